Background: an optimization exercise with open tools, aiming at small area. Do not read the settings as production practice. Function was checked by simulation only, so behaviour that the tests miss may differ from the original. Runs are listed by start time; runs that overlapped did not see each other's results, and the first one shown may already differ from the original design. The series may have gaps, and a smaller design here may also do less where the tests do not look. Power and IR drop assume default switching activity.

==> design/flow/design.v <==
module RAM(din,clk,rst_n,rx_valid,dout,tx_valid);
parameter MEM_DEPTH = 256;
parameter ADDR_SIZE = 8;
reg[ADDR_SIZE-1:0] mem[MEM_DEPTH-1:0];
input clk,rst_n,rx_valid;
input[9:0] din;
output reg[ADDR_SIZE-1:0] dout;
output reg tx_valid;
reg[ADDR_SIZE-1:0] addr_wr;
reg[ADDR_SIZE-1:0] addr_rd;
always @(posedge clk or negedge rst_n) begin
	if (!rst_n) begin 
            dout<=0;
            addr_rd<=0;
            addr_wr<=0;
            tx_valid<=0;
	            end
	else begin
         tx_valid<=(din[9:8]==2'b11 && rx_valid)?1:0;
        if(rx_valid) begin
		case(din[9:8])
		2'b00 : addr_wr<=din[7:0];
		2'b10 : addr_rd<=din[7:0];
        2'b11 : dout<=mem[addr_rd];
        default : ;
          endcase
        end
	end
end
always @(posedge clk) begin
	if (rst_n && rx_valid && din[9:8]==2'b01) mem[addr_wr]<=din[7:0];
end
endmodule
module SPI_SLAVE(MOSI,tx_valid,tx_data,rst_n,SS_n,clk,MISO,rx_valid,rx_data);
parameter IDLE = 3'b000;
parameter CHK_CMD = 3'b001;
parameter WRITE = 3'b010;
parameter READ_DATA = 3'b011;
parameter READ_ADD = 3'b100;
input clk,rst_n,tx_valid,MOSI,SS_n;
input[7:0] tx_data;
output reg MISO;
output rx_valid;
output reg[9:0] rx_data;
reg[3:0] counter_1,counter_2;
reg stop,read_data;
reg[2:0] cs,ns;
always @(posedge clk or negedge rst_n) begin
	if (~rst_n) begin
	       cs<=IDLE;
	       read_data<=0;
	end
	else begin
	       cs<=ns;
	       if(cs==READ_ADD && counter_1<=10) read_data<=1;
	       else if(cs==READ_DATA && counter_1<=10) read_data<=0;
	end
end
always @(*) begin
	case(cs)
	IDLE : begin
		ns=SS_n?IDLE:CHK_CMD;
	end 
	CHK_CMD : begin
	    if(SS_n) ns=IDLE;
		else if(~MOSI) ns=WRITE;
		else if(~read_data) begin
			ns=READ_ADD;
		end
		else begin
			ns=READ_DATA;
		end 
	end
	WRITE: ns=SS_n?IDLE:WRITE;
    READ_ADD: ns=SS_n?IDLE:READ_ADD;
    READ_DATA: ns=SS_n?IDLE:READ_DATA;
    default : ns=IDLE;
    endcase  
end
always @(posedge clk) begin
	case(cs)
	IDLE: begin 
	    counter_1<=1;
	    counter_2<=1;
	end
	WRITE: begin
	if(counter_1<=10) begin
		rx_data[10-counter_1]<=MOSI;
	    counter_1<=counter_1+1;
	    end
	end
	READ_ADD: begin
		if(counter_1<=10) begin
		rx_data[10-counter_1]<=MOSI;
	    counter_1<=counter_1+1;
	    end
	end
    READ_DATA: begin
    	if(counter_1<=10) begin
    	rx_data[10-counter_1]<=MOSI;
	    counter_1<=counter_1+1;
	    end
	    if(tx_valid && counter_2<=8) begin
	    	MISO<=tx_data[8-counter_2];
	    	counter_2<=counter_2+1;
	    end
    end
    default: begin
    	counter_1<=1;
	    counter_2<=1;
    end
    endcase
end
assign rx_valid = ((cs==WRITE || cs==READ_DATA || cs==READ_ADD) && counter_1>10)?1:0;
endmodule 
module SPI_Wrapper(MISO,MOSI,SS_n,clk,rst_n);
parameter MEM_DEPTH = 256;
parameter ADDR_SIZE = 8;
input MOSI,SS_n,clk,rst_n;
output MISO;
wire[9:0] rx_data;
wire[7:0] tx_data;
wire tx_valid,rx_valid;
RAM #(MEM_DEPTH,ADDR_SIZE) ram(rx_data,clk,rst_n,rx_valid,tx_data,tx_valid);
SPI_SLAVE spi(MOSI,tx_valid,tx_data,rst_n,SS_n,clk,MISO,rx_valid,rx_data);
endmodule
==> design/flow/run.sh <==
#!/bin/bash
# synth_recipe.tcl (not shown) runs the flow's synth.tcl, then flattens the netlist and writes it again
# the make line also repeats each setting of config.mk as NAME=value (left out here)
make -C /OpenROAD-flow-scripts/flow DESIGN_CONFIG=/design/flow/config.mk WORK_HOME=/design/flow/orfs CLKGATE_MAP_FILE= SYNTH_SCRIPT=/design/flow/synth_recipe.tcl finish
==> design/flow/config.mk <==
export PLATFORM = sky130hd
export DESIGN_NAME = SPI_Wrapper
export DESIGN_NICKNAME = SPI_Wrapper
export VERILOG_FILES = /design/flow/design.v
export SDC_FILE = /design/flow/constraint.sdc
export NUM_CORES = 4
export LEC_CHECK = 0
export CAP_MARGIN = 20
export CORE_MARGIN = 2
export CORE_UTILIZATION = 40
export SLEW_MARGIN = 20
==> design/flow/constraint.sdc <==
create_clock -name core_clock -period 5.0 [get_ports {clk}]
set_input_delay 1.0000 -clock core_clock [delete_from_list [all_inputs] [get_ports {clk}]]
set_output_delay 1.0000 -clock core_clock [all_outputs]
set_load 0.01 [all_outputs]
==> impl_metrics.toml, run 1 <==
[cells_and_area]
layout.cells.non_filler = 6983
multi_input_area_mm2 = 0.0183
final_common_cell = "edfxtp_1"
ff_latch_area_mm2 = 0.0628
fillers = 17000
final_cell_mix = "2063 x edfxtp_1, 417 x mux4_2, 316 x nor2_1, 208 x clkbuf_16, 189 x mux2i_1"
syn_to_final_growth_pct = 11.8
layout-drive-gt1-share = 0.213
num-nets-final = 4134

[floorplan]
rows = 166
ios = 5
die_y_um = 459
core_mm2 = 0.205
die_area_mm2 = 0.210
die_w_um = 459
start_util = 0.403

[clock_tree]
cts-root-buf = "clkbuf_16"
cts.reportedPaths.clkPinSlew_ns = 0.06
tritoncts = "yes"
h-tree-depth = 4
clock_path_buffers = 3
clock_latency_ns = 0.86
cts_buffers = 206
post_cts_buffers = 0
cts_resized = 0
holdBufCountCts = 0
clock_sinks = 2096

[sta]
rsz0062_at_grt = "false"
fin_tns_setup_ns = 0
worst_pin_slew_ns = 1.20
fmax_mhz = 230
hold_viol = 0
setup_violations = 0
postLayoutSetupSlackWorst_ns = 0.650
maxSlewHeadroom = 0.187
finalCriticalPeriod_ns = 4.35
fin_skew_ns = 0.0461
period_share = 0.870
maxSlewViolCount = 0

[logic_synthesis]
syn_area_per_cell_um2 = 20.7
synth_ff_type = "edfxtp_1"
ys_ff_latch = 2096
synth_edf_count = 2063
syn_nets = 4015
postSynth.asyncResetShare = 0.0138
synth-seq-area-share = 0.759
syn_area_mm2 = 0.0827
ys_types = 79
syn_inst = 3999
synth_warnings = 2

[place]
dp.cells = 6597
gp_congestion = 0.865
hpwl_um = 132000
io_buffer_count = 4
pre_cts_ws_ns = 0.378

[power]
p_per_area_mw_per_mm2 = 395
leakage_nw = 26.5
peakVddDrop_mv = 0.346

[worst_hold_path]
min_path_cells = 2
hold_class = "reg2reg"

[global_routing]
grt_max_degree = 202
grt_usage = 0.206
overflow = 0
antenna_found_initial = 7
grt_pass1_wl_um = 309000
grt_pass1_vias = 41100

[worst_setup_path]
slowest_stage = "nor2_1"
required_ns = 5.47
cp.arrival_ns = 4.81
critical_path.cell_chain = "nor2b_1, o2111a_1, nand3b_1, nor3_1, nand2_1, nor2_1"
r2r_cells = 6
crit_fanout = 16
cp-end-kind = "register"
critPathKind = "reg2reg"
cp-start-kind = "register"
cp_slowest_stage_delay_ns = 0.84

[drt]
drt_first_pass_iters = 8
wl_per_cell_um = 31.1
routed_wl_um = 218000
vias = 41100
vias_per_cell = 5.88
drc = 0
antenna_left = 0
drt-initial-drc-count = 5053

[outcome]
outcome = "no timing/DRC/antenna violations"

[job]
cap_violations = 0
synth_stat cells (all sizes together) (7+ instances only):
master,n,area share
a22oi,21,0.0019
dfrtp,29,0.0088
buf,142,0.016
nor2,317,0.014
nand3,38,0.0023
mux2,42,0.0057
o22ai,66,0.0051
edfxtp,2063,0.75
nor4,15,0.0011
nor2b,18,0.0014
clkbuf,87,0.0040
a2111oi,23,0.0026
nand2,108,0.0049
a21oi,46,0.0028
mux4,461,0.13
o21ai,49,0.0030
nand3b,7,0.00064
o211ai,11,0.0012
ha,12,0.0018
a211oi,26,0.0024
nand4,13,0.00098
nor3,46,0.0028
and2,17,0.0013
o311ai,7,0.00083
inv,15,0.00068
o221ai,28,0.0030
mux2i,189,0.023
report_power, final:
part	internal (W)	switching (W)	total (W)
Sequential	0.0199	0.0000642	0.0200
Clock	0.00864	0.00664	0.0153
Combinational	0.000203	0.00107	0.00128
Total	0.0288	0.00778	0.0365
metal layers:
layer,GRT usage,vias up,share of wire
li1,-,16900,-
met1,0.288,22000,0.41
met2,0.316,1906,0.47
met3,0.0523,313,0.094
met4,0.0663,0,0.031
met5,0,-,0
state kept, by name, summed over array words and instances (netlist names):
name and flops:
ram.mem 2048, spi.rx_data 10, ram.addr_rd 8, ram.addr_wr 8
ram.dout 8, spi.counter_1 4, spi.counter_2 4, spi.cs 3
ram.tx_valid 1, spi.MISO 1, spi.read_data 1
final cells by class:
| type | count | area share |
|---|---|---|
| diodes | 1 | 0.0000271 |
| repair buffers | 141 | 0.0147 |
| inverters | 15 | 0.000663 |
| flip-flops and latches | 2096 | 0.679 |
| multi-input cells | 1658 | 0.198 |
| clock inverters | 122 | 0.0133 |
| well taps | 2688 | 0.0364 |
| clock buffers | 262 | 0.0587 |
stage by stage:
| step | utilization | cell area (um2) | power [W] | hold slack (ns) |
|---|---|---|---|---|
| after floorplan | - | 82700 | 0.0211 | 0.451 |
| after global placement | 0.419 | 85800 | 0.0216 | 0.495 |
| after detailed placement | 0.419 | 85800 | 0.0217 | 0.500 |
| after CTS | 0.451 | 92500 | 0.0368 | 0.513 |
| after global routing | 0.451 | 92500 | 0.0375 | 0.552 |
| final | 0.451 | 92500 | 0.0365 | 0.513 |
path summary, 6_finish.rpt:
| path | slack, ns | end | startpoint |
|---|---|---|---|
| worst max-delay path | 0.65 | ram.mem[25][3]$_DFFE_PP_ | spi.cs[1]$_DFF_PN0_ |
| worst min-delay path | 0.51 | ram.dout[7]$_DFFE_PN0P_ | ram.dout[7]$_DFFE_PN0P_ |
| worst max register to register | 0.65 | ram.mem[25][3]$_DFFE_PP_ | spi.cs[1]$_DFF_PN0_ |
| worst min register to register | 0.51 | ram.dout[7]$_DFFE_PN0P_ | ram.dout[7]$_DFFE_PN0P_ |
| max in group asynchronous | 3.95 | ram.addr_rd[2]$_DFFE_PN0P_ | rst_n |
| min in group asynchronous | 0.62 | ram.addr_rd[7]$_DFFE_PN0P_ | rst_n |
logic make-up (layout without fill, tap and decap cells):
| group | count (synthesis) | count (layout) | synth area share |
|---|---|---|---|
| xor gates and xnor gates | 7 | 7 | 0.000741 |
| DFF | 2096 | 2096 | 0.759 |
| and+or+nand+nor | 621 | 621 | 0.0340 |
| adders and majority gates | 12 | 12 | 0.00182 |
| buffers and inverters | 245 | 540 | 0.0207 |
| muxes | 692 | 692 | 0.156 |
| other | 0 | 1 | 0 |
| AOI/OAI and AO/OA | 326 | 326 | 0.0279 |
critical path, delay by kind of cell (launching register included):
family | cells | cell delay [ns]
and+or+nand+nor | 5 | 3.11
AOI/OAI and AO/OA | 1 | 0.31
DFF | 1 | 0.51
==> run 2: changes to the inputs <==
==> design/flow/design.v (replaced) <==
module RAM(clk,rst_n,ld_wa,ld_ra,ld_wr,rx_byte,rx_last,tx_data);
parameter MEM_DEPTH = 256;
parameter ADDR_SIZE = 8;
localparam NW = 18;           
localparam NR = 19;           
input clk,rst_n,ld_wa,ld_ra,ld_wr;
input[7:0] rx_byte,rx_last;
output reg[7:0] tx_data;
reg[ADDR_SIZE-1:0] addr_wr;
reg[ADDR_SIZE-1:0] addr_rd;
reg[ADDR_SIZE-1:0] wp_addr;   
reg[7:0] wp_data;             
reg[7:0] c;
reg[8*MEM_DEPTH-1:0] ring;
function integer wtap;        
	input integer k;
	wtap = (k * MEM_DEPTH) / NW;
endfunction
function integer iswtap;      
	input integer s;
	integer k;
	begin
		iswtap = 0;
		for (k = 0; k < NW; k = k + 1)
			if (wtap(k) == s) iswtap = 1;
	end
endfunction
function integer rtap;        
	input integer k;
	rtap = (k * MEM_DEPTH) / NR;
endfunction
always @(posedge clk or negedge rst_n) begin
	if (!rst_n) begin
		addr_wr <= 0;
		addr_rd <= 0;
	end else begin
		if (ld_wa) addr_wr <= rx_last;
		if (ld_ra) addr_rd <= rx_last;
	end
end
always @(posedge clk) begin
	c <= c + 8'd1;
	if (ld_wr) begin
		wp_addr <= addr_wr;
		wp_data <= rx_byte;
	end
end
wire[7:0] u = wp_addr + c + 8'd1;
wire[7:0] v = addr_rd + c;
genvar s, k;
generate
	for (s = 0; s < MEM_DEPTH; s = s + 1) begin : st
		wire[7:0] prev = ring[8*((s+MEM_DEPTH-1)%MEM_DEPTH) +: 8];
		if (iswtap(s)) begin : wt
			always @(posedge clk)
				ring[8*s +: 8] <= (u == s) ? wp_data : prev;
		end else begin : pl
			always @(posedge clk)
				ring[8*s +: 8] <= prev;
		end
	end
endgenerate
wire[8*NR-1:0] rterm;
generate
	for (k = 0; k < NR; k = k + 1) begin : rt
		assign rterm[8*k +: 8] = (v == rtap(k)) ? ring[8*rtap(k) +: 8] : 8'd0;
	end
endgenerate
reg[7:0] rword;
reg rhit;
integer i;
always @(*) begin
	rword = 8'd0;
	rhit = 1'b0;
	for (i = 0; i < NR; i = i + 1) begin
		rword = rword | rterm[8*i +: 8];
		rhit = rhit | (v == rtap(i));
	end
end
always @(posedge clk) begin
	if (wp_addr == addr_rd) tx_data <= wp_data;
	else if (rhit) tx_data <= rword;
end
endmodule
module SPI_SLAVE(MOSI,SS_n,clk,rst_n,tx_data,MISO,ld_wa,ld_ra,ld_wr,rx_byte,rx_last);
input clk,rst_n,MOSI,SS_n;
input[7:0] tx_data;           
output reg MISO;
output ld_wa;                 
output ld_ra;                 
output ld_wr;                 
output[7:0] rx_byte;          
output[7:0] rx_last;          
localparam IDLE = 2'd0;
localparam CHK  = 2'd1;
localparam DATA = 2'd2;
reg[1:0] cs;
reg[4:0] cnt;                 
reg[9:0] rx;
reg read_data;                
reg rdd;                      
always @(posedge clk or negedge rst_n) begin
	if (~rst_n) begin
		cs <= IDLE;
		read_data <= 1'b0;
	end else begin
		case (cs)
		IDLE: cs <= SS_n ? IDLE : CHK;
		CHK: begin
			cs <= SS_n ? IDLE : DATA;
			if (~SS_n && MOSI) read_data <= ~read_data;
		end
		DATA: cs <= SS_n ? IDLE : DATA;
		default: cs <= IDLE;
		endcase
	end
end
always @(posedge clk) begin
	rx <= {rx[8:0], MOSI};
	if (cs == CHK) begin
		cnt <= 5'd1;
		rdd <= MOSI & read_data;
	end else begin
		if (cnt != 5'd20) cnt <= cnt + 5'd1;
		if (cnt == 5'd1 || cnt == 5'd2) rdd <= rdd & MOSI;
	end
	if (cs == DATA && rdd && cnt >= 5'd12 && cnt <= 5'd19)
		MISO <= tx_data[5'd19 - cnt];
end
wire at11 = (cs == DATA) && (cnt == 5'd10) && ~SS_n;
assign ld_wa = at11 && rx[8:7] == 2'b00;
assign ld_ra = at11 && rx[8:7] == 2'b10;
assign ld_wr = (cs == DATA) && (cnt == 5'd11) && rx[9:8] == 2'b01;
assign rx_byte = rx[7:0];
assign rx_last = {rx[6:0], MOSI};
endmodule
module SPI_Wrapper(MISO,MOSI,SS_n,clk,rst_n);
parameter MEM_DEPTH = 256;
parameter ADDR_SIZE = 8;
input MOSI,SS_n,clk,rst_n;
output MISO;
wire[7:0] tx_data,rx_byte,rx_last;
wire ld_wa,ld_ra,ld_wr;
RAM #(MEM_DEPTH,ADDR_SIZE) ram(clk,rst_n,ld_wa,ld_ra,ld_wr,rx_byte,rx_last,tx_data);
SPI_SLAVE spi(MOSI,SS_n,clk,rst_n,tx_data,MISO,ld_wa,ld_ra,ld_wr,rx_byte,rx_last);
endmodule
==> run 2 against run 1 <==
- via count decreased by 53%
- first-iteration DRC count decreased by 77%
- global-route usage decreased by 6.5 points
- die area decreased by 42%
- largest cell class unchanged
- critical endpoint is now ram.tx_data[4]$_DFFE_PP_
- critical path depth increased by 5
- critical path type unchanged
==> impl_metrics.toml, run 2 <==
[floorplan]
die_area_mm2 = 0.123
die_w_um = 350
rows = 126
die_y_um = 350
core_mm2 = 0.118
ios = 5
start_util = 0.405

[cells_and_area]
final_common_cell = "dfxtp_1"
num-nets-final = 2944
layout-drive-gt1-share = 0.160
top_register = "ram.ring"
final_cell_mix = "2071 x dfxtp_1, 184 x clkbuf_16, 145 x mux2_2, 46 x clkbuf_8, 40 x clkbuf_1"
syn_to_final_growth_pct = 17.2
utilization = 0.474
largest_register_ffs = 2048
biggestRegsByFlops = "ram.ring x2048, spi.rx x10"

[place]
gp_congestion = 0.825
hpwl_um = 54300
pre_cts_ws_ns = 0.861
io_buffer_count = 4

[global_routing]
grt_pass1_wl_um = 123000
grt_pass1_vias = 19000
grt_usage = 0.141
antenna_found_initial = 21
grt_max_degree = 20
overflow = 0

[clock_tree]
tritoncts = "yes"
cts_buffers = 180
holdBufCountCts = 0
cts.reportedPaths.clkPinSlew_ns = 0.07
cts_resized = 0
post_cts_buffers = 0
clock_sinks = 2116
h-tree-depth = 4
clock_path_buffers = 3
cts-root-buf = "clkbuf_16"
clock_latency_ns = 0.79

[logic_synthesis]
synthDominantCellAreaShare = 0.866
postSynth.asyncResetShare = 0.00898
ys_ff_latch = 2116
synth.most_common_cell = "dfxtp_1"
synth_ff_type = "dfxtp_1"
syn_nets = 2780
synth_compound_area_frac = 0.0260
synth_area_leader_cell = "dfxtp_1"
synth_warnings = 2
syn_inst = 2751
synthSimpleGateAreaFrac = 0.0241
syn_area_per_cell_um2 = 17.4
synthAdderAreaFrac = 0.00684
syn_area_mm2 = 0.0479
synth_xor_area_frac = 0.00677
synth_top_family_by_area = "multiplexers"
synth_mux_area_frac = 0.0390
synth-seq-area-share = 0.892
synth_commonest_cells = "2071 x dfxtp_1, 145 x mux2_2, 36 x nor2_1, 26 x edfxtp_1, 24 x nand2_1"
synth_edf_count = 26
synth_area_leaders = "dfxtp_1 87%, mux2_2 3.4%, edfxtp_1 1.6%"
ys_types = 83

[power]
p_per_area_mw_per_mm2 = 558
leakage_nw = 22.4
p_total_w = 0.0314
p_comb_frac = 0.006
p_clk_frac = 0.451
swShare = 0.194
power.switching_w = 0.00609
power.internal_w = 0.0253
peakVddDrop_mv = 0.367
seqPwrFrac = 0.543

[job]
cap_violations = 0

[worst_setup_path]
rrSetupSlack_ns = 0.81
critPathKind = "reg2reg"
regToRegStartpoint = "ram.c[0]$_DFF_P_"
r2r_cells = 11
crit_fanout = 11
reg2reg_to = "ram.tx_data[4]$_DFFE_PP_"
cp-end-kind = "register"
cp-start-kind = "register"
required_ns = 5.35
cp.arrival_ns = 4.54

[drt]
wl_per_cell_um = 18.2
drt_first_pass_iters = 7
drt-initial-drc-count = 1162
antenna_left = 0
drc = 0
vias_per_cell = 4.17
vias = 19500
routed_wl_um = 84800

[sta]
worst_pin_slew_ns = 1.03
rsz0062_at_grt = "false"
maxSlewViolCount = 0
fmax_mhz = 239
hold_viol = 0
period_share = 0.837
postLayoutSetupSlackWorst_ns = 0.813
fin_skew_ns = 0.0281
finalCriticalPeriod_ns = 4.19
maxSlewHeadroom = 0.314
fin_tns_setup_ns = 0
setup_violations = 0

[worst_hold_path]
holdPathEnd = "ram.ring[951]$_DFF_P_"
min_from = "ram.ring[943]$_DFF_P_"
min_path_cells = 0
hold_class = "reg2reg"

[outcome]
outcome = "no timing/DRC/antenna violations"
## run 2: changes by cell type in the layout (fill, tap and decap cells not counted), moves of 64 or more
cell / previous run / this run
o22ai_1: 64 / 0
dfxtp_1: 4 / 2071
mux4_2: 417 / 2
mux2_2: 42 / 145
buf_4: 113 / 21
nor2_1: 316 / 36
mux2i_1: 189 / 1
edfxtp_1: 2063 / 26
nand2_1: 106 / 24
## run 2: cells by family (layout without fill, tap and decap cells)
family,count (synthesis),count (layout)
flops,2116,2116
other cells,0,4
simple gates,196,196
xor+xnor,37,37
fa+ha+maj,25,25
mux,164,164
compound gates,153,153
buf+inv,60,369
## run 2: through the flow
stage,instances,area (um2),hold slack [ns]
finish,4664,56200,0.303
global route,4660,56100,0.310
CTS,4660,56100,0.306
detailed placement,4333,49900,0.312
global placement,4333,49900,0.309
floorplan,2751,47900,0.310
## run 2: power by group through the flow
stage / registers (W) / logic [W] / clock network (W)
after floorplan: 0.0174 / 0.000145 / 0
after global placement: 0.0174 / 0.000191 / 0
after detailed placement: 0.0174 / 0.000192 / 0
after CTS: 0.0170 / 0.000194 / 0.0145
after global routing: 0.0170 / 0.000219 / 0.0152
final: 0.0170 / 0.000192 / 0.0141
## run 2: worst max-delay path, stage by stage (launching register included)
cell and delay, ns:
dfxtp_1 0.38, ha_1 0.22, inv_1 0.08, fa_1 0.54, nand2b_1 0.19, a21oi_1 0.31, xor2_2 0.46, nor4b_1 0.18
and2_1 0.28, or3_1 0.36, nor4_1 0.25, nand4b_1 0.49
## run 2: per-layer routing
metal	vias to the layer above	track usage	wire [um]
li1	9421	-	-
met1	9459	0.200	42100
met2	414	0.204	35400
met3	161	0.0356	4650
met4	0	0.0603	2650
met5	-	0	0
## run 2: worst max path at each step
stage	startpoint	endpoint	cells after the start
2_1_floorplan	ram.c[0]$_DFF_P_	ram.tx_data[0]$_DFFE_PP_	13
3_3_place_gp	ram.addr_rd[0]$_DFFE_PN0P_	ram.tx_data[1]$_DFFE_PP_	11
3_5_place_dp	ram.c[0]$_DFF_P_	ram.tx_data[1]$_DFFE_PP_	11
4_1_cts	ram.c[0]$_DFF_P_	ram.tx_data[4]$_DFFE_PP_	11
5_1_grt	ram.c[0]$_DFF_P_	ram.tx_data[4]$_DFFE_PP_	11
6_report	ram.c[0]$_DFF_P_	ram.tx_data[4]$_DFFE_PP_	11
## run 2: layout make-up
type                    instances  area (um2)
fillers                      9967       62200
clock inverters                57         841
well taps                    1600        2000
multi-input cells             575        4930
inverters                      17        63.8
diodes                          4        10.0
flip-flops and latches       2116       42700
clock buffers                 270        5390
repair buffers                 25         198
==> run 3: changes to the inputs <==
--- a/design/flow/config.mk
+++ b/design/flow/config.mk
@@ -7,5 +7,8 @@
 export LEC_CHECK = 0
 export CAP_MARGIN = 20
 export CORE_MARGIN = 2
-export CORE_UTILIZATION = 40
+export CORE_UTILIZATION = 65
+export CTS_BUF_LIST = sky130_fd_sc_hd__clkbuf_8
+export CTS_CLUSTER_DIAMETER = 60
+export CTS_CLUSTER_SIZE = 20
 export SLEW_MARGIN = 20
==> run 3 against run 2 <==
- clock skew up 0.033 ns
- synthesized area unchanged
- cell area down 9.2%
- critical path type unchanged
- hold slack worse by 0.016 ns
- clock-buffer cell count down 151
- cell count down 18%
- largest cell class unchanged
- global-route usage up 8.9 points
- first-iteration DRC count down 4.9%
- sequential share of layout area up 7.7 points
==> impl_metrics.toml, run 3 <==
[logic_synthesis]
synth_ff_type = "dfxtp_1"
synth_warnings = 2
synth_area_leader_cell = "dfxtp_1"
ys_ff_latch = 2116
syn_nets = 2780
syn_area_mm2 = 0.0479
synth_edf_count = 26
syn_area_per_cell_um2 = 17.4
syn_inst = 2751
synth_area_leaders = "dfxtp_1 87%, mux2_2 3.4%, edfxtp_1 1.6%"
synth-seq-area-share = 0.892
ys_types = 83
postSynth.asyncResetShare = 0.00898
synth.most_common_cell = "dfxtp_1"
synth_commonest_cells = "2071 x dfxtp_1, 145 x mux2_2, 36 x nor2_1, 26 x edfxtp_1, 24 x nand2_1"
synthDominantCellAreaShare = 0.866

[worst_setup_path]
cp_slowest_stage_delay_ns = 0.86
regToRegStartpoint = "ram.addr_rd[0]$_DFFE_PN0P_"
critical_path.cell_chain = "ha_1, inv_1, fa_1, nand2b_1, a21oi_1, xor2_1, buf_4, nor3_1, and3_1, a22o_1, nor3_1, a41oi_2"
reg2reg_to = "ram.tx_data[3]$_DFFE_PP_"
cp-end-kind = "register"
required_ns = 5.62
crit_fanout = 14
cp.arrival_ns = 4.75
cp-start-kind = "register"
r2r_cells = 12
rrSetupSlack_ns = 0.87
critPathMostFrequentCell = "nor3_1"
slowest_stage = "nor3_1"
critPathKind = "reg2reg"

[place]
dp.cells = 3689
pre_cts_ws_ns = 0.904
io_buffer_count = 4
hpwl_um = 58600
placed_cell_area_mm2 = 0.0491
gp_congestion = 0.875

[sta]
worst_pin_slew_ns = 1.14
maxSlewViolCount = 0
fin_tns_setup_ns = 0
rsz0062_at_grt = "false"
fin_skew_ns = 0.0611
finalCriticalPeriod_ns = 4.13
period_share = 0.827
maxSlewHeadroom = 0.236
postLayoutSetupSlackWorst_ns = 0.866
fmax_mhz = 242
setup_violations = 0
hold_viol = 0

[drt]
vias_per_cell = 4.89
wl_per_cell_um = 22.4
drc = 0
antenna_left = 0
drt_first_pass_iters = 5
vias = 18800
routed_wl_um = 85800
drt-initial-drc-count = 1105

[clock_tree]
cts.reportedPaths.clkPinSlew_ns = 0.12
h-tree-depth = 3
clock_path_buffers = 3
cts_buffers = 118
tritoncts = "yes"
cts_resized = 0
holdBufCountCts = 0
post_cts_buffers = 0
clock_sinks = 2116
cts-root-buf = "clkbuf_8"
clock_latency_ns = 0.78

[floorplan]
core_mm2 = 0.0730
ios = 5
start_util = 0.656
die_area_mm2 = 0.0759
rows = 99
die_w_um = 275
die_y_um = 275

[power]
peakVddDrop_mv = 0.429
swShare = 0.199
p_per_area_mw_per_mm2 = 473
leakage_nw = 20.4
p_comb_frac = 0.008
seqPwrFrac = 0.707
power.internal_w = 0.0193
p_clk_frac = 0.285
power.switching_w = 0.00478

[global_routing]
busiest_layer = "met2"
grt_pass1_wl_um = 123000
met3_usage = 0.0365
globalRouteMet2Util = 0.365
antenna_found_initial = 18
overflow = 0
grt_util_met1 = 0.328
grt_pass1_vias = 19100
grt_max_degree = 22
grt_usage = 0.230

[cells_and_area]
utilization = 0.699
final_common_cell = "dfxtp_1"
num-nets-final = 2879
biggestRegsByFlops = "ram.ring x2048, spi.rx x10"
fin_area_mm2 = 0.0510
fillers = 4428
final_cell_mix = "2071 x dfxtp_1, 145 x mux2_2, 119 x clkbuf_8, 36 x nor2_1, 28 x inv_1"
syn_to_final_growth_pct = 6.41
layout-drive-gt1-share = 0.114
top_register = "ram.ring"
multi_input_area_mm2 = 0.00493
layout.cells.non_filler = 3833
ff_latch_area_mm2 = 0.0427
largest_register_ffs = 2048

[job]
cap_violations = 0

[outcome]
outcome = "no timing/DRC/antenna violations"

[worst_hold_path]
min_from = "ram.ring[1414]$_DFF_P_"
min_path_cells = 0
hold_class = "reg2reg"
holdPathEnd = "ram.ring[1422]$_DFF_P_"
-- run 3: kinds of logic after synthesis --
kind of cell | Yosys count | share of synthesized area
mux | 164 | 0.0390
fa+ha+maj | 25 | 0.00684
simple gates | 196 | 0.0241
xor+xnor | 37 | 0.00677
flops | 2116 | 0.892
buf+inv | 60 | 0.00541
compound gates | 153 | 0.0260
-- run 3: how the worst max path moves through the flow --
stage,start,end,slack (ns),cells after the start
2_1_floorplan,ram.c[0]$_DFF_P_,ram.tx_data[0]$_DFFE_PP_,1.59,13
5_1_grt,ram.addr_rd[0]$_DFFE_PN0P_,ram.tx_data[3]$_DFFE_PP_,0.60,12
3_3_place_gp,ram.c[0]$_DFF_P_,ram.tx_data[3]$_DFFE_PP_,0.97,12
6_report,ram.addr_rd[0]$_DFFE_PN0P_,ram.tx_data[3]$_DFFE_PP_,0.87,12
3_5_place_dp,ram.c[0]$_DFF_P_,ram.tx_data[3]$_DFFE_PP_,0.90,12
4_1_cts,ram.addr_rd[0]$_DFFE_PN0P_,ram.tx_data[3]$_DFFE_PP_,0.84,12
-- run 3: area by class of cell --
| class | instances | area share |
|---|---|---|
| multi-input cells | 575 | 0.0967 |
| clock buffers | 119 | 0.0321 |
| flip-flops and latches | 2116 | 0.838 |
| repair buffers | 22 | 0.00344 |
| well taps | 959 | 0.0235 |
| inverters | 17 | 0.00125 |
| diodes | 3 | 0.000147 |
| clock inverters | 22 | 0.00469 |
-- run 3: power groups by stage --
stage	clock, W	sequential, W	combinational [W]
floorplan	0	0.0174	0.000145
global placement	0	0.0174	0.000186
detailed placement	0	0.0174	0.000196
CTS	0.00703	0.0170	0.000197
global route	0.00763	0.0170	0.000217
finish	0.00687	0.0170	0.000198
-- run 3: critical path, delay by kind of cell (launching register included) --
kind,cells,cell delay (ns)
compound gates,3,0.65
xor+xnor,1,0.14
fa+ha+maj,2,0.75
buf+inv,2,0.29
flops,1,0.40
simple gates,4,1.73
-- run 3: metal layers --
metal / up-vias / share of wire
met5: - / 0
met4: 0 / 0.028
met3: 130 / 0.038
met2: 330 / 0.46
met1: 9154 / 0.48
li1: 9140 / -
-- run 3: stage by stage --
step                hold slack [ns]  total power (W)
floorplan                     0.310           0.0175
global placement              0.309           0.0176
detailed placement            0.312           0.0176
CTS                           0.284           0.0242
global route                  0.277           0.0249
finish                        0.287           0.0241
==> run 4: changes to the inputs <==
--- a/design/flow/config.mk
+++ b/design/flow/config.mk
@@ -7,7 +7,7 @@
 export LEC_CHECK = 0
 export CAP_MARGIN = 20
 export CORE_MARGIN = 2
-export CORE_UTILIZATION = 65
+export CORE_UTILIZATION = 40
 export CTS_BUF_LIST = sky130_fd_sc_hd__clkbuf_8
 export CTS_CLUSTER_DIAMETER = 60
 export CTS_CLUSTER_SIZE = 20
==> run 4 against run 3 <==
- global-route usage down 9.6 points
- hold slack gained 0.014 ns
- largest cell class unchanged
- critical endpoint is now ram.tx_data[4]$_DFFE_PP_
- cell count up 17%
- non-clock buffer count grew 3
- register-to-register slack got worse by 0.06 ns
- clock power is 2% higher
- still clean on timing, DRC and antenna
- clock skew shrank 0.018 ns
- routed wire length fell by 5.0%
- cell area up 1.8%
- die area increased by 61%
==> impl_metrics.toml, run 4 <==
[cells_and_area]
multi_input_area_mm2 = 0.00493
top_register = "ram.ring"
biggestRegsByFlops = "ram.ring x2048, spi.rx x10"
ff_latch_area_mm2 = 0.0427
final_common_cell = "dfxtp_1"
final_cell_mix = "2071 x dfxtp_1, 145 x mux2_2, 122 x clkbuf_8, 36 x nor2_1, 27 x inv_1"
num-nets-final = 2883
utilization = 0.438
layout.cells.non_filler = 4487
fin_area_mm2 = 0.0519
layout-drive-gt1-share = 0.118
largest_register_ffs = 2048
syn_to_final_growth_pct = 8.28
fillers = 10400

[place]
dp.cells = 4333
placed_cell_area_mm2 = 0.0499
hpwl_um = 54300
io_buffer_count = 4
gp_congestion = 0.825
pre_cts_ws_ns = 0.861

[drt]
vias_per_cell = 4.18
vias = 18800
wl_per_cell_um = 18.2
routed_wl_um = 81500
antenna_left = 0
drt_first_pass_iters = 5
drc = 0
drt-initial-drc-count = 1173

[worst_setup_path]
cp-end-kind = "register"
rrSetupSlack_ns = 0.81
critPathKind = "reg2reg"
required_ns = 5.39
cp.arrival_ns = 4.59
critPathLaunch = "ram.addr_rd[0]$_DFFE_PN0P_"
crit_fanout = 11
cp-start-kind = "register"
regToRegStartpoint = "ram.addr_rd[0]$_DFFE_PN0P_"

[logic_synthesis]
syn_area_per_cell_um2 = 17.4
synth_commonest_cells = "2071 x dfxtp_1, 145 x mux2_2, 36 x nor2_1, 26 x edfxtp_1, 24 x nand2_1"
synth.most_common_cell = "dfxtp_1"
ys_types = 83
synth_area_leaders = "dfxtp_1 87%, mux2_2 3.4%, edfxtp_1 1.6%"
syn_inst = 2751
ys_ff_latch = 2116
synth_ff_type = "dfxtp_1"
synth_area_leader_cell = "dfxtp_1"
syn_area_mm2 = 0.0479
synthDominantCellAreaShare = 0.866
syn_nets = 2780
synth-seq-area-share = 0.892
synth_edf_count = 26
synth_warnings = 2
postSynth.asyncResetShare = 0.00898

[sta]
setup_violations = 0
maxSlewHeadroom = 0.297
fin_tns_setup_ns = 0
rsz0062_at_grt = "false"
hold_viol = 0
maxSlewViolCount = 0
period_share = 0.839
postLayoutSetupSlackWorst_ns = 0.807
worst_pin_slew_ns = 1.05
finalCriticalPeriod_ns = 4.19
fin_skew_ns = 0.0433
fmax_mhz = 238

[global_routing]
grt_pass1_vias = 18000
grt_usage = 0.134
overflow = 0
grt_max_degree = 22
grt_pass1_wl_um = 118000
antenna_found_initial = 24

[power]
power.internal_w = 0.0194
p_comb_frac = 0.008
p_clk_frac = 0.290
peakVddDrop_mv = 0.306
seqPwrFrac = 0.702
p_per_area_mw_per_mm2 = 467
swShare = 0.200
power.switching_w = 0.00484
leakage_nw = 20.4

[clock_tree]
clock_path_buffers = 3
cts_buffers = 119
holdBufCountCts = 0
clock_sinks = 2116
h-tree-depth = 3
tritoncts = "yes"
cts-root-buf = "clkbuf_8"
cts.reportedPaths.clkPinSlew_ns = 0.12
clock_latency_ns = 0.84
post_cts_buffers = 0
cts_resized = 0

[floorplan]
rows = 126
core_mm2 = 0.118
die_area_mm2 = 0.123
die_w_um = 350
start_util = 0.405
die_y_um = 350
ios = 5

[worst_hold_path]
hold_class = "reg2reg"
min_from = "ram.ring[1302]$_DFF_P_"

[job]
cap_violations = 0

[outcome]
outcome = "no timing/DRC/antenna violations"
## run 4: cell counts after synthesis
No cell type changed its count.
## run 4: final timing paths
kind / endpoint / depth (start not counted)
setup / recovery: ram.tx_data[4]$_DFFE_PP_ / 11
hold / removal: ram.ring[1310]$_DFF_P_ / 0
setup reg to reg: ram.tx_data[4]$_DFFE_PP_ / 11
hold reg to reg: ram.ring[1310]$_DFF_P_ / 0
max in group asynchronous: ram.addr_rd[1]$_DFFE_PN0P_ / 1
min in group asynchronous: spi.cs[1]$_DFF_PN0_ / 1
## run 4: layer usage
layer | track usage | up-vias | wire length (um)
met5 | 0 | - | 0
met4 | 0.0441 | 0 | 2420
met3 | 0.0292 | 143 | 4120
met2 | 0.196 | 349 | 33700
met1 | 0.197 | 9127 | 41200
li1 | - | 9141 | -
## run 4: area by class of cell
cell class                      instances  share of cell area
Multi-Input combinational cell        575              0.0951
Clock inverter                         26             0.00487
Tap cell                             1600              0.0386
Antenna cell                            6            0.000290
Timing Repair Buffer                   25             0.00381
Inverter                               17             0.00123
Clock buffer                          122              0.0324
Sequential cell                      2116               0.824
## run 4: cells by family (layout without fill, tap and decap cells)
family / Yosys count / after routing / share of synthesized area
xor gates and xnor gates: 37 / 37 / 0.00677
and+or+nand+nor: 196 / 196 / 0.0241
DFF: 2116 / 2116 / 0.892
other: 0 / 6 / 0
buffers and inverters: 60 / 190 / 0.00541
adders and majority gates: 25 / 25 / 0.00684
AOI/OAI and AO/OA: 153 / 153 / 0.0260
muxes: 164 / 164 / 0.0390
## run 4: worst max-delay path, cell delays in order (launching register included)
cell,delay (ns)
dfrtp_1,0.40
ha_1,0.21
inv_1,0.08
fa_1,0.54
nand2b_1,0.19
a21oi_1,0.31
xor2_2,0.46
nor4b_1,0.18
and2_1,0.28
or3_1,0.36
nor4_1,0.26
nand4b_1,0.49
## run 4: stage by stage
step	total power, W	hold slack (ns)
6_report	0.0242	0.301
2_1_floorplan	0.0175	0.310
4_1_cts	0.0245	0.305
3_5_place_dp	0.0176	0.312
3_3_place_gp	0.0176	0.309
5_1_grt	0.0252	0.316
## run 4: power groups by stage
stage	clock, W	sequential [W]	combinational (W)
after CTS	0.00733	0.0170	0.000194
after global placement	0	0.0174	0.000191
after detailed placement	0	0.0174	0.000192
after global routing	0.00793	0.0170	0.000219
after floorplan	0	0.0174	0.000145
final	0.00704	0.0170	0.000192
==> run 5: changes to the inputs <==
==> design/flow/config.mk (replaced) <==
export PLATFORM = sky130hd
export DESIGN_NAME = SPI_Wrapper
export DESIGN_NICKNAME = SPI_Wrapper
export VERILOG_FILES = /design/flow/design.v
export SDC_FILE = /design/flow/constraint.sdc
export NUM_CORES = 4
export LEC_CHECK = 0
export ABC_AREA = 1
export CAP_MARGIN = 20
export CORE_MARGIN = 2
export CORE_UTILIZATION = 65
export CTS_BUF_LIST = sky130_fd_sc_hd__clkbuf_8
export CTS_CLUSTER_DIAMETER = 60
export CTS_CLUSTER_SIZE = 18
export SLEW_MARGIN = 20
==> run 5 against run 4 <==
- register-to-register slack improved by 0.65 ns
- still clean
- critical path type unchanged
- clock skew rose by 0.0066 ns
- highest routed layer unchanged
- utilization rose by 26 points
- setup slack improved by 0.65 ns
==> impl_metrics.toml, run 5 <==
[cells_and_area]
layout.cells.non_filler = 4255
top_register = "ram.ring"
num-nets-final = 3296
syn_to_final_growth_pct = 6.88
final_cell_mix = "2071 x dfxtp_1, 322 x nand2_1, 148 x nand3_1, 144 x clkbuf_8, 140 x o21ai_0"
fillers = 4685
layout-drive-gt1-share = 0.0713
largest_register_ffs = 2048
final_common_cell = "dfxtp_1"
multi_input_area_mm2 = 0.00468
biggestRegsByFlops = "ram.ring x2048, spi.rx x10"
ff_latch_area_mm2 = 0.0427

[worst_setup_path]
crit_fanout = 14
critical_path.cell_chain = "ha_1, inv_1, fa_1, xor2_2, nand2_1, nor2_2, nand3_1, nand4_1, nor2_1, nand4_1"
rrSetupSlack_ns = 1.46
slowest_stage = "nor2_2"
cp_slowest_stage_delay_ns = 0.49
regToRegStartpoint = "ram.addr_rd[0]$_DFFE_PN0P_"
cp-start-kind = "register"
required_ns = 5.46
path_buf_inv = 1
cp-end-kind = "register"
cp.arrival_ns = 4.00
reg2reg_to = "ram.tx_data[6]$_DFFE_PP_"
r2r_cells = 10
critPathKind = "reg2reg"
critPathMostFrequentCell = "nand4_1"
critPathLaunch = "ram.addr_rd[0]$_DFFE_PN0P_"
cp_top_family = "simple AND/OR/NAND/NOR gates"

[clock_tree]
clock_path_buffers = 3
clock_sinks = 2116
cts-root-buf = "clkbuf_8"
cts_resized = 0
h-tree-depth = 4
post_cts_buffers = 0
tritoncts = "yes"
clock_latency_ns = 0.82
holdBufCountCts = 0
cts.reportedPaths.clkPinSlew_ns = 0.11
cts_buffers = 138

[logic_synthesis]
syn_area_per_cell_um2 = 15.2
synthDominantCellAreaShare = 0.865
ys_ff_latch = 2116
synth_area_leader_cell = "dfxtp_1"
synth-seq-area-share = 0.892
synth.most_common_cell = "dfxtp_1"
synth_warnings = 2
syn_area_mm2 = 0.0479
syn_nets = 3188
synth_ff_type = "dfxtp_1"
postSynth.asyncResetShare = 0.00898
syn_inst = 3159
synth_commonest_cells = "2071 x dfxtp_1, 322 x nand2_1, 148 x nand3_1, 140 x o21ai_0, 109 x nor2_1"
synth_edf_count = 26
ys_types = 42
synth_area_leaders = "dfxtp_1 87%, nand2_1 2.5%, edfxtp_1 1.6%"

[floorplan]
start_util = 0.657
die_area_mm2 = 0.0759
die_w_um = 275
ios = 5
rows = 99
core_mm2 = 0.0730
die_y_um = 275

[drt]
routed_wl_um = 85100
antenna_left = 0
wl_per_cell_um = 20.0
vias = 20800
drt_first_pass_iters = 5
vias_per_cell = 4.88
drc = 0
drt-initial-drc-count = 1402

[sta]
fin_skew_ns = 0.0499
maxSlewHeadroom = 0.364
worst_pin_slew_ns = 0.952
hold_viol = 0
setup_violations = 0
rsz0062_at_grt = "false"
fmax_mhz = 282
period_share = 0.708
finalCriticalPeriod_ns = 3.54
fin_tns_setup_ns = 0
maxSlewViolCount = 0

[power]
leakage_nw = 20.7
p_per_area_mw_per_mm2 = 483
peakVddDrop_mv = 0.438

[place]
hpwl_um = 57600
gp_congestion = 0.857
io_buffer_count = 4
dp.cells = 4086

[global_routing]
grt_usage = 0.230
grt_pass1_wl_um = 126000
grt_max_degree = 36
grt_pass1_vias = 20800
antenna_found_initial = 10
overflow = 0

[worst_hold_path]
hold_class = "in2async"

[job]
cap_violations = 0

[outcome]
outcome = "no timing/DRC/antenna violations"
==> run 5: changes by cell type after synthesis, moves of 15 or more <==
cell,previous run,this run
a22o_1,15,0
a22oi_1,23,0
and3_1,17,1
buf_2,9,27
inv_1,17,72
mux2_1,16,0
mux2_2,145,15
nand2_1,24,322
nand3_1,21,148
nand4_1,9,53
nor2_1,36,109
nor2_2,0,19
o21ai_0,9,140
o21ai_1,4,21
==> run 5: final cells by class <==
type,instances,area share
antenna,2,0.0000977
tap,959,0.0234
clock buffer,144,0.0387
sequential,2116,0.834
clock inverter,23,0.00452
multi-input combinational,923,0.0914
inverter,74,0.00542
timing repair buffer,14,0.00215
==> run 5: worst register-to-register path: cells and delay by family (launching register included) <==
kind / cells / cell delay, ns
buffers and inverters: 1 / 0.07
adder cells (fa/ha/maj): 2 / 0.70
XOR/XNOR: 1 / 0.46
AND/OR/NAND/NOR: 6 / 1.54
flip-flops: 1 / 0.42
==> run 5: cell families (layout without fill, tap and decap cells) <==
kind of cell               count (synthesis)  after routing  share of synthesized area
AOI/OAI and AO/OA                        183            183                     0.0197
xor gates and xnor gates                  22             22                    0.00418
adders and majority gates                 25             25                    0.00684
buffers and inverters                    120            255                     0.0109
DFF                                     2116           2116                      0.892
muxes                                     15             15                    0.00353
other                                      0              2                          0
and+or+nand+nor                          678            678                     0.0632
==> run 5: how the worst max path moves through the flow <==
stage                                          end  slack [ns]  depth (start not counted)
after CTS                 ram.tx_data[4]$_DFFE_PP_        1.47                         10
after floorplan           ram.tx_data[0]$_DFFE_PP_        2.31                         15
after detailed placement  ram.tx_data[4]$_DFFE_PP_        1.47                         10
after global placement    ram.tx_data[2]$_DFFE_PP_        1.53                         10
final                     ram.tx_data[6]$_DFFE_PP_        1.46                         10
after global routing      ram.tx_data[0]$_DFFE_PP_        1.22                         11
==> run 5: report_power, final <==
| group | total [W] | switching [W] | internal, W |
|---|---|---|---|
| clock | 0.00746 | 0.00474 | 0.00273 |
| sequential | 0.0170 | 0.0000490 | 0.0169 |
| combinational | 0.000287 | 0.000199 | 0.0000885 |
==> run 5: per-layer routing <==
layer / global-route usage / up-vias / wire, um
met2: 0.367 / 369 / 39200
met3: 0.0373 / 118 / 2990
met5: 0 / - / 0
met4: 0.0663 / 0 / 1820
met1: 0.327 / 10100 / 41100
li1: - / 10200 / -
==> run 5: per-stage QoR <==
step                 util  area (um2)  hold WS (ns)  total power (W)  setup slack, ns
floorplan               -       47900         0.310           0.0176             2.31
global placement    0.671       49000         0.309           0.0176             1.53
detailed placement  0.671       49000         0.312           0.0177             1.47
CTS                 0.702       51200         0.308           0.0249             1.47
global route        0.702       51200         0.127           0.0256             1.22
finish              0.702       51200         0.133           0.0247             1.46
==> run 6: changes to the inputs <==
--- a/design/flow/design.v
+++ b/design/flow/design.v
@@ -2,7 +2,7 @@
 parameter MEM_DEPTH = 256;
 parameter ADDR_SIZE = 8;
 localparam NW = 18;           
-localparam NR = 19;           
+localparam NR = 18;           
 input clk,rst_n,ld_wa,ld_ra,ld_wr;
 input[7:0] rx_byte,rx_last;
 output reg[7:0] tx_data;
@@ -84,8 +84,8 @@
 endmodule
 module SPI_SLAVE(MOSI,SS_n,clk,rst_n,tx_data,MISO,ld_wa,ld_ra,ld_wr,rx_byte,rx_last);
 input clk,rst_n,MOSI,SS_n;
-input[7:0] tx_data;           
-output reg MISO;
+input[7:0] tx_data;
+output MISO;
 output ld_wa;                 
 output ld_ra;                 
 output ld_wr;                 
@@ -95,7 +95,7 @@
 localparam CHK  = 2'd1;
 localparam DATA = 2'd2;
 reg[1:0] cs;
-reg[4:0] cnt;                 
+reg[4:0] cnt;
 reg[9:0] rx;
 reg read_data;                
 reg rdd;                      
@@ -118,19 +118,18 @@
 always @(posedge clk) begin
 	rx <= {rx[8:0], MOSI};
 	if (cs == CHK) begin
-		cnt <= 5'd1;
+		cnt <= 5'd4;
 		rdd <= MOSI & read_data;
 	end else begin
-		if (cnt != 5'd20) cnt <= cnt + 5'd1;
-		if (cnt == 5'd1 || cnt == 5'd2) rdd <= rdd & MOSI;
+		if (cnt != 5'd31) cnt <= cnt + 5'd1;
+		if (cnt == 5'd4 || cnt == 5'd5) rdd <= rdd & MOSI;
 	end
-	if (cs == DATA && rdd && cnt >= 5'd12 && cnt <= 5'd19)
-		MISO <= tx_data[5'd19 - cnt];
 end
-wire at11 = (cs == DATA) && (cnt == 5'd10) && ~SS_n;
+assign MISO = rdd && cnt[4:3] == 2'b10 && tx_data[3'd7 - cnt[2:0]];
+wire at11 = (cs == DATA) && (cnt == 5'd13) && ~SS_n;
 assign ld_wa = at11 && rx[8:7] == 2'b00;
 assign ld_ra = at11 && rx[8:7] == 2'b10;
-assign ld_wr = (cs == DATA) && (cnt == 5'd11) && rx[9:8] == 2'b01;
+assign ld_wr = (cs == DATA) && (cnt == 5'd14) && rx[9:8] == 2'b01;
 assign rx_byte = rx[7:0];
 assign rx_last = {rx[6:0], MOSI};
 endmodule
--- a/design/flow/config.mk
+++ b/design/flow/config.mk
@@ -11,5 +11,5 @@
 export CORE_UTILIZATION = 65
 export CTS_BUF_LIST = sky130_fd_sc_hd__clkbuf_8
 export CTS_CLUSTER_DIAMETER = 60
-export CTS_CLUSTER_SIZE = 18
+export CTS_CLUSTER_SIZE = 20
 export SLEW_MARGIN = 20
==> run 6 against run 5 <==
- register-to-register slack better by 0.06 ns
- synthesized area is 0.31% lower
- hold slack gained 0.18 ns
- first-iteration DRC count up 11%
- utilization down 0.51 points
- via count is 2.7% lower
- clock-buffer cell count is 24 lower
- routed wire length decreased by 8.1%
- largest power group unchanged
- highest routed layer is now met5
==> impl_metrics.toml, run 6 <==
[outcome]
outcome = "no timing/DRC/antenna violations"

[clock_tree]
cts.reportedPaths.clkPinSlew_ns = 0.12
clock_latency_ns = 0.79
post_cts_buffers = 0
holdBufCountCts = 0
cts_resized = 0
clock_path_buffers = 3
h-tree-depth = 3
cts_buffers = 119
cts-root-buf = "clkbuf_8"
clock_sinks = 2115
tritoncts = "yes"

[sta]
period_share = 0.799
worst_pin_slew_ns = 0.969
setup_violations = 0
finalCriticalPeriod_ns = 3.99
fin_tns_setup_ns = 0
maxSlewViolCount = 0
fmax_mhz = 250
maxSlewHeadroom = 0.352
rsz0062_at_grt = "false"
fin_skew_ns = 0.0332
whs_ns = 0.318
hold_viol = 0

[worst_setup_path]
slowest_stage = "clkdlybuf4s50_1"
critPathKind = "reg2out"
r2r_cells = 14
cp-end-kind = "output pin"
cp_slowest_stage_delay_ns = 0.58
cp-start-kind = "register"
path_buf_inv = 2
required_ns = 4.00
cp.arrival_ns = 2.99
crit_fanout = 8
critical_path_depth = 6
critical_path.cell_chain = "inv_1, o21ai_0, o22ai_1, o2111ai_1, nor2_1, clkdlybuf4s50_1"
cp_top_family = "buffers and inverters"

[drt]
drc = 0
wl_per_cell_um = 18.6
drt_first_pass_iters = 8
antenna_left = 0
vias = 20200
vias_per_cell = 4.81
drt-initial-drc-count = 1553
routed_wl_um = 78200

[global_routing]
antenna_found_initial = 17
grt_pass1_wl_um = 116000
overflow = 0
grt_usage = 0.210
grt_max_degree = 37
grt_pass1_vias = 19600

[job]
cap_violations = 0

[cells_and_area]
fin_area_mm2 = 0.0507
final_cell_mix = "2071 x dfxtp_1, 284 x nand2_1, 164 x nand3_1, 121 x o21ai_1, 120 x clkbuf_8"
largest_register_ffs = 2048
layout-drive-gt1-share = 0.0661
biggestRegsByFlops = "ram.ring x2048, spi.rx x10"
num-nets-final = 3245
final_common_cell = "dfxtp_1"
top_register = "ram.ring"
syn_to_final_growth_pct = 6.25
fillers = 4957

[place]
hpwl_um = 53600
placed_cell_area_mm2 = 0.0488
gp_congestion = 0.968
io_buffer_count = 4

[logic_synthesis]
synth_commonest_cells = "2071 x dfxtp_1, 284 x nand2_1, 164 x nand3_1, 121 x o21ai_1, 94 x nor2_1"
synth_area_leader_cell = "dfxtp_1"
syn_area_per_cell_um2 = 15.2
synth_warnings = 2
ys_ff_latch = 2115
synth.most_common_cell = "dfxtp_1"
postSynth.asyncResetShare = 0.00898
syn_inst = 3132
syn_nets = 3162
ys_types = 43
synth_area_leaders = "dfxtp_1 87%, nand2_1 2.2%, nand3_1 1.7%"
synth_edf_count = 25
synthDominantCellAreaShare = 0.868
synth-seq-area-share = 0.894
synth_ff_type = "dfxtp_1"
syn_area_mm2 = 0.0478

[power]
peakVddDrop_mv = 0.375
leakage_nw = 20.4
p_per_area_mw_per_mm2 = 481

[worst_hold_path]
hold_class = "reg2reg"
min_path_cells = 0

[floorplan]
die_y_um = 275
die_w_um = 275
core_mm2 = 0.0728
ios = 5
start_util = 0.656
rows = 99
die_area_mm2 = 0.0757
## run 6: stage by stage
step,std cells,setup slack [ns],total power [W],util
2_1_floorplan,3132,2.30,0.0176,-
3_3_place_gp,4053,1.75,0.0177,0.670
3_5_place_dp,4053,1.59,0.0178,0.670
4_1_cts,4196,1.03,0.0246,0.697
5_1_grt,4199,0.897,0.0253,0.697
6_report,4201,1.01,0.0244,0.697
## run 6: worst paths after layout
kind | end | startpoint | slack, ns
hold / removal | ram.ring[1133]$_DFF_P_ | ram.ring[1125]$_DFF_P_ | 0.32
hold reg to reg | ram.ring[1133]$_DFF_P_ | ram.ring[1125]$_DFF_P_ | 0.32
setup reg to reg | ram.tx_data[0]$_DFFE_PP_ | ram.addr_rd[0]$_DFFE_PN0P_ | 1.52
setup / recovery | MISO | spi.cnt[0]$_SDFFE_PP0P_ | 1.01
min in group asynchronous | spi.read_data$_DFFE_PN0P_ | rst_n | 0.74
max in group asynchronous | ram.addr_rd[7]$_DFFE_PN0P_ | rst_n | 3.65
## run 6: layer usage
| metal | up-vias | part of all wire | track usage |
|---|---|---|---|
| li1 | 10000 | - | - |
| met1 | 9512 | 0.50 | 0.310 |
| met2 | 493 | 0.42 | 0.307 |
| met3 | 194 | 0.045 | 0.0382 |
| met4 | 2 | 0.042 | 0.0862 |
| met5 | - | 0.00014 | 0 |
## run 6: power by group
part | total (W) | internal, W | leakage (nW) | switching [W]
clock | 0.00701 | 0.00243 | 1.01 | 0.00458
combinational | 0.000364 | 0.000104 | 2.14 | 0.000260
sequential | 0.0170 | 0.0170 | 17.2 | 0.0000739
total | 0.0244 | 0.0195 | 20.4 | 0.00491
## run 6: area by class of cell
class / instances / area, um2 / area share
clock buffers: 120 / 1650 / 0.0325
repair buffers: 15 / 123 / 0.00242
well taps: 959 / 1200 / 0.0236
multi-input cells: 882 / 4480 / 0.0883
inverters: 82 / 308 / 0.00607
diodes: 5 / 12.5 / 0.000247
flip-flops and latches: 2115 / 42700 / 0.841
clock inverters: 23 / 280 / 0.00552
## run 6: cells by family (layout without fill, tap and decap cells)
| kind of cell | Yosys count | after routing | synth area share |
|---|---|---|---|
| DFF | 2115 | 2115 | 0.894 |
| adders and majority gates | 26 | 26 | 0.00713 |
| other | 0 | 5 | 0 |
| buffers and inverters | 135 | 240 | 0.0125 |
| xor gates and xnor gates | 17 | 17 | 0.00343 |
| and+or+nand+nor | 642 | 642 | 0.0614 |
| AOI/OAI and AO/OA | 197 | 197 | 0.0218 |
## run 6: worst register-to-register path: cells and delay by family (launching register included)
| family | cells | cell delay [ns] |
|---|---|---|
| simple gates | 11 | 1.77 |
| flops | 1 | 0.42 |
| buf+inv | 1 | 0.39 |
| fa+ha+maj | 2 | 0.77 |
==> run 7: changes to the inputs <==
==> design/flow/flow/run.sh (new file) <==
#!/bin/bash
# The standard layout (standard.sh: standard synthesis, floorplan,
# placement, CTS, routing, finish), with clock tree synthesis run without
# dummy loads. Each step's own log is under orfs/logs/; make's output goes
# to standard.log here.
set -euo pipefail
export CTS_ARGS="-sink_clustering_enable -repair_clock_nets -dont_use_dummy_load -buf_list sky130_fd_sc_hd__clkbuf_8 -sink_clustering_size 20 -sink_clustering_max_diameter 60"
bash standard.sh finish > standard.log 2>&1
==> design/flow/standard.sh (new file) <==
#!/bin/bash
# synth_recipe.tcl (not shown) runs the flow's synth.tcl, then flattens the netlist and writes it again
# the make line also repeats each setting of config.mk as NAME=value (left out here)
make -C /OpenROAD-flow-scripts/flow DESIGN_CONFIG=/design/flow/config.mk WORK_HOME=/design/flow/orfs CLKGATE_MAP_FILE= SYNTH_SCRIPT=/design/flow/synth_recipe.tcl "${@:-finish}"
removed: design/flow/run.sh
==> run 7 against run 6 <==
- non-clock buffer count did not move
- sequential cell count is the same
- routed wire length decreased by 0.24%
- synthesized area unchanged
- critical path depth unchanged
- largest power group unchanged
- maximum frequency increased by 2.0%
- utilization shrank 0.41 points
- still clean
- total power fell by 1.9%
- sequential power about the same
- register-to-register slack got worse by 0.03 ns
- via count hardly changed
==> impl_metrics.toml, run 7 <==
[clock_tree]
h-tree-depth = 3
clock_path_buffers = 3
cts_resized = 0
cts-root-buf = "clkbuf_8"
holdBufCountCts = 0
clock_latency_ns = 0.78
clock_sinks = 2115
post_cts_buffers = 0
tritoncts = "yes"
cts_buffers = 119
cts.reportedPaths.clkPinSlew_ns = 0.12

[worst_setup_path]
cp-end-kind = "output pin"
regToRegStartpoint = "ram.addr_rd[0]$_DFFE_PN0P_"
critical_path.cell_chain = "inv_1, o21ai_0, o22ai_1, o2111ai_1, nor2_1, clkdlybuf4s50_1"
cp.arrival_ns = 2.91
required_ns = 4.00
path_buf_inv = 2
cp_slowest_stage_delay_ns = 0.58
cp-start-kind = "register"
slowest_stage = "clkdlybuf4s50_1"
critPathKind = "reg2out"
critPathLaunch = "spi.cnt[0]$_SDFFE_PP0P_"
cp_top_family = "buffers and inverters"
crit_fanout = 8

[cells_and_area]
layout-drive-gt1-share = 0.0613
syn_to_final_growth_pct = 5.62
fillers = 4995
num-nets-final = 3245
top_register = "ram.ring"
final_cell_mix = "2071 x dfxtp_1, 284 x nand2_1, 164 x nand3_1, 121 x o21ai_1, 119 x clkbuf_8"
fin_area_mm2 = 0.0504
final_common_cell = "dfxtp_1"
biggestRegsByFlops = "ram.ring x2048, spi.rx x10"
largest_register_ffs = 2048

[place]
placed_cell_area_mm2 = 0.0488
hpwl_um = 53600
gp_congestion = 0.968
io_buffer_count = 4

[floorplan]
start_util = 0.656
die_y_um = 275
core_mm2 = 0.0728
ios = 5
die_area_mm2 = 0.0757
die_w_um = 275
rows = 99

[global_routing]
grt_max_degree = 37
grt_pass1_vias = 19600
grt_pass1_wl_um = 116000
grt_usage = 0.210
antenna_found_initial = 15
overflow = 0

[logic_synthesis]
syn_inst = 3132
synth_edf_count = 25
ys_types = 43
postSynth.asyncResetShare = 0.00898
syn_nets = 3162
synth_ff_type = "dfxtp_1"
synth-seq-area-share = 0.894
synthDominantCellAreaShare = 0.868
synth.most_common_cell = "dfxtp_1"
syn_area_per_cell_um2 = 15.2
ys_ff_latch = 2115
synth_area_leader_cell = "dfxtp_1"
syn_area_mm2 = 0.0478
synth_commonest_cells = "2071 x dfxtp_1, 284 x nand2_1, 164 x nand3_1, 121 x o21ai_1, 94 x nor2_1"
synth_warnings = 2
synth_area_leaders = "dfxtp_1 87%, nand2_1 2.2%, nand3_1 1.7%"

[worst_hold_path]
hold_class = "reg2reg"
min_from = "ram.ring[1272]$_DFF_P_"

[sta]
fin_tns_setup_ns = 0
rsz0062_at_grt = "false"
worst_pin_slew_ns = 0.953
period_share = 0.783
finalCriticalPeriod_ns = 3.91
fmax_mhz = 255
maxSlewViolCount = 0
maxSlewHeadroom = 0.363
fin_skew_ns = 0.100
setup_violations = 0
hold_viol = 0

[drt]
antenna_left = 0
drc = 0
wl_per_cell_um = 18.7
routed_wl_um = 78000
drt-initial-drc-count = 1642
drt_first_pass_iters = 6
vias = 20200
vias_per_cell = 4.85

[power]
leakage_nw = 20.2
p_total_w = 0.0239
p_per_area_mw_per_mm2 = 475
peakVddDrop_mv = 0.374

[outcome]
outcome = "no timing/DRC/antenna violations"

[job]
cap_violations = 0
run 7: kinds of logic after synthesis:
group / share of synthesized area
flip-flops: 0.894
AND/OR/NAND/NOR: 0.0614
AO/OA/AOI/OAI: 0.0218
buffers and inverters: 0.0125
adder cells (fa/ha/maj): 0.00713
XOR/XNOR: 0.00343
run 7: area by class of cell:
type | count | area [um2] | area share
tap | 959 | 1200 | 0.0238
inverter | 82 | 308 | 0.00610
antenna | 3 | 7.51 | 0.000149
multi-input combinational | 882 | 4480 | 0.0889
clock buffer | 119 | 1640 | 0.0325
timing repair buffer | 15 | 123 | 0.00243
sequential | 2115 | 42700 | 0.846
run 7: final timing paths:
path                                         endpoint  slack [ns]  cells past startpoint
hold / removal                 ram.ring[1280]$_DFF_P_        0.27                      0
max in group asynchronous  ram.addr_wr[7]$_DFFE_PN0P_        3.59                      1
min in group asynchronous  ram.addr_wr[1]$_DFFE_PN0P_        0.78                      1
setup reg to reg             ram.tx_data[0]$_DFFE_PP_        1.49                     14
hold reg to reg                ram.ring[1280]$_DFF_P_        0.27                      0
setup / recovery                                 MISO        1.09                      6
run 7: per-stage QoR:
stage	util	setup WS, ns	std cells	hold slack [ns]
after floorplan	-	2.30	3132	0.310
after global placement	0.670	1.75	4053	0.309
after detailed placement	0.670	1.59	4053	0.312
after CTS	0.692	1.10	4172	0.282
after global routing	0.693	0.959	4174	0.280
final	0.693	1.09	4175	0.274
run 7: where the power goes:
| group | leakage (nW) | switching (W) | total, W | internal [W] |
|---|---|---|---|---|
| logic | 2.14 | 0.000256 | 0.000359 | 0.000103 |
| clock network | 0.856 | 0.00441 | 0.00654 | 0.00214 |
| registers | 17.2 | 0.0000737 | 0.0170 | 0.0170 |
run 7: per-layer routing:
layer / wire length (um) / vias up / track usage / part of all wire
li1: - / 9987 / - / -
met1: 38800 / 9555 / 0.310 / 0.50
met2: 32400 / 489 / 0.306 / 0.42
met3: 3610 / 198 / 0.0394 / 0.046
met4: 3180 / 2 / 0.0861 / 0.041
met5: 7 / - / 0 / 0.000090
==> run 8: changes to the inputs <==
--- a/design/flow/design.v
+++ b/design/flow/design.v
@@ -1,8 +1,6 @@
 module RAM(clk,rst_n,ld_wa,ld_ra,ld_wr,rx_byte,rx_last,tx_data);
 parameter MEM_DEPTH = 256;
 parameter ADDR_SIZE = 8;
-localparam NW = 18;           
-localparam NR = 18;           
 input clk,rst_n,ld_wa,ld_ra,ld_wr;
 input[7:0] rx_byte,rx_last;
 output reg[7:0] tx_data;
@@ -10,25 +8,9 @@
 reg[ADDR_SIZE-1:0] addr_rd;
 reg[ADDR_SIZE-1:0] wp_addr;   
 reg[7:0] wp_data;             
-reg[7:0] c;
-reg[8*MEM_DEPTH-1:0] ring;
-function integer wtap;        
-	input integer k;
-	wtap = (k * MEM_DEPTH) / NW;
-endfunction
-function integer iswtap;      
-	input integer s;
-	integer k;
-	begin
-		iswtap = 0;
-		for (k = 0; k < NW; k = k + 1)
-			if (wtap(k) == s) iswtap = 1;
-	end
-endfunction
-function integer rtap;        
-	input integer k;
-	rtap = (k * MEM_DEPTH) / NR;
-endfunction
+reg[7:0] w0;                  
+reg[3:0] c;
+reg[7:0] ring[0:15][0:15];    
 always @(posedge clk or negedge rst_n) begin
 	if (!rst_n) begin
 		addr_wr <= 0;
@@ -38,48 +20,39 @@
 		if (ld_ra) addr_rd <= rx_last;
 	end
 end
+wire wa0 = (addr_wr == 0);
 always @(posedge clk) begin
-	c <= c + 8'd1;
-	if (ld_wr) begin
+	c <= c + 4'd1;
+	if (ld_wr && wa0) w0 <= rx_byte;
+	if (ld_wr && !wa0) begin
 		wp_addr <= addr_wr;
 		wp_data <= rx_byte;
 	end
 end
-wire[7:0] u = wp_addr + c + 8'd1;
-wire[7:0] v = addr_rd + c;
-genvar s, k;
+wire wphase = ((wp_addr[7:4] ^ c) == 4'hf);
+genvar r, s;
 generate
-	for (s = 0; s < MEM_DEPTH; s = s + 1) begin : st
-		wire[7:0] prev = ring[8*((s+MEM_DEPTH-1)%MEM_DEPTH) +: 8];
-		if (iswtap(s)) begin : wt
+	for (r = 0; r < 16; r = r + 1) begin : rg
+		always @(posedge clk)
+			ring[r][0] <= (wphase && wp_addr[3:0] == r) ? wp_data : ring[r][15];
+		for (s = 1; s < 16; s = s + 1) begin : sl
 			always @(posedge clk)
-				ring[8*s +: 8] <= (u == s) ? wp_data : prev;
-		end else begin : pl
-			always @(posedge clk)
-				ring[8*s +: 8] <= prev;
+				ring[r][s] <= ring[r][s-1];
 		end
 	end
 endgenerate
-wire[8*NR-1:0] rterm;
-generate
-	for (k = 0; k < NR; k = k + 1) begin : rt
-		assign rterm[8*k +: 8] = (v == rtap(k)) ? ring[8*rtap(k) +: 8] : 8'd0;
+wire[3:0] rh = addr_rd[7:4] ^ c;
+wire rphase = (rh == 4'hf);
+wire rphase7 = (rh[2:0] == 3'h7);
+wire[7:0] w15 = ring[addr_rd[3:0]][15];
+wire[7:0] w7 = ring[addr_rd[3:0]][7];
+always @(posedge clk) begin
+	if (addr_rd == 0) tx_data <= w0;
+	else if (addr_rd == wp_addr) tx_data <= wp_data;
+	else begin
+		if (rphase) tx_data[6:0] <= w15[6:0];
+		if (rphase7) tx_data[7] <= rh[3] ? w15[7] : w7[7];
 	end
-endgenerate
-reg[7:0] rword;
-reg rhit;
-integer i;
-always @(*) begin
-	rword = 8'd0;
-	rhit = 1'b0;
-	for (i = 0; i < NR; i = i + 1) begin
-		rword = rword | rterm[8*i +: 8];
-		rhit = rhit | (v == rtap(i));
-	end
-end
-always @(posedge clk) begin
-	if (wp_addr == addr_rd) tx_data <= wp_data;
-	else if (rhit) tx_data <= rword;
 end
 endmodule
 module SPI_SLAVE(MOSI,SS_n,clk,rst_n,tx_data,MISO,ld_wa,ld_ra,ld_wr,rx_byte,rx_last);
==> design/flow/run.sh (new file) <==
#!/bin/bash
# synth_recipe.tcl (not shown) runs the flow's synth.tcl, then flattens the netlist and writes it again
# the make line also repeats each setting of config.mk as NAME=value (left out here)
make -C /OpenROAD-flow-scripts/flow DESIGN_CONFIG=/design/flow/config.mk WORK_HOME=/design/flow/orfs CLKGATE_MAP_FILE= SYNTH_SCRIPT=/design/flow/synth_recipe.tcl finish
removed: design/flow/flow/run.sh
removed: design/flow/standard.sh
==> run 8 against run 7 <==
- register-to-register slack better by 1.1 ns
- maximum frequency grew 14%
- cell area shrank 2.2%
- total power is 0.95% higher
- combinational power is 6.1% lower
- sequential cell count grew 4
- critical path type unchanged
==> impl_metrics.toml, run 8 <==
[worst_setup_path]
path_buf_inv = 2
slowest_stage = "clkdlybuf4s50_1"
cp-end-kind = "output pin"
critPathKind = "reg2out"
cp_slowest_stage_delay_ns = 0.57
required_ns = 4.00
r2r_cells = 7
reg2reg_to = "ram.tx_data[4]$_DFFE_PP_"
cp-start-kind = "register"
cp.arrival_ns = 2.43
rrSetupSlack_ns = 2.55
cp_top_family = "buffers and inverters"
regToRegStartpoint = "ram.addr_rd[1]$_DFFE_PN0P_"
crit_fanout = 8
critical_path.cell_chain = "inv_1, nor2_1, o22ai_1, nand2_1, a21oi_1, clkdlybuf4s50_1"

[drt]
wl_per_cell_um = 17.2
drt-initial-drc-count = 1018
routed_wl_um = 68000
antenna_left = 0
vias_per_cell = 4.66
drt_first_pass_iters = 5
vias = 18500
drc = 0

[sta]
fin_skew_ns = 0.0274
setup_violations = 0
hold_viol = 0
worst_pin_slew_ns = 0.979
period_share = 0.686
maxSlewHeadroom = 0.346
fin_tns_setup_ns = 0
fmax_mhz = 292
finalCriticalPeriod_ns = 3.43
rsz0062_at_grt = "false"
maxSlewViolCount = 0

[logic_synthesis]
synth_compound_area_frac = 0.0193
synth_commonest_cells = "2067 x dfxtp_1, 359 x nand2_1, 149 x o21ai_0, 57 x nor2_1, 55 x inv_1"
synthAdderAreaFrac = 0.00270
synth_area_leaders = "dfxtp_1 89%, nand2_1 2.9%, edfxtp_1 2.1%"
postSynth.asyncResetShare = 0.00897
synth_xor_area_frac = 0.00283
synth-seq-area-share = 0.924
syn_area_mm2 = 0.0464
syn_nets = 2917
synthSimpleGateAreaFrac = 0.0441
synth_area_leader_cell = "dfxtp_1"
synth_edf_count = 33
ys_ff_latch = 2119
ys_types = 31
synth_mux_area_frac = 0
synth.most_common_cell = "dfxtp_1"
synth_warnings = 3
syn_inst = 2903
synthDominantCellAreaShare = 0.892
synth_top_family_by_area = "simple AND/OR/NAND/NOR gates"
syn_area_per_cell_um2 = 16.0
synth_ff_type = "dfxtp_1"

[cells_and_area]
final_common_cell = "dfxtp_1"
top_register = "ram.ring"
final_cell_mix = "2067 x dfxtp_1, 359 x nand2_1, 149 x o21ai_0, 119 x clkbuf_8, 61 x inv_1"
ff_latch_area_mm2 = 0.0428
multi_input_area_mm2 = 0.00320
fillers = 4696
syn_to_final_growth_pct = 6.35
biggestRegsByFlops = "ram.ring x2048, spi.rx x10"
fin_area_mm2 = 0.0493
num-nets-final = 3019
largest_register_ffs = 2048
layout-drive-gt1-share = 0.0493

[place]
placed_cell_area_mm2 = 0.0475
gp_congestion = 0.946
io_buffer_count = 4
hpwl_um = 44300

[clock_tree]
h-tree-depth = 3
cts_resized = 0
cts_buffers = 117
cts-root-buf = "clkbuf_8"
clock_latency_ns = 0.77
cts.reportedPaths.clkPinSlew_ns = 0.11
tritoncts = "yes"
clock_sinks = 2119
clock_path_buffers = 3
post_cts_buffers = 0
holdBufCountCts = 0

[outcome]
outcome = "no timing/DRC/antenna violations"

[worst_hold_path]
min_from = "ram.ring[141][5]$_DFF_P_"
hold_class = "reg2reg"
min_path_cells = 0
holdPathEnd = "ram.ring[142][5]$_DFF_P_"

[floorplan]
rows = 97
die_area_mm2 = 0.0735
ios = 5
core_mm2 = 0.0704
die_y_um = 271
die_w_um = 271
start_util = 0.659

[global_routing]
grt_max_degree = 22
grt_pass1_wl_um = 104000
grt_usage = 0.188
grt_pass1_vias = 18200
overflow = 0
antenna_found_initial = 1

[power]
peakVddDrop_mv = 0.419
p_comb_frac = 0.014
p_clk_frac = 0.280
leakage_nw = 19.7
swShare = 0.199
power.internal_w = 0.0194
power.switching_w = 0.00481
p_per_area_mw_per_mm2 = 490
seqPwrFrac = 0.706

[job]
cap_violations = 0
[run 8: logic make-up after synthesis]
kind of cell,count (synthesis)
buf+inv,86
fa+ha+maj,10
xor+xnor,15
simple gates,497
flops,2119
compound gates,176
[run 8: worst max path at each step]
| stage | startpoint | end | slack (ns) | depth (start not counted) |
|---|---|---|---|---|
| 2_1_floorplan | spi.cs[0]$_DFF_PN0_ | ram.wp_addr[0]$_DFFE_PP_ | 2.88 | 5 |
| 3_3_place_gp | spi.cnt[0]$_SDFFE_PP0P_ | MISO | 2.40 | 6 |
| 3_5_place_dp | spi.cnt[0]$_SDFFE_PP0P_ | MISO | 2.42 | 6 |
| 4_1_cts | spi.cnt[0]$_SDFFE_PP0P_ | MISO | 1.52 | 6 |
| 5_1_grt | spi.cnt[0]$_SDFFE_PP0P_ | MISO | 1.43 | 6 |
| 6_report | spi.cnt[0]$_SDFFE_PP0P_ | MISO | 1.57 | 6 |
[run 8: through the flow]
stage / instances / util / total power, W / hold slack, ns / worst slack (ns)
floorplan: 2903 / - / 0.0177 / 0.310 / 2.88
global placement: 3826 / 0.675 / 0.0178 / 0.309 / 2.40
detailed placement: 3826 / 0.675 / 0.0178 / 0.312 / 2.42
CTS: 3961 / 0.701 / 0.0244 / 0.323 / 1.52
global route: 3962 / 0.701 / 0.0251 / 0.315 / 1.43
finish: 3964 / 0.701 / 0.0242 / 0.322 / 1.57
[run 8: routing by layer]
layer  wire length, um  track usage  vias to the layer above
met5                 0            0                        -
met4              2450       0.0740                        0
met3              2770       0.0349                      140
met2             29300        0.285                      328
met1             33500        0.272                     8780
li1                  -            -                     9216
[run 8: final cells by class]
| cell class | count | area share |
|---|---|---|
| inverters | 57 | 0.00434 |
| diodes | 3 | 0.000152 |
| multi-input cells | 698 | 0.0648 |
| clock buffers | 119 | 0.0332 |
| well taps | 940 | 0.0238 |
| clock inverters | 16 | 0.00304 |
| flip-flops and latches | 2119 | 0.869 |
| repair buffers | 12 | 0.00203 |
[run 8: power groups by stage]
| stage | combinational (W) | sequential (W) | clock (W) |
|---|---|---|---|
| 2_1_floorplan | 0.000244 | 0.0174 | 0 |
| 3_3_place_gp | 0.000320 | 0.0175 | 0 |
| 3_5_place_dp | 0.000331 | 0.0175 | 0 |
| 4_1_cts | 0.000333 | 0.0171 | 0.00700 |
| 5_1_grt | 0.000387 | 0.0171 | 0.00760 |
| 6_report | 0.000337 | 0.0171 | 0.00676 |
==> run 9: changes to the inputs <==
==> design/flow/flow/run.sh (new file) <==
#!/bin/bash
# The standard layout (standard.sh: standard synthesis, floorplan,
# placement, CTS, routing, finish), with clock tree synthesis run without
# dummy loads. Each step's own log is under orfs/logs/; make's output goes
# to standard.log here.
set -euo pipefail
export CTS_ARGS="-sink_clustering_enable -repair_clock_nets -dont_use_dummy_load -buf_list sky130_fd_sc_hd__clkbuf_8 -sink_clustering_size 20 -sink_clustering_max_diameter 60"
bash standard.sh finish > standard.log 2>&1
==> design/flow/standard.sh (new file) <==
#!/bin/bash
# synth_recipe.tcl (not shown) runs the flow's synth.tcl, then flattens the netlist and writes it again
# the make line also repeats each setting of config.mk as NAME=value (left out here)
make -C /OpenROAD-flow-scripts/flow DESIGN_CONFIG=/design/flow/config.mk WORK_HOME=/design/flow/orfs CLKGATE_MAP_FILE= SYNTH_SCRIPT=/design/flow/synth_recipe.tcl "${@:-finish}"
removed: design/flow/run.sh
==> run 9 against run 8 <==
- maximum frequency grew 2.8%
- largest power group unchanged
- non-clock buffer count unchanged
- total power fell by 1.1%
- largest cell class unchanged
- utilization is 0.26 points lower
- hold slack got worse by 0.066 ns
- setup slack gained 0.094 ns
- sequential share of layout area up 0.32 points
- sequential power barely moved
- first-iteration DRC count increased by 2.8%
- register-to-register slack got worse by 0.02 ns
- clock-buffer cell count decreased by 2
- critical endpoint unchanged
- synthesized area unchanged
==> impl_metrics.toml, run 9 <==
[worst_hold_path]
holdPathEnd = "ram.ring[186][0]$_DFF_P_"
min_path_cells = 0
hold_class = "reg2reg"
min_from = "ram.ring[185][0]$_DFF_P_"

[sta]
maxSlewViolCount = 0
maxSlewHeadroom = 0.342
fmax_mhz = 300
worst_pin_slew_ns = 0.986
setup_violations = 0
fin_skew_ns = 0.0639
hold_viol = 0
finalCriticalPeriod_ns = 3.34
rsz0062_at_grt = "false"
fin_tns_setup_ns = 0
period_share = 0.667

[logic_synthesis]
syn_area_mm2 = 0.0464
synthAdderAreaFrac = 0.00270
synth_area_leaders = "dfxtp_1 89%, nand2_1 2.9%, edfxtp_1 2.1%"
synth_ff_type = "dfxtp_1"
ys_ff_latch = 2119
synth_xor_area_frac = 0.00283
synth_mux_area_frac = 0
syn_nets = 2917
postSynth.asyncResetShare = 0.00897
synth_commonest_cells = "2067 x dfxtp_1, 359 x nand2_1, 149 x o21ai_0, 57 x nor2_1, 55 x inv_1"
synth-seq-area-share = 0.924
synth_compound_area_frac = 0.0193
ys_types = 31
synth_top_family_by_area = "simple AND/OR/NAND/NOR gates"
synthDominantCellAreaShare = 0.892
synth_area_leader_cell = "dfxtp_1"
syn_area_per_cell_um2 = 16.0
syn_inst = 2903
synth_edf_count = 33
synth_warnings = 3
synth.most_common_cell = "dfxtp_1"
synthSimpleGateAreaFrac = 0.0441

[cells_and_area]
biggestRegsByFlops = "ram.ring x2048, spi.rx x10"
layout-drive-gt1-share = 0.0456
num-nets-final = 3019
syn_to_final_growth_pct = 5.96
largest_register_ffs = 2048
fillers = 4718
top_register = "ram.ring"
final_cell_mix = "2067 x dfxtp_1, 359 x nand2_1, 149 x o21ai_0, 117 x clkbuf_8, 57 x nor2_1"
final_common_cell = "dfxtp_1"

[floorplan]
die_y_um = 271
die_w_um = 271
die_area_mm2 = 0.0735
rows = 97
ios = 5
start_util = 0.659
core_mm2 = 0.0704

[clock_tree]
tritoncts = "yes"
cts_buffers = 117
post_cts_buffers = 0
cts.reportedPaths.clkPinSlew_ns = 0.10
clock_path_buffers = 3
cts_resized = 0
clock_latency_ns = 0.75
cts-root-buf = "clkbuf_8"
clock_sinks = 2119
holdBufCountCts = 0
h-tree-depth = 3

[drt]
vias = 18400
drc = 0
vias_per_cell = 4.67
routed_wl_um = 67800
drt_first_pass_iters = 5
wl_per_cell_um = 17.2
drt-initial-drc-count = 1046
antenna_left = 0

[global_routing]
grt_max_degree = 21
grt_pass1_wl_um = 103000
busiest_layer = "met2"
grt_pass1_vias = 18100
grt_util_met1 = 0.272
globalRouteMet2Util = 0.285
antenna_found_initial = 1
overflow = 0
met3_usage = 0.0312
grt_usage = 0.187

[place]
io_buffer_count = 4
hpwl_um = 44300
gp_congestion = 0.946

[power]
p_total_w = 0.0239
peakVddDrop_mv = 0.420
leakage_nw = 19.6
p_per_area_mw_per_mm2 = 487

[worst_setup_path]
cp-start-kind = "register"
critPathKind = "reg2out"
crit_fanout = 8
regToRegStartpoint = "ram.addr_rd[1]$_DFFE_PN0P_"
reg2reg_to = "ram.tx_data[3]$_DFFE_PP_"
cp-end-kind = "output pin"
cp.arrival_ns = 2.34
rrSetupSlack_ns = 2.53
r2r_cells = 7
required_ns = 4.00

[job]
cap_violations = 0

[outcome]
outcome = "no timing/DRC/antenna violations"
run 9: cell counts after synthesis:
No cell type changed its count.
run 9: critical path, cell delays in order, from the launching register on:
cell	delay (ns)
dfxtp_1	0.39
inv_1	0.19
nor2_1	0.07
o22ai_1	0.18
nand2_1	0.07
a21oi_1	0.18
clkdlybuf4s50_1	0.57
run 9: how the worst max path moves through the flow:
stage | from | to | slack [ns] | depth (start not counted)
after floorplan | spi.cs[0]$_DFF_PN0_ | ram.wp_addr[0]$_DFFE_PP_ | 2.88 | 5
after global placement | spi.cnt[0]$_SDFFE_PP0P_ | MISO | 2.40 | 6
after detailed placement | spi.cnt[0]$_SDFFE_PP0P_ | MISO | 2.42 | 6
after CTS | spi.cnt[0]$_SDFFE_PP0P_ | MISO | 1.60 | 6
after global routing | spi.cnt[0]$_SDFFE_PP0P_ | MISO | 1.52 | 6
final | spi.cnt[0]$_SDFFE_PP0P_ | MISO | 1.66 | 6
run 9: area by class of cell:
| cell class | count | area [um2] | share of cell area |
|---|---|---|---|
| clock buffer | 117 | 1610 | 0.0328 |
| inverter | 57 | 214 | 0.00435 |
| tap | 940 | 1180 | 0.0239 |
| multi-input combinational | 698 | 3200 | 0.0650 |
| antenna | 2 | 5.00 | 0.000102 |
| sequential | 2119 | 42800 | 0.872 |
| timing repair buffer | 12 | 100 | 0.00204 |
run 9: metrics by stage:
step | setup WS (ns) | instances | cell area (um2) | hold slack, ns | utilization
final | 1.66 | 3945 | 49100 | 0.256 | 0.698
after global routing | 1.52 | 3944 | 49100 | 0.248 | 0.698
after CTS | 1.60 | 3943 | 49100 | 0.257 | 0.698
after detailed placement | 2.42 | 3826 | 47500 | 0.312 | 0.675
after global placement | 2.40 | 3826 | 47500 | 0.309 | 0.675
after floorplan | 2.88 | 2903 | 46400 | 0.310 | -
run 9: logic make-up after synthesis:
family | after synthesis
xor+xnor | 15
flops | 2119
fa+ha+maj | 10
buf+inv | 86
simple gates | 497
compound gates | 176
run 9: report_power, final:
| group | internal (W) | total (W) | switching, W |
|---|---|---|---|
| logic | 0.000109 | 0.000337 | 0.000229 |
| clock network | 0.00211 | 0.00650 | 0.00439 |
| registers | 0.0170 | 0.0171 | 0.0000623 |
run 9: per-layer routing:
metal	wire, um	up-vias
met5	0	-
met4	2470	0
met3	2710	142
met2	29100	335
met1	33500	8770
li1	-	9186
==> run 10: changes to the inputs <==
==> design/flow/flow/run.sh (replaced) <==
#!/bin/bash
# The standard layout (standard.sh: standard synthesis, floorplan,
# placement, CTS, routing, finish), with clock tree synthesis run without
# dummy loads. Each step's own log is under orfs/logs/; make's output goes
# to standard.log here.
set -euo pipefail
export CTS_ARGS="-sink_clustering_enable -repair_clock_nets -dont_use_dummy_load -buf_list sky130_fd_sc_hd__clkbuf_8 -sink_clustering_size 22 -sink_clustering_max_diameter 60"
bash standard.sh finish > standard.log 2>&1
==> run 10 against run 9 <==
- still clean
- hold slack gained 0.022 ns
- synthesized area is the same
- clock-buffer cell count shrank 9
- synthesized cell count is the same
- critical path depth is the same
- combinational power is essentially flat
- routed wire length shrank 0.82%
- setup slack lost 0.013 ns
- sequential power is essentially flat
- cell count shrank 0.23%
- total power shrank 0.90%
- global-route usage shrank 0.12 points
==> impl_metrics.toml, run 10 <==
[outcome]
outcome = "no timing/DRC/antenna violations"

[logic_synthesis]
synth.most_common_cell = "dfxtp_1"
synth_ff_type = "dfxtp_1"
synth-seq-area-share = 0.924
syn_inst = 2903
syn_area_per_cell_um2 = 16.0
synth_area_leaders = "dfxtp_1 89%, nand2_1 2.9%, edfxtp_1 2.1%"
synth_commonest_cells = "2067 x dfxtp_1, 359 x nand2_1, 149 x o21ai_0, 57 x nor2_1, 55 x inv_1"
syn_nets = 2917
ys_types = 31
synth_warnings = 3
synth_area_leader_cell = "dfxtp_1"
postSynth.asyncResetShare = 0.00897
ys_ff_latch = 2119
syn_area_mm2 = 0.0464
synth_edf_count = 33
synthDominantCellAreaShare = 0.892

[worst_setup_path]
required_ns = 4.00
cp-end-kind = "output pin"
critPathLaunch = "spi.cnt[0]$_SDFFE_PP0P_"
crit_fanout = 8
cp_slowest_stage_delay_ns = 0.57
slowest_stage = "clkdlybuf4s50_1"
reg2reg_to = "ram.tx_data[1]$_DFFE_PP_"
critical_path.cell_chain = "inv_1, nor2_1, o22ai_1, nand2_1, a21oi_1, clkdlybuf4s50_1"
regToRegStartpoint = "ram.addr_rd[1]$_DFFE_PN0P_"
cp.arrival_ns = 2.35
cp-start-kind = "register"
critPathKind = "reg2out"
cp-endpoint = "MISO"
r2r_cells = 7
rrSetupSlack_ns = 2.54

[drt]
drc = 0
drt_first_pass_iters = 5
routed_wl_um = 67300
drt-initial-drc-count = 1083
wl_per_cell_um = 17.1
vias = 18400
vias_per_cell = 4.68
antenna_left = 0

[sta]
fin_skew_ns = 0.0686
finalCriticalPeriod_ns = 3.35
rsz0062_at_grt = "false"
hold_viol = 0
setup_violations = 0
maxSlewViolCount = 0
maxSlewHeadroom = 0.329
fin_tns_setup_ns = 0
worst_pin_slew_ns = 1.01
period_share = 0.670
fmax_mhz = 299

[power]
swShare = 0.195
p_comb_frac = 0.014
p_clk_frac = 0.265
p_per_area_mw_per_mm2 = 483
power.internal_w = 0.0191
seqPwrFrac = 0.721
peakVddDrop_mv = 0.350
p_total_w = 0.0237
leakage_nw = 19.6
power.switching_w = 0.00462

[clock_tree]
cts_resized = 0
cts.reportedPaths.clkPinSlew_ns = 0.11
post_cts_buffers = 0
clock_sinks = 2119
cts-root-buf = "clkbuf_8"
clock_latency_ns = 0.75
tritoncts = "yes"
holdBufCountCts = 0
h-tree-depth = 3
clock_path_buffers = 3
cts_buffers = 108

[place]
gp_congestion = 0.946
io_buffer_count = 4
dp.cells = 3826
hpwl_um = 44300

[floorplan]
start_util = 0.659
die_w_um = 271
core_mm2 = 0.0704
die_y_um = 271
rows = 97
die_area_mm2 = 0.0735
ios = 5

[global_routing]
overflow = 0
grt_pass1_wl_um = 103000
grt_usage = 0.186
grt_pass1_vias = 18000
grt_max_degree = 23
antenna_found_initial = 1

[cells_and_area]
ff_latch_area_mm2 = 0.0428
top_register = "ram.ring"
multi_input_area_mm2 = 0.00320
num-nets-final = 3010
final_common_cell = "dfxtp_1"
fillers = 4730
final_cell_mix = "2067 x dfxtp_1, 359 x nand2_1, 149 x o21ai_0, 108 x clkbuf_8, 57 x nor2_1"
largest_register_ffs = 2048
layout-drive-gt1-share = 0.0428
syn_to_final_growth_pct = 5.69
layout.cells.non_filler = 3936
biggestRegsByFlops = "ram.ring x2048, spi.rx x10"

[job]
cap_violations = 0

[worst_hold_path]
hold_class = "reg2reg"
run 10: cells by family after synthesis:
| kind of cell | Yosys count | synth area share |
|---|---|---|
| buffers and inverters | 86 | 0.00734 |
| adder cells (fa/ha/maj) | 10 | 0.00270 |
| AND/OR/NAND/NOR | 497 | 0.0441 |
| flip-flops | 2119 | 0.924 |
| XOR/XNOR | 15 | 0.00283 |
| AO/OA/AOI/OAI | 176 | 0.0193 |
run 10: power by group through the flow:
stage / logic (W) / registers, W / clock network, W
floorplan: 0.000244 / 0.0174 / 0
global placement: 0.000320 / 0.0175 / 0
detailed placement: 0.000331 / 0.0175 / 0
CTS: 0.000332 / 0.0171 / 0.00652
global route: 0.000387 / 0.0171 / 0.00710
finish: 0.000337 / 0.0171 / 0.00628
run 10: per-layer routing:
metal,GRT usage,routed length [um],vias up
met5,0,0,-
met4,0.0750,2620,0
li1,-,-,9178
met1,0.269,33000,8776
met2,0.281,28800,327
met3,0.0363,2790,147
run 10: stage by stage:
step,util,cell area (um2),hold slack (ns),worst slack [ns]
floorplan,-,46400,0.310,2.88
global placement,0.675,47500,0.309,2.40
detailed placement,0.675,47500,0.312,2.42
CTS,0.696,49000,0.257,1.61
global route,0.696,49000,0.260,1.52
finish,0.696,49000,0.277,1.65
run 10: worst min path at each step:
stage                                  start                        to  slack (ns)  cells after the start
finish               ram.ring[51][0]$_DFF_P_   ram.ring[52][0]$_DFF_P_        0.28                      0
global route        ram.ring[108][7]$_DFF_P_  ram.ring[109][7]$_DFF_P_        0.26                      0
CTS                 ram.ring[216][7]$_DFF_P_  ram.ring[217][7]$_DFF_P_        0.26                      0
detailed placement  ram.ring[178][0]$_DFF_P_  ram.ring[179][0]$_DFF_P_        0.31                      0
global placement     ram.ring[32][0]$_DFF_P_   ram.ring[33][0]$_DFF_P_        0.31                      0
floorplan            ram.ring[99][0]$_DFF_P_  ram.ring[100][0]$_DFF_P_        0.31                      0
run 10: area by class of cell:
cell class | count | area share
Antenna cell | 2 | 0.000102
Tap cell | 940 | 0.0240
Multi-Input combinational cell | 698 | 0.0652
Timing Repair Buffer | 12 | 0.00204
Inverter | 57 | 0.00436
Clock buffer | 108 | 0.0303
Sequential cell | 2119 | 0.874
run 10: worst max-delay path, delay by kind of cell (launching register included):
kind,cells,cell delay [ns]
AOI/OAI and AO/OA,2,0.35
buffers and inverters,2,0.77
DFF,1,0.39
and+or+nand+nor,2,0.15
==> run 11: changes to the inputs <==
==> design/flow/flow/run.sh (replaced) <==
#!/bin/bash
# The standard layout (standard.sh) with two changes:
#  1. After the standard synthesis, the logic between the registers is mapped
#     again with ABC's area-oriented mapper (resynth.sh). The registers, their
#     names and cell types, and the ports are kept as synthesis made them.
#  2. Clock tree synthesis runs without dummy loads, with clkbuf_8 clusters
#     of up to 22 sinks.
# Logs: synth.log and standard.log (make's output), resynth.log (Yosys);
# each ORFS step's own log is under orfs/logs/.
set -euo pipefail
export CTS_ARGS="-sink_clustering_enable -repair_clock_nets -dont_use_dummy_load -buf_list sky130_fd_sc_hd__clkbuf_8 -sink_clustering_size 22 -sink_clustering_max_diameter 60"
bash standard.sh synth > synth.log 2>&1
bash flow/resynth.sh orfs/results/$FLOW_PLATFORM/SPI_Wrapper/base/1_2_yosys.v
bash standard.sh finish > standard.log 2>&1
==> design/flow/flow/resynth.sh (new file) <==
#!/bin/bash
# resynth.sh NETLIST: maps the logic of the synthesized NETLIST again with
# ABC (strash; dch; map -a), keeping every sequential cell instance (kept as
# a black box) and the ports. The standard netlist is kept as NETLIST.std;
# Yosys's output goes to resynth.log in the current folder.
set -euo pipefail
N=$1
YOSYS=$(command -v yosys || echo "$FLOW_HOME/../tools/install/yosys/bin/yosys")
LIB=$FLOW_HOME/platforms/sky130hd/lib/sky130_fd_sc_hd__tt_025C_1v80.lib
cp "$N" "$N.std"
# sequential cells used by the netlist: kept as black boxes
SEQ=$(grep -oE "sky130_fd_sc_hd__(df|edf|sdf|sedf|dl)[a-z0-9_]+" "$N.std" | sort -u | tr '\n' ' ')
# the platform's don't-use cells
DU=""
for c in sky130_fd_sc_hd__probe_p_8 sky130_fd_sc_hd__probec_p_8 $(grep -oE 'cell *\("?sky130_fd_sc_hd__lpflow_[a-z0-9_]+' "$LIB" | grep -oE 'sky130_fd_sc_hd__lpflow_[a-z0-9_]+' | sort -u); do
  DU="$DU -dont_use $c"
done
printf 'strash\ndch\nmap -a\ntopo\n' > resynth.abc
$YOSYS -l resynth.log -p "
read_liberty -ignore_miss_func $LIB
blackbox $SEQ
read_verilog $N.std
hierarchy -top $FLOW_TOP
flatten
opt -purge
abc -liberty $LIB $DU -script resynth.abc
opt_clean -purge
stat -liberty $LIB
write_verilog -noattr -nohex -nodec $N
" > /dev/null
touch "$N"
==> run 11 against run 10 <==
- synthesized cell count fell by 4.6%
- clock power hardly changed
- hold slack got worse by 0.062 ns
- largest power group unchanged
- largest cell class unchanged
- highest routed layer unchanged
- total power shrank 0.17%
- non-clock buffer count rose by 3
- critical path type unchanged
==> impl_metrics.toml, run 11 <==
[outcome]
outcome = "no timing/DRC/antenna violations"

[cells_and_area]
final_common_cell = "dfxtp_1"
multi_input_area_mm2 = 0.00277
biggestRegsByFlops = "ram.ring x2048, spi.rx x10"
final_cell_mix = "2067 x dfxtp_1, 129 x nor2_1, 109 x clkbuf_8, 107 x nand2_1, 99 x clkinv_1"
syn_to_final_growth_pct = 6.15
layout-drive-gt1-share = 0.0477
layout.cells.non_filler = 3838
fillers = 4701
ff_latch_area_mm2 = 0.0428
num-nets-final = 2900
largest_register_ffs = 2048
top_register = "ram.ring"
fin_area_mm2 = 0.0488

[worst_setup_path]
cp-start-kind = "register"
cp-end-kind = "output pin"
r2r_cells = 7
required_ns = 4.00
crit_fanout = 3
critical_path.cell_chain = "clkinv_1, nor2_1, a22oi_1, a31o_2, a31oi_1, clkdlybuf4s50_1"
regToRegStartpoint = "ram.addr_rd[1]$_DFFE_PN0P_"
reg2reg_to = "ram.tx_data[3]$_DFFE_PP_"
critPathKind = "reg2out"
slowest_stage = "clkdlybuf4s50_1"
cp_slowest_stage_delay_ns = 0.62
cp.arrival_ns = 2.79
rrSetupSlack_ns = 1.92

[sta]
maxSlewViolCount = 0
rsz0062_at_grt = "false"
fin_skew_ns = 0.122
finalCriticalPeriod_ns = 3.79
postLayoutSetupSlackWorst_ns = 1.21
worst_pin_slew_ns = 1.08
fin_tns_setup_ns = 0
hold_viol = 0
fmax_mhz = 264
period_share = 0.759
setup_violations = 0
maxSlewHeadroom = 0.280

[place]
placed_cell_area_mm2 = 0.0473
gp_congestion = 0.997
hpwl_um = 48200
dp.cells = 3725
io_buffer_count = 4
pre_cts_ws_ns = 2.00

[drt]
drc = 0
routed_wl_um = 71200
drt-initial-drc-count = 1301
antenna_left = 0
vias_per_cell = 4.76
vias = 18300
wl_per_cell_um = 18.5
drt_first_pass_iters = 6

[power]
peakVddDrop_mv = 0.479
p_per_area_mw_per_mm2 = 485
leakage_nw = 19.2

[global_routing]
grt_pass1_vias = 17400
busiest_layer = "met1"
overflow = 0
globalRouteMet2Util = 0.286
grt_usage = 0.197
met3_usage = 0.0343
antenna_found_initial = 9
grt_max_degree = 23
grt_pass1_wl_um = 106000
grt_util_met1 = 0.299

[logic_synthesis]
syn_area_per_cell_um2 = 16.6
syn_nets = 2774
synth_warnings = 3
syn_area_mm2 = 0.0460
syn_inst = 2770

[floorplan]
start_util = 0.656
rows = 97
die_y_um = 270
die_area_mm2 = 0.0729
ios = 5
die_w_um = 270
core_mm2 = 0.0700

[worst_hold_path]
hold_class = "in2async"

[clock_tree]
post_cts_buffers = 0
clock_latency_ns = 0.76
clock_path_buffers = 3
holdBufCountCts = 0
clock_sinks = 2119
cts.reportedPaths.clkPinSlew_ns = 0.12
cts_buffers = 109
cts_resized = 0
h-tree-depth = 3
cts-root-buf = "clkbuf_8"
tritoncts = "yes"

[job]
cap_violations = 0
[run 11: metrics by stage]
stage          hold slack [ns]  total power (W)  utilization
6_report                 0.216           0.0237        0.697
3_5_place_dp             0.312           0.0177        0.675
2_1_floorplan            0.310           0.0176            -
4_1_cts                  0.278           0.0239        0.697
5_1_grt                  0.187           0.0245        0.697
3_3_place_gp             0.310           0.0177        0.675
[run 11: power breakdown]
group	total (W)	internal (W)	switching (W)	leakage, nW
combinational	0.000284	0.0000950	0.000189	1.07
sequential	0.0171	0.0170	0.0000607	17.3
clock	0.00629	0.00197	0.00432	0.784
[run 11: final cells by class]
class / count / area share
Antenna cell: 4 / 0.000205
Multi-Input combinational cell: 552 / 0.0568
Tap cell: 940 / 0.0241
Inverter: 99 / 0.00762
Sequential cell: 2119 / 0.878
Clock buffer: 109 / 0.0307
Timing Repair Buffer: 15 / 0.00241
[run 11: metal layers]
metal | part of all wire | wire length (um)
met2 | 0.42 | 29700
met5 | 0 | 0
met4 | 0.033 | 2380
met3 | 0.053 | 3770
met1 | 0.50 | 35300
[run 11: how the worst max path moves through the flow]
stage | startpoint | cells after the start | to
floorplan | ram.addr_rd[2]$_DFFE_PN0P_ | 7 | ram.tx_data[0]$_DFFE_PP_
global placement | spi.cnt[1]$_SDFFE_PP0P_ | 6 | MISO
detailed placement | ram.addr_rd[7]$_DFFE_PN0P_ | 6 | ram.tx_data[3]$_DFFE_PP_
CTS | spi.cnt[0]$_SDFFE_PP0P_ | 6 | MISO
global route | spi.cnt[0]$_SDFFE_PP0P_ | 6 | MISO
finish | spi.cnt[0]$_SDFFE_PP0P_ | 6 | MISO
[run 11: worst max-delay path: cells and delay by family (launching register included)]
family / cells / cell delay (ns)
AOI/OAI and AO/OA: 3 / 0.73
buffers and inverters: 2 / 0.74
DFF: 1 / 0.38
and+or+nand+nor: 1 / 0.21

re-timing with driven ports:
Ports are ideal in the flow. The routed layouts listed here were re-timed in OpenROAD.
Step 1 assumes that a clkbuf_16 drives the clock port and a buf_2 every other input.
Step 2 moves the port delays by t, midway between the first and last clock arrival at a register: inputs arrive t later, outputs are due t later. That takes back most of the time a late clock gives input paths.
Three values: no drivers, after step 1, after step 2; two values: the first two.
run	t, ns	setup slack, ns	latest minus earliest clock arrival (ns)	worst register clock-pin slew, ns	pins driven straight from the clock port
run 1	0.929	0.650 / 0.650 / 0.284	0.053 / 0.052	0.07 / 0.07	1
run 2	0.843	0.813 / 0.813 / 0.813	0.031 / 0.031	0.07 / 0.07	1
run 3	0.814	0.866 / 0.866 / 0.866	0.063 / 0.062	0.12 / 0.12	1
run 4	0.881	0.807 / 0.807 / 0.807	0.046 / 0.047	0.13 / 0.13	1
run 5	0.855	1.458 / 1.458 / 1.458	0.055 / 0.055	0.11 / 0.11	1
run 6	0.837	1.007 / 0.943 / 1.517	0.038 / 0.039	0.12 / 0.12	1
run 7	0.784	1.086 / 1.029 / 1.488	0.107 / 0.108	0.12 / 0.12	1
run 8	0.811	1.570 / 1.512 / 2.323	0.035 / 0.035	0.12 / 0.12	1
run 9	0.770	1.664 / 1.605 / 2.376	0.072 / 0.073	0.12 / 0.12	1
run 10	0.775	1.651 / 1.591 / 2.367	0.079 / 0.079	0.12 / 0.12	1
run 11	0.752	1.205 / 1.151 / 1.903	0.124 / 0.123	0.12 / 0.12	1
After both steps every run listed still meets setup and hold. The setup slack of run 1, which loses most, moves by 0.000 ns with the drivers and by -0.366 ns with both steps.
